Context: an optimization exercise on an open-source flow, tuned for small area, a short achievable clock period and few clock cycles per item. The choices shown serve that exercise and are no tape-out recipe.
In this exercise RTL edits were held to simulation tests only and were not proved equivalent to the original.
Runs are listed by start time; runs that overlapped did not see each other's results, and the first one shown may already differ from the original design.
Some runs may be left out. An edit can pass the tests and still lose a function that they never use.
Power figures rest on the tool's default switching activity, not on a simulated workload.

[config.mk]
export PLATFORM = sky130hd
export DESIGN_NAME = divider_top
export DESIGN_NICKNAME = divider_top
export VERILOG_FILES = /design/flow/design.v
export SDC_FILE = /design/flow/constraint.sdc
export NUM_CORES = 4
export LEC_CHECK = 0
export CAP_MARGIN = 20
export CORE_MARGIN = 2
export CORE_UTILIZATION = 40
export SLEW_MARGIN = 20
[constraint.sdc]
create_clock -name core_clock -period 130.0 [get_ports {clk}]
set_input_delay 26.0000 -clock core_clock [delete_from_list [all_inputs] [get_ports {clk}]]
set_output_delay 26.0000 -clock core_clock [all_outputs]
set_load 0.01 [all_outputs]
[design.v]
module divider #(parameter S = 8, parameter W = 32 + S - 1, parameter STYLE = 0) (
  input  wire [31:0]  rem_in,
  input  wire [W-1:0] d,
  output wire [31:0]  rem_out,
  output wire [S-1:0] qbits
);
  wire [31:0] r [0:S];
  assign r[0] = rem_in;
  genvar t, i;
  generate
    for (t = 0; t < S; t = t + 1) begin : step
      wire [W-1:0] y = d >> t;
      wire         ovf;
      if (W - 1 >= 32 + t) begin : hi
        assign ovf = |y[W-1:32];
      end else begin : nohi
        assign ovf = 1'b0;
      end
      wire [31:0] diff;
      wire        nb;    
      if (STYLE == 0) begin : op
        wire [32:0] dd = {1'b0, r[t]} - {1'b0, y[31:0]};
        assign diff = dd[31:0];
        assign nb = ~dd[32];
      end else begin : rip
        wire [32:0] c;
        assign c[0] = 1'b1;
        for (i = 0; i < 32; i = i + 1) begin : b
          wire a = r[t][i];
          wire bb = ~y[i];
          assign diff[i] = a ^ bb ^ c[i];
          assign c[i+1] = (a & bb) | (a & c[i]) | (bb & c[i]);
        end
        assign nb = c[32];
      end
      wire        ge = nb & ~ovf;
      assign r[t+1] = ge ? diff : r[t];
      assign qbits[S-1-t] = ge;
    end
  endgenerate
  assign rem_out = r[S];
endmodule
module divider_top (
  input  wire        clk,
  input  wire        rst,
  input  wire        start,
  input  wire [31:0] dividend,
  input  wire [31:0] divisor,
  output wire        ready,
  output reg         done,
  output reg  [31:0] quotient
);
  localparam S  = 8;
  localparam W  = 32 + S - 1;
  localparam K  = (32 + S - 1) / S;           
  localparam CW = (K > 16) ? 5 : (K > 8) ? 4 : (K > 4) ? 3 : (K > 2) ? 2 : 1;
  reg  [31:0]   rem_r;     
  reg  [31:0]   q_r;       
  reg  [W-1:0]  d_r;       
  reg  [CW-1:0] cnt_r;     
  reg           busy_r;
  reg           ready_r;
  reg [CW-1:0] z;
  integer c;
  always @(*) begin
    z = K - 1;
    for (c = K - 2; c >= 0; c = c - 1)
      if ((divisor >> (32 - S * (c + 1))) != 32'd0) z = c;
  end
  wire [31:0] dnorm = divisor << (S * z);
  wire [31:0]  rem_n;
  wire [S-1:0] qb;
  divider #(.S(S)) u_div (.rem_in(rem_r), .d(d_r), .rem_out(rem_n), .qbits(qb));
  wire [31:0] q_n = (q_r << S) | qb;
  wire last   = (cnt_r == 0);
  wire accept = start & ready_r & ~rst;
  always @(posedge clk) begin
    if (ready_r) begin
      rem_r <= dividend;
      q_r   <= 32'd0;
      d_r   <= {dnorm, {(S-1){1'b0}}};
    end else begin
      rem_r <= rem_n;
      q_r   <= q_n;
      d_r   <= d_r >> S;
    end
    quotient <= q_n;
  end
  always @(posedge clk) begin
    if (rst) begin
      busy_r  <= 1'b0;
      done    <= 1'b0;
      ready_r <= 1'b1;
      cnt_r   <= 0;
    end else begin
      done <= busy_r & last;
      if (accept) begin
        busy_r  <= 1'b1;
        cnt_r   <= z;
        ready_r <= (z == 0);
      end else begin
        busy_r  <= busy_r & ~last;
        cnt_r   <= cnt_r - 1'b1;
        ready_r <= ~busy_r | last | (cnt_r == 1);
      end
    end
  end
  assign ready = ready_r;
endmodule
[run.sh]
#!/bin/bash
# synth_recipe.tcl (not shown) runs the flow's synth.tcl, then flattens the netlist and writes it again
# the make line also repeats each setting of config.mk as NAME=value (left out here)
make -C /OpenROAD-flow-scripts/flow DESIGN_CONFIG=/design/flow/config.mk WORK_HOME=/design/flow/orfs CLKGATE_MAP_FILE= SYNTH_SCRIPT=/design/flow/synth_recipe.tcl finish
==> results.cfg, run 1 <==
[outcome]
outcome = finished clean

[power_and_ir_drop]
power_leakage_nw = 10.1
power_uw = 302
power_density_nw_per_um2 = 12.8
ir_worst_vdd_uv = 11.8

[synth]
syn_avg_cell_area_um2 = 7.23
async_reset_ff_share_pct = 0
synth-edff-count = 0
ys_ff_latch = 132
synth-warning-count = 2
dominantRegCellSynth = dfxtp_1
synth-seq-area-share_pct = 12.4
netlist_instances = 2942
synth_cell_types = 102
synth_area_um2 = 21300

[worst_setup_path]
path_class = flop to flop
timing.rr.end = rem_r[0]$_DFF_P_
r2r-start = d_r[4]$_SDFF_PP0_
critical_path_peak_fanout = 50
end_kind = flop
reg2reg_slack_ps = 101420
slowest_delay_ps = 710
worstRegToRegCells = 98
cp.arrival_ps = 28910
start_kind = flop
crit_required_ps = 130320
cp_slowest_cell = o21ai_4
crit_top_cell = buf_4

[timing]
relSlewSlack_pct = 42.8
fmax_mhz = 35.0
min_period_over_period_pct = 22.0
tns_ps = 0
rsz0062_at_grt = no
slew_viol_final = 0
finalHoldViolations = 0
setup_viol = 0
worst_pin_slew_ps = 850
worst_slack_ps = 101420
clock-skew-final_ps = 21.6
fin_crit_ps = 28580

[cts]
cts.clk_slew.worst_paths_ps = 80
htree_levels = 4
tritoncts = yes
numCtsBuffers = 17
clock_sinks = 132
ctsRootBufferMaster = clkbuf_16
post_cts.repair.setup_buffers = 0
cts_max_path_buffers = 2
cts_hold_buf = 0
cts_resized = 0
clk_latency_ps = 480

[global_routing]
gr-total-overflow = 0
track_usage_pct = 29.9
grt_pass1_wl_um = 127000
antenna_found_initial = 2
grt_max_degree = 60
grt_pass1_vias = 22000

[min_path]
hold_path_class = flop to flop
hold_start = q_r[20]$_SDFF_PP0_
hold_path_depth = 0
whs_endpoint = quotient[28]$_DFF_P_

[floorplan]
die_area_um2 = 55000
initial_core_util_pct = 40.5
die_h_um = 235
io_pins = 101
die_w_um = 235
rows = 84
core_area_um2 = 52600

[placed_design]
dpl.hpwl_um = 67300
portBuffers = 100
gp_congestion = 0.986
pre_cts_slack_ps = 101290
place_area_um2 = 23000

[cells_and_area]
fin_nets = 3320
drive_gt1_share_pct = 5.90
areaGrowthSynthToFinish_pct = 11.0
fin_util_pct = 44.9
fin_area_um2 = 23600
antenna_cells = 0

[routing]
drt_iter0_drc = 2685
routed_wl_um = 83400
drcViolationCount = 0
antenna_left = 0
route.vias.total = 23200
routedWlPerCell_um = 22.6
dr.pass1.iters = 6
via_per_inst = 6.29

[run]
maxCapViolations = 0
[per-stage QoR]
step / std cells / hold WS, ps
after floorplan: 2942 / 310
after global placement: 3656 / 310
after detailed placement: 3656 / 312
after CTS: 3688 / 322
after global routing: 3688 / 327
final: 3688 / 319
[where the power goes]
part           internal (mW)  total [mW]  switching, mW
clock                 0.0278      0.0517         0.0239
sequential            0.0424      0.0445        0.00208
combinational         0.0810       0.206          0.125
[synth_stat cells (42+ instances only)]
cell,count,area share (%)
o21ai_0,166,3.9
inv_1,153,2.7
a31oi_1,42,1.2
xnor2_1,122,5.0
nand2_1,286,5.0
dfxtp_1,132,12
a21o_1,111,3.9
mux2i_1,47,2.2
o211ai_1,44,1.6
a21oi_1,296,7.0
nand3_1,64,1.5
xor2_1,71,2.9
o21a_1,71,2.5
nor3_1,54,1.3
clkbuf_1,79,1.4
nor2_1,250,4.4
ha_1,258,15
[per-layer routing]
metal  global-route usage [%]  up-vias  routed length [um]
met2                     49.6     1130               38000
li1                         -    11000                   -
met3                     5.26      156                7630
met4                     9.08        0                2270
met1                     39.4    10900               35500
met5                        0        -                   0
[worst max-delay path by stage]
stage,from,end,slack [ps],depth (start not counted)
after detailed placement,divisor[28],d_r[26]$_DFF_P_,101290,6
after floorplan,divisor[20],d_r[28]$_DFF_P_,101630,6
after CTS,divisor[28],d_r[26]$_DFF_P_,101800,6
after global routing,d_r[4]$_SDFF_PP0_,rem_r[0]$_DFF_P_,99880,100
after global placement,divisor[25],d_r[26]$_DFF_P_,100920,6
final,d_r[4]$_SDFF_PP0_,rem_r[0]$_DFF_P_,101420,98
[registers in the layout, indices dropped and copies added (netlist names)]
register and flops:
busy_r 1, cnt_r 2, d_r 39, done 1, q_r 24, quotient 32
ready_r 1, rem_r 32
[logic make-up (layout without fill, tap and decap cells)]
group | after synthesis | after routing | share of synthesized area, %
AO/OA/AOI/OAI | 1078 | 1078 | 34.2
XOR/XNOR | 193 | 193 | 7.95
adder cells (fa/ha/maj) | 266 | 266 | 15.9
buffers and inverters | 277 | 335 | 5.09
flip-flops | 132 | 132 | 12.4
multiplexers | 76 | 76 | 3.82
AND/OR/NAND/NOR | 920 | 920 | 20.6
[critical path: cells and delay by family, from the launching register on]
kind / cells / cell delay (ps)
adder cells (fa/ha/maj): 10 / 3440
AND/OR/NAND/NOR: 21 / 5340
AO/OA/AOI/OAI: 44 / 12770
flip-flops: 1 / 390
buffers and inverters: 22 / 5730
multiplexers: 1 / 460
[placed cells by master (no fill, tap or decap), types with 42 or more instances in the layout]
cell type,n
ha_1,258
nor2_1,249
o211ai_1,44
nor3_1,52
o21a_1,71
a31oi_1,42
inv_1,153
nand2_1,286
xnor2_1,122
clkdlybuf4s50_1,100
o21ai_0,166
xor2_1,71
mux2i_1,47
a21oi_1,296
nand3_1,64
buf_4,43
dfxtp_1,131
a21o_1,111
[cell type report]
type,count,area (um^2)
Timing Repair Buffer,143,1320
Sequential cell,132,2650
Multi-Input combinational cell,2533,17600
Clock inverter,14,153
Fill cell,5327,28900
Clock buffer,18,439
Inverter,160,603
Tap cell,688,861
Testbench counts, summed over its fixed seeds: cycles 7,980, items 3,200.
==> run 2: changes to the inputs <==
--- a/design.v
+++ b/design.v
@@ -1,4 +1,4 @@
-module divider #(parameter S = 8, parameter W = 32 + S - 1, parameter STYLE = 0) (
+module divider #(parameter S = 8, parameter G = 4, parameter LOCAL = 0) (
   input  wire [31:0]  rem_in,
-  input  wire [W-1:0] d,
+  input  wire [31:0]  d,
   output wire [31:0]  rem_out,
@@ -6,11 +6,13 @@
 );
+  localparam NG = 32 / G;
   wire [31:0] r [0:S];
   assign r[0] = rem_in;
-  genvar t, i;
+  genvar t, i, j;
   generate
     for (t = 0; t < S; t = t + 1) begin : step
-      wire [W-1:0] y = d >> t;
-      wire         ovf;
-      if (W - 1 >= 32 + t) begin : hi
-        assign ovf = |y[W-1:32];
+      localparam SH = S - 1 - t;
+      wire [31:0] y = d << SH;
+      wire        ovf;
+      if (SH > 0) begin : hi
+        assign ovf = |d[31:32-SH];
       end else begin : nohi
@@ -18,20 +20,27 @@
       end
-      wire [31:0] diff;
-      wire        nb;    
-      if (STYLE == 0) begin : op
-        wire [32:0] dd = {1'b0, r[t]} - {1'b0, y[31:0]};
-        assign diff = dd[31:0];
-        assign nb = ~dd[32];
-      end else begin : rip
-        wire [32:0] c;
-        assign c[0] = 1'b1;
-        for (i = 0; i < 32; i = i + 1) begin : b
-          wire a = r[t][i];
-          wire bb = ~y[i];
-          assign diff[i] = a ^ bb ^ c[i];
-          assign c[i+1] = (a & bb) | (a & c[i]) | (bb & c[i]);
+      wire [31:0] p = r[t] ~^ y;
+      wire [31:0] g = r[t] & ~y;
+      wire [NG:0] gc;
+      wire [31:0] c;
+      assign gc[0] = 1'b1;
+      for (i = 0; i < NG; i = i + 1) begin : grp
+        wire [G-1:0] pg, gg;
+        assign pg[0] = p[G*i];
+        assign gg[0] = g[G*i];
+        for (j = 1; j < G; j = j + 1) begin : pre
+          assign gg[j] = g[G*i+j] | p[G*i+j] & gg[j-1];
+          assign pg[j] = p[G*i+j] & pg[j-1];
         end
-        assign nb = c[32];
+        assign gc[i+1] = gg[G-1] | pg[G-1] & gc[i];
+        assign c[G*i] = gc[i];
+        for (j = 1; j < G; j = j + 1) begin : lc
+          if (LOCAL == 0) begin : la
+            assign c[G*i+j] = gg[j-1] | pg[j-1] & gc[i];
+          end else begin : rp
+            assign c[G*i+j] = g[G*i+j-1] | p[G*i+j-1] & c[G*i+j-1];
+          end
+        end
       end
-      wire        ge = nb & ~ovf;
+      wire [31:0] diff = p ^ c;
+      wire        ge = gc[NG] & ~ovf;
       assign r[t+1] = ge ? diff : r[t];
@@ -53,3 +62,2 @@
   localparam S  = 8;
-  localparam W  = 32 + S - 1;
   localparam K  = (32 + S - 1) / S;           
@@ -57,4 +65,4 @@
   reg  [31:0]   rem_r;     
-  reg  [31:0]   q_r;       
-  reg  [W-1:0]  d_r;       
+  reg           first_r;   
+  reg  [31:0]   d_r;       
   reg  [CW-1:0] cnt_r;     
@@ -72,4 +80,4 @@
   wire [S-1:0] qb;
-  divider #(.S(S)) u_div (.rem_in(rem_r), .d(d_r), .rem_out(rem_n), .qbits(qb));
-  wire [31:0] q_n = (q_r << S) | qb;
+  divider #(.S(S), .G(4), .LOCAL(0)) u_div (.rem_in(rem_r), .d(d_r), .rem_out(rem_n), .qbits(qb));
+  wire [31:0] q_n = (first_r ? 32'd0 : (quotient << S)) | qb;
   wire last   = (cnt_r == 0);
@@ -79,9 +87,8 @@
       rem_r <= dividend;
-      q_r   <= 32'd0;
-      d_r   <= {dnorm, {(S-1){1'b0}}};
+      d_r   <= dnorm;
     end else begin
       rem_r <= rem_n;
-      q_r   <= q_n;
       d_r   <= d_r >> S;
     end
+    first_r  <= ready_r;
     quotient <= q_n;
==> run 2 against run 1 <==
Effect of this change: utilization up 0.28 points; die area is 22% lower; routed wire length shrank 32%; synthesized area is 23% lower; clock-buffer cell count down 7; critical path depth decreased by 3; fmax up 0.16%; cell count is 28% lower; synthesized cell count decreased by 30%; worst hold slack better by 120 ps; cell area fell by 22%; highest routed layer unchanged.
==> results.cfg, run 2 <==
[outcome]
outcome = finished clean

[timing]
worst_slack_ps = 101460
finalHoldViolations = 0
clock-skew-final_ps = 20.2
min_period_over_period_pct = 22.0
tns_ps = 0
fin_crit_ps = 28540
worst_pin_slew_ps = 970
rsz0062_at_grt = no
slew_viol_final = 0
setup_viol = 0
relSlewSlack_pct = 35.3
fmax_mhz = 35.0

[floorplan]
initial_core_util_pct = 40.4
die_h_um = 207
die_w_um = 207
die_area_um2 = 42700
core_area_um2 = 40600
rows = 74
io_pins = 101

[run]
maxCapViolations = 0

[synth]
synth-warning-count = 2
syn_avg_cell_area_um2 = 7.97
synth_top_area_share_pct = 17.8
async_reset_ff_share_pct = 0
yosys.area.top_type = ha_1
synth-seq-area-share_pct = 12.5
synth-edff-count = 1
ys_ff_latch = 102
netlist_instances = 2061
synth_cell_types = 94
dominantRegCellSynth = dfxtp_1
post-synth-top-count-cell = ha_1
synth_area_um2 = 16400
ys_top_cells_by_count = 234 x ha_1, 169 x nand2_1, 156 x a21oi_1
synth_area_leaders = ha_1 18%, dfxtp_1 12%, fa_1 6.5%

[cts]
tritoncts = yes
numCtsBuffers = 9
ctsRootBufferMaster = clkbuf_16
cts_max_path_buffers = 2
cts_resized = 0
cts_hold_buf = 0
post_cts.repair.setup_buffers = 0
htree_levels = 3
clock_sinks = 102
clk_latency_ps = 400
cts.clk_slew.worst_paths_ps = 80

[worst_setup_path]
end_kind = flop
path_class = flop to flop
cp_slowest_cell = nor2_1
crit_required_ps = 130230
timing.rr.end = rem_r[14]$_DFF_P_
start_kind = flop
reg2reg_slack_ps = 101460
worstRegToRegCells = 95
crit_top_cell = buf_4
critical_path_peak_fanout = 46
slowest_delay_ps = 760
cp.arrival_ps = 28770
r2r-start = d_r[14]$_DFF_P_

[placed_design]
gp_congestion = 0.946
dpl.hpwl_um = 46500
dpl.cell_count = 2656
portBuffers = 100
pre_cts_slack_ps = 101560

[cells_and_area]
areaGrowthSynthToFinish_pct = 11.9
ff_latch_area_um2 = 2060
fin_cells = 2673
fill_cells = 3986
final_cell_mix = 234 x ha_1, 169 x nand2_1, 156 x a21oi_1
multi_input_area_um2 = 13600
final_common_cell = ha_1
drive_gt1_share_pct = 6.64
top_regs = d_r (32), quotient (32), rem_r (32)
fin_nets = 2489

[min_path]
hold_path_depth = 2
whs_endpoint = done$_SDFF_PP0_
hold_path_class = flop to flop
hold_start = busy_r$_SDFF_PP0_

[global_routing]
grt_max_degree = 60
grt_pass1_wl_um = 86700
antenna_found_initial = 2
grt_pass1_vias = 15200
track_usage_pct = 26.7
gr-total-overflow = 0

[routing]
drt_iter0_drc = 1385
routedWlPerCell_um = 21.3
antenna_left = 0
route.vias.total = 15900
drcViolationCount = 0
via_per_inst = 5.96
routed_wl_um = 57000
dr.pass1.iters = 5
-- run 2: layout make-up --
class                      count  share of cell area [%]
antenna                        1                  0.0136
tap                          532                    3.62
timing repair buffer         128                    6.59
clock inverter                 5                   0.429
inverter                     137                    2.80
sequential                   102                    11.2
multi-input combinational   1757                    74.0
clock buffer                  11                    1.38
-- run 2: stage by stage --
step,instance area (um^2),utilization (%),hold WS (ps)
finish,18400,45.2,438
global route,18400,45.2,460
CTS,18400,45.2,444
global placement,18000,44.4,428
floorplan,16400,-,417
detailed placement,18000,44.4,434
-- run 2: routing by layer --
metal  wire length, um  global-route usage (%)  vias to the layer above  part of all wire (%)
met1             26900                    38.1                     7556                    47
met3              3880                    4.19                       69                   6.8
met2             24500                    40.8                      541                    43
met4              1700                    9.11                        0                   3.0
li1                  -                       -                     7757                     -
met5                 0                       0                        -                     0
-- run 2: critical path: cells and delay by family (launching register included) --
| family | cells | cell delay (ps) |
|---|---|---|
| compound gates | 47 | 13160 |
| simple gates | 17 | 5260 |
| buf+inv | 22 | 5950 |
| mux | 1 | 360 |
| fa+ha+maj | 8 | 2740 |
| flops | 1 | 650 |
-- run 2: worst max-delay path by stage --
stage                          from           endpoint  slack (ps)  cells after the start
floorplan               divisor[20]    d_r[21]$_DFF_P_      101630                      6
global placement        divisor[28]    d_r[18]$_DFF_P_      101290                      6
detailed placement      divisor[21]    d_r[21]$_DFF_P_      101560                      6
CTS                 d_r[14]$_DFF_P_  rem_r[20]$_DFF_P_      101800                     95
global route        d_r[14]$_DFF_P_  rem_r[20]$_DFF_P_       99870                     95
finish              d_r[14]$_DFF_P_  rem_r[14]$_DFF_P_      101460                     95
-- run 2: cells by family (layout without fill, tap and decap cells) --
logic type / Yosys count / count (layout) / share of synthesized area, %
AOI/OAI and AO/OA: 670 / 670 / 27.9
xor gates and xnor gates: 145 / 145 / 7.73
adders and majority gates: 287 / 287 / 24.3
buffers and inverters: 205 / 281 / 4.96
DFF: 102 / 102 / 12.5
muxes: 101 / 101 / 6.83
other: 1 / 5 / 0.0228
and+or+nand+nor: 550 / 550 / 15.8
Testbench counts for the RTL of run 2, summed over its fixed seeds: cycles 7,980, items 3,200.
Power of run 2 is not shown: the default activity estimate is doubtful for this run.
==> run 3: changes to the inputs <==
--- a/config.mk
+++ b/config.mk
@@ -9,3 +9,3 @@
 export CORE_MARGIN = 2
-export CORE_UTILIZATION = 40
+export CORE_UTILIZATION = 65
 export SLEW_MARGIN = 20
==> run 3 against run 2 <==
Effect of this change: critical path depth fell by 7; setup slack got worse by 400 ps; die area down 38%; critical path type unchanged; synthesized area stayed put; first-iteration DRC count increased by 7.6%; cell count shrank 7.8%; global-route usage grew 14 points; critical endpoint is now rem_r[11]$_DFF_P_; sequential share of layout area is 0.20 points higher; clock skew shrank 2.5 ps; flip-flop and latch count unchanged; via count grew 3.7%; cell area decreased by 1.8%.
==> results.cfg, run 3 <==
[routing]
routed_wl_um = 54700
via_per_inst = 6.70
drt_iter0_drc = 1490
dr.pass1.iters = 7
routedWlPerCell_um = 22.2
drcViolationCount = 0
route.vias.total = 16500
antenna_left = 0

[cts]
clock_sinks = 102
tritoncts = yes
cts_hold_buf = 0
htree_levels = 3
cts.clk_slew.worst_paths_ps = 80
post_cts.repair.setup_buffers = 0
cts_resized = 0
numCtsBuffers = 9
cts_max_path_buffers = 2
ctsRootBufferMaster = clkbuf_16
clk_latency_ps = 370

[worst_setup_path]
start_kind = flop
crit_required_ps = 130210
worstRegToRegCells = 88
slowest_delay_ps = 830
path_class = flop to flop
crit_top_cell = inv_1
cp.arrival_ps = 29150
reg2reg_slack_ps = 101060
cp_slowest_cell = o311ai_0
crit_family = compound AO/OA/AOI/OAI gates
critical_path_peak_fanout = 47
worst-path-buf-inv = 18
end_kind = flop
r2r-start = d_r[14]$_DFF_P_
timing.rr.end = rem_r[11]$_DFF_P_

[min_path]
hold_start = busy_r$_SDFF_PP0_
hold_path_class = flop to flop
hold_path_depth = 2
whs_endpoint = done$_SDFF_PP0_

[timing]
worst_pin_slew_ps = 1090
fin_crit_ps = 28940
fmax_mhz = 34.6
slew_viol_final = 0
clock-skew-final_ps = 17.7
tns_ps = 0
setup_viol = 0
min_period_over_period_pct = 22.3
rsz0062_at_grt = no
relSlewSlack_pct = 26.8
finalHoldViolations = 0

[global_routing]
gr-total-overflow = 0
grt_pass1_vias = 15800
track_usage_pct = 40.9
grt_pass1_wl_um = 84300
antenna_found_initial = 1
grt_max_degree = 73

[placed_design]
dpl.cell_count = 2447
dpl.hpwl_um = 44800
gp_congestion = 1.02
portBuffers = 100

[synth]
synth-edff-count = 1
synth_area_leaders = ha_1 18%, dfxtp_1 12%, fa_1 6.5%
post-synth-top-count-cell = ha_1
netlist_instances = 2061
ys_top_cells_by_count = 234 x ha_1, 169 x nand2_1, 156 x a21oi_1
synth_cell_types = 94
yosys.area.top_type = ha_1
synth-seq-area-share_pct = 12.5
dominantRegCellSynth = dfxtp_1
syn_avg_cell_area_um2 = 7.97
async_reset_ff_share_pct = 0
synth_top_area_share_pct = 17.8
synth-warning-count = 2
ys_ff_latch = 102
synth_area_um2 = 16400

[run]
maxCapViolations = 0

[floorplan]
core_area_um2 = 25000
die_h_um = 163
initial_core_util_pct = 65.8
rows = 58
die_area_um2 = 26600
io_pins = 101
die_w_um = 163

[outcome]
outcome = finished clean

[cells_and_area]
fin_cells = 2464
areaGrowthSynthToFinish_pct = 9.86
ff_latch_area_um2 = 2060
final_common_cell = ha_1
top_regs = d_r (32), quotient (32), rem_r (32)
final_cell_mix = 234 x ha_1, 169 x nand2_1, 156 x a21oi_1
multi_input_area_um2 = 13600
fin_nets = 2482
fill_cells = 2015
drive_gt1_share_pct = 6.33
run 3: cell counts after synthesis:
No cell type changed its count.
run 3: cells by family after synthesis:
group | synth area share [%]
AND/OR/NAND/NOR | 15.8
multiplexers | 6.83
other | 0.0228
XOR/XNOR | 7.73
buffers and inverters | 4.96
AO/OA/AOI/OAI | 27.9
flip-flops | 12.5
adder cells (fa/ha/maj) | 24.3
run 3: routing by layer:
metal	wire, um	vias to the layer above	GRT usage [%]
met1	21400	7757	49.3
met2	24300	812	65.6
met3	4450	205	6.82
li1	-	7732	-
met5	0	-	0
met4	4500	0	30.4
run 3: worst max-delay path by stage:
stage                          startpoint  slack (ps)                end  cells past startpoint
after floorplan               divisor[20]      101630    d_r[21]$_DFF_P_                      6
after global placement        divisor[28]      101350    d_r[22]$_DFF_P_                      6
after detailed placement      divisor[16]      101550    d_r[17]$_DFF_P_                      6
after CTS                     divisor[16]      101940    d_r[17]$_DFF_P_                      6
after global routing      d_r[14]$_DFF_P_       99790  rem_r[12]$_DFF_P_                     89
final                     d_r[14]$_DFF_P_      101060  rem_r[11]$_DFF_P_                     88
run 3: final cells by class:
type / count / share of cell area, %
inverters: 137 / 2.85
well taps: 330 / 2.29
diodes: 1 / 0.0139
clock inverters: 7 / 0.472
repair buffers: 121 / 6.42
flip-flops and latches: 102 / 11.4
multi-input cells: 1757 / 75.3
clock buffers: 9 / 1.25
run 3: metrics by stage:
step	setup slack, ps	instance area [um^2]	utilization (%)	hold WS [ps]
CTS	101940	18000	72.3	444
global route	99790	18000	72.3	466
finish	101060	18000	72.3	446
global placement	101350	17700	71.0	429
floorplan	101630	16400	-	417
detailed placement	101550	17700	71.0	430
run 3: worst min-delay path, delay by kind of cell, from the launching register on:
kind | cells | cell delay [ps]
simple gates | 2 | 90
flops | 1 | 320
Power of run 3 is not shown: the default activity estimate is doubtful for this run.
==> run 4: changes to the inputs <==
--- a/design.v
+++ b/design.v
@@ -7,5 +7,6 @@
   localparam NG = 32 / G;
+  localparam LV = (NG > 16) ? 5 : (NG > 8) ? 4 : (NG > 4) ? 3 : (NG > 2) ? 2 : 1;
   wire [31:0] r [0:S];
   assign r[0] = rem_in;
-  genvar t, i, j;
+  genvar t, i, j, lv;
   generate
@@ -25,2 +26,19 @@
       assign gc[0] = 1'b1;
+      wire [NG-1:0] GGa, GPa;
+      wire [NG-1:0] GL [0:LV];
+      wire [NG-1:0] PL [0:LV];
+      assign GL[0] = {GGa[NG-1:1], GGa[0] | GPa[0]};
+      assign PL[0] = GPa;
+      for (lv = 0; lv < LV; lv = lv + 1) begin : lvl
+        for (i = 0; i < NG; i = i + 1) begin : nd
+          if ((i >> lv) & 1) begin : cmb
+            localparam integer SRC = ((i >> lv) << lv) - 1;
+            assign GL[lv+1][i] = GL[lv][i] | PL[lv][i] & GL[lv][SRC];
+            assign PL[lv+1][i] = PL[lv][i] & PL[lv][SRC];
+          end else begin : pass
+            assign GL[lv+1][i] = GL[lv][i];
+            assign PL[lv+1][i] = PL[lv][i];
+          end
+        end
+      end
       for (i = 0; i < NG; i = i + 1) begin : grp
@@ -33,3 +51,9 @@
         end
-        assign gc[i+1] = gg[G-1] | pg[G-1] & gc[i];
+        assign GGa[i] = gg[G-1];
+        assign GPa[i] = pg[G-1];
+        if (LOCAL == 2) begin : pfx
+          assign gc[i+1] = GL[LV][i];
+        end else begin : rip
+          assign gc[i+1] = gg[G-1] | pg[G-1] & gc[i];
+        end
         assign c[G*i] = gc[i];
@@ -61,3 +85,3 @@
 );
-  localparam S  = 8;
+  localparam S  = 7;
   localparam K  = (32 + S - 1) / S;           
@@ -77,3 +101,8 @@
   end
-  wire [31:0] dnorm = divisor << (S * z);
+  reg [31:0] dnorm;
+  always @(*) begin
+    dnorm = 32'd0;
+    for (c = 0; c < K; c = c + 1)
+      if (z == c) dnorm = divisor << (S * c);
+  end
   wire [31:0]  rem_n;
--- a/config.mk
+++ b/config.mk
@@ -9,3 +9,3 @@
 export CORE_MARGIN = 2
-export CORE_UTILIZATION = 65
+export CORE_UTILIZATION = 40
 export SLEW_MARGIN = 20
==> run 4 against run 3 <==
Effect of this change: still clean; first-iteration DRC count down 29%; cell count is 1.4% lower; fmax is 2.1% higher; critical path type is now input port to flop; highest routed layer is now met5.
==> results.cfg, run 4 <==
[global_routing]
grt_pass1_wl_um = 78800
grt_max_degree = 68
track_usage_pct = 26.2
antenna_found_initial = 5
gr-total-overflow = 0
grt_pass1_vias = 14100

[worst_setup_path]
critPathCapture = cnt_r[0]$_SDFF_PP0_
reg2reg_slack_ps = 104360
worstRegToRegCells = 78
end_kind = flop
timing.rr.end = rem_r[11]$_DFF_P_
cp.arrival_ps = 28650
cp-startpoint = divisor[22]
r2r-start = d_r[0]$_DFF_P_
start_kind = input port
critical_path_peak_fanout = 12
crit_required_ps = 130310
path_class = input port to flop

[timing]
tns_ps = 0
finalHoldViolations = 0
slew_viol_final = 0
rsz0062_at_grt = no
clock-skew-final_ps = 11.9
relSlewSlack_pct = 35.2
min_period_over_period_pct = 21.8
setup_viol = 0
worst_pin_slew_ps = 959
fin_crit_ps = 28340
fmax_mhz = 35.3

[cts]
post_cts.repair.setup_buffers = 0
numCtsBuffers = 9
htree_levels = 3
cts_resized = 0
cts_hold_buf = 0
ctsRootBufferMaster = clkbuf_16
cts.clk_slew.worst_paths_ps = 80
cts_max_path_buffers = 2
tritoncts = yes
clk_latency_ps = 380
clock_sinks = 103

[synth]
ys_top_cells_by_count = 210 x ha_1, 171 x nor2_1, 169 x a21oi_1
ys_ff_latch = 103
yosys.area.top_type = ha_1
synth_area_leaders = ha_1 18%, dfxtp_1 14%, fa_1 6.3%
synth_top_area_share_pct = 17.5
synth-seq-area-share_pct = 13.8
synth-edff-count = 1
synth_cell_types = 104
post-synth-top-count-cell = ha_1
synth_area_um2 = 15000
synth-warning-count = 2
syn_avg_cell_area_um2 = 7.95
async_reset_ff_share_pct = 0
netlist_instances = 1886
dominantRegCellSynth = dfxtp_1

[placed_design]
gp_congestion = 0.901
place_area_um2 = 16400
portBuffers = 100
dpl.hpwl_um = 41800

[min_path]
hold_path_class = flop to flop
hold_start = busy_r$_SDFF_PP0_

[cells_and_area]
drive_gt1_share_pct = 6.88
fin_nets = 2281
final_common_cell = ha_1
areaGrowthSynthToFinish_pct = 11.7
fill_cells = 3711
fin_area_um2 = 16700
final_cell_mix = 210 x ha_1, 171 x nor2_1, 169 x a21oi_1
top_regs = d_r (32), quotient (32), rem_r (32)

[routing]
route.vias.total = 14500
via_per_inst = 5.95
routed_wl_um = 50500
routedWlPerCell_um = 20.8
drt_iter0_drc = 1058
dr.pass1.iters = 6
antenna_left = 0
drcViolationCount = 0

[outcome]
outcome = finished clean

[floorplan]
initial_core_util_pct = 40.8
die_area_um2 = 39100
rows = 70
core_area_um2 = 36800
io_pins = 101
die_w_um = 198
die_h_um = 198

[run]
maxCapViolations = 0
-- run 4: worst min path at each step --
stage,endpoint,slack (ps),cells after the start
4_1_cts,done$_SDFF_PP0_,440,2
3_5_place_dp,done$_SDFF_PP0_,430,2
2_1_floorplan,done$_SDFF_PP0_,420,2
6_report,done$_SDFF_PP0_,440,2
3_3_place_gp,done$_SDFF_PP0_,430,2
5_1_grt,quotient[24]$_SDFF_PP0_,470,1
-- run 4: cells by family (layout without fill, tap and decap cells) --
group                    count (synthesis)  in the layout  share of synthesized area [%]
AO/OA/AOI/OAI                          601            601                           27.4
XOR/XNOR                               122            122                           7.13
adder cells (fa/ha/maj)                257            257                           23.8
buffers and inverters                  192            265                           5.25
flip-flops                             103            103                           13.8
multiplexers                            76             76                           5.60
other                                    1              4                         0.0250
AND/OR/NAND/NOR                        534            534                           17.0
-- run 4: area by class of cell --
type	count	area, um^2	area share [%]
inverters	135	509	3.04
well taps	468	586	3.50
flip-flops and latches	103	2070	12.4
diodes	1	2.50	0.0149
repair buffers	115	1110	6.65
multi-input cells	1593	12200	72.6
clock inverters	4	55.1	0.329
clock buffers	11	243	1.45
-- run 4: per-layer routing --
metal	track usage [%]	share of wire (%)
met2	40.4	43
met3	3.67	6.1
met4	11.2	4.0
met1	36.5	47
met5	0	0.069
-- run 4: metrics by stage --
stage | util (%) | hold WS [ps] | setup WS [ps] | instances
after detailed placement | 44.7 | 428 | 101230 | 2414
after global routing | 45.5 | 472 | 101290 | 2429
final | 45.5 | 442 | 101660 | 2430
after floorplan | - | 417 | 102380 | 1888
after global placement | 44.7 | 432 | 100860 | 2414
after CTS | 45.5 | 441 | 101600 | 2429
-- run 4: worst max-delay path, stage by stage --
cell	delay, ps
clkdlybuf4s50_1	480
nor4_1	340
and2_1	460
nand3_1	360
nor3b_1	280
buf_4	230
nor2_1	60
or3_1	300
a21oi_1	150
Testbench counts for the RTL of run 4, summed over its fixed seeds: cycles 8,917, items 3,200.
Power of run 4 is left out: the tool's default activity adds up to more than one toggle a clock period on the data nets, which glitch-free logic cannot reach.
==> run 5: changes to the inputs <==
--- a/design.v
+++ b/design.v
@@ -7,6 +7,5 @@
   localparam NG = 32 / G;
-  localparam LV = (NG > 16) ? 5 : (NG > 8) ? 4 : (NG > 4) ? 3 : (NG > 2) ? 2 : 1;
   wire [31:0] r [0:S];
   assign r[0] = rem_in;
-  genvar t, i, j, lv;
+  genvar t, i, j;
   generate
@@ -26,19 +25,2 @@
       assign gc[0] = 1'b1;
-      wire [NG-1:0] GGa, GPa;
-      wire [NG-1:0] GL [0:LV];
-      wire [NG-1:0] PL [0:LV];
-      assign GL[0] = {GGa[NG-1:1], GGa[0] | GPa[0]};
-      assign PL[0] = GPa;
-      for (lv = 0; lv < LV; lv = lv + 1) begin : lvl
-        for (i = 0; i < NG; i = i + 1) begin : nd
-          if ((i >> lv) & 1) begin : cmb
-            localparam integer SRC = ((i >> lv) << lv) - 1;
-            assign GL[lv+1][i] = GL[lv][i] | PL[lv][i] & GL[lv][SRC];
-            assign PL[lv+1][i] = PL[lv][i] & PL[lv][SRC];
-          end else begin : pass
-            assign GL[lv+1][i] = GL[lv][i];
-            assign PL[lv+1][i] = PL[lv][i];
-          end
-        end
-      end
       for (i = 0; i < NG; i = i + 1) begin : grp
@@ -51,9 +33,3 @@
         end
-        assign GGa[i] = gg[G-1];
-        assign GPa[i] = pg[G-1];
-        if (LOCAL == 2) begin : pfx
-          assign gc[i+1] = GL[LV][i];
-        end else begin : rip
-          assign gc[i+1] = gg[G-1] | pg[G-1] & gc[i];
-        end
+        assign gc[i+1] = gg[G-1] | pg[G-1] & gc[i];
         assign c[G*i] = gc[i];
@@ -85,3 +61,3 @@
 );
-  localparam S  = 7;
+  localparam S  = 8;
   localparam K  = (32 + S - 1) / S;           
@@ -101,8 +77,3 @@
   end
-  reg [31:0] dnorm;
-  always @(*) begin
-    dnorm = 32'd0;
-    for (c = 0; c < K; c = c + 1)
-      if (z == c) dnorm = divisor << (S * c);
-  end
+  wire [31:0] dnorm = divisor << (S * z);
   wire [31:0]  rem_n;
--- a/config.mk
+++ b/config.mk
@@ -7,2 +7,3 @@
 export LEC_CHECK = 0
+export ABC_AREA = 1
 export CAP_MARGIN = 20
==> run 5 against run 4 <==
Effect of this change: setup slack got worse by 240 ps; cell count grew 29%; clock-buffer cell count down 1; critical endpoint is now d_r[25]$_SDFF_PN0_.
==> results.cfg, run 5 <==
[outcome]
outcome = finished clean

[cells_and_area]
antenna_cells = 0
fill_cells = 4324
top_regs = d_r (32), quotient (32), rem_r (32)
fin_nets = 2961
fin_cells = 3144
final_common_cell = nand2_1
fin_area_um2 = 18300
drive_gt1_share_pct = 8.77
final_cell_mix = 667 x nand2_1, 349 x inv_1, 290 x nand3_1
areaGrowthSynthToFinish_pct = 10.0

[cts]
cts_hold_buf = 0
post_cts.repair.setup_buffers = 0
clock_sinks = 102
cts_max_path_buffers = 2
tritoncts = yes
numCtsBuffers = 9
cts.clk_slew.worst_paths_ps = 90
clk_latency_ps = 390
cts_resized = 0
htree_levels = 3
ctsRootBufferMaster = clkbuf_16

[worst_setup_path]
timing.rr.end = rem_r[16]$_DFF_P_
worstRegToRegCells = 190
path_class = input port to flop
crit_required_ps = 130260
cp.arrival_ps = 28850
r2r-start = d_r[2]$_DFF_P_
reg2reg_slack_ps = 105260
start_kind = input port
cp-startpoint = divisor[25]
critPathCapture = d_r[25]$_SDFF_PN0_
end_kind = flop
critical_path_peak_fanout = 18

[timing]
fin_crit_ps = 28580
setup_viol = 0
worst_pin_slew_ps = 885
min_period_over_period_pct = 22.0
relSlewSlack_pct = 41.0
tns_ps = 0
clock-skew-final_ps = 23.6
slew_viol_final = 0
fmax_mhz = 35.0
rsz0062_at_grt = no
worst_slack_ps = 101420
finalHoldViolations = 0

[placed_design]
portBuffers = 100
gp_congestion = 0.896
dpl.hpwl_um = 39700
pre_cts_slack_ps = 101090
place_area_um2 = 18000
dpl.cell_count = 3128

[floorplan]
core_area_um2 = 40900
die_h_um = 208
rows = 74
die_area_um2 = 43200
initial_core_util_pct = 40.6
die_w_um = 208
io_pins = 101

[routing]
routed_wl_um = 49900
antenna_left = 0
route.vias.total = 16400
routedWlPerCell_um = 15.9
dr.pass1.iters = 6
drcViolationCount = 0
drt_iter0_drc = 1021
via_per_inst = 5.23

[synth]
synth-warning-count = 2
yosys.area.top_type = ha_1
synth_top_area_share_pct = 17.6
ys_top_cells_by_count = 667 x nand2_1, 349 x inv_1, 290 x nand3_1
synth-seq-area-share_pct = 12.3
synth_area_um2 = 16600
dominantRegCellSynth = dfxtp_1
synth_area_leaders = ha_1 18%, nand2_1 15%, dfxtp_1 12%
synth_cell_types = 52
ys_ff_latch = 102
async_reset_ff_share_pct = 0
synth-edff-count = 1
netlist_instances = 2539
syn_avg_cell_area_um2 = 6.55
post-synth-top-count-cell = nand2_1

[min_path]
hold_start = quotient[7]$_DFF_P_
hold_path_class = flop to flop

[global_routing]
grt_pass1_wl_um = 79000
grt_max_degree = 48
grt_pass1_vias = 15600
gr-total-overflow = 0
track_usage_pct = 22.7
antenna_found_initial = 1

[run]
maxCapViolations = 0
[run 5: cell types whose count changed after synthesis, sizes merged, moves of 42 or more]
cell	before	now
a21oi	177	128
nand3	35	343
nor2b	42	0
nand2	135	744
inv	135	365
o21ai	123	77
a21o	50	1
[run 5: through the flow]
| step | util (%) | hold WS, ps |
|---|---|---|
| 2_1_floorplan | - | 417 |
| 3_3_place_gp | 44.0 | 406 |
| 3_5_place_dp | 44.0 | 410 |
| 4_1_cts | 44.7 | 424 |
| 5_1_grt | 44.7 | 438 |
| 6_report | 44.7 | 419 |
[run 5: worst max-delay path, cell delays in order]
cell and delay [ps]:
clkdlybuf4s50_1 450, or4_1 510, nor2_1 610, inv_1 160, nor2_1 250, inv_1 100
nand2_1 470, o21bai_1 210, o21ai_0 100
[run 5: worst min path at each step]
stage	slack [ps]	cells after the start	to
2_1_floorplan	420	2	done$_SDFF_PP0_
3_3_place_gp	410	2	quotient[25]$_SDFF_PP0_
3_5_place_dp	410	2	quotient[31]$_SDFF_PP0_
4_1_cts	420	2	quotient[31]$_SDFF_PP0_
5_1_grt	440	2	quotient[26]$_SDFF_PP0_
6_report	420	2	quotient[15]$_SDFF_PP0_
[run 5: logic make-up (layout without fill, tap and decap cells)]
| kind of cell | count (synthesis) | in the layout | synth area share, % |
|---|---|---|---|
| other cells | 1 | 4 | 0.0225 |
| xor+xnor | 93 | 93 | 4.90 |
| buf+inv | 427 | 497 | 10.8 |
| simple gates | 1363 | 1363 | 38.6 |
| compound gates | 266 | 266 | 9.37 |
| fa+ha+maj | 287 | 287 | 24.0 |
| flops | 102 | 102 | 12.3 |
[run 5: metal layers]
layer / up-vias / part of all wire, % / GRT usage [%]
met2: 328 / 50 / 41.4
met3: 87 / 3.2 / 2.63
met4: 0 / 4.1 / 9.56
met1: 7667 / 43 / 26.7
met5: - / 0 / 0
li1: 8358 / - / -
[run 5: area by class of cell]
class | instances | area (um^2) | area share [%]
Clock buffer | 10 | 229 | 1.25
Inverter | 365 | 1370 | 7.50
Timing Repair Buffer | 116 | 1120 | 6.13
Multi-Input combinational cell | 2013 | 12800 | 69.9
Sequential cell | 102 | 2060 | 11.2
Tap cell | 532 | 666 | 3.64
Clock inverter | 6 | 65.1 | 0.356
Testbench counts for the RTL of run 5, summed over its fixed seeds: cycles 7,980, items 3,200.
Power of run 5 is not shown: the default activity estimate is doubtful for this run.
==> run 6: changes to the inputs <==
--- a/design.v
+++ b/design.v
@@ -7,5 +7,6 @@
   localparam NG = 32 / G;
+  localparam LV = (NG > 16) ? 5 : (NG > 8) ? 4 : (NG > 4) ? 3 : (NG > 2) ? 2 : 1;
   wire [31:0] r [0:S];
   assign r[0] = rem_in;
-  genvar t, i, j;
+  genvar t, i, j, lv;
   generate
@@ -25,2 +26,19 @@
       assign gc[0] = 1'b1;
+      wire [NG-1:0] GGa, GPa;
+      wire [NG-1:0] GL [0:LV];
+      wire [NG-1:0] PL [0:LV];
+      assign GL[0] = {GGa[NG-1:1], GGa[0] | GPa[0]};
+      assign PL[0] = GPa;
+      for (lv = 0; lv < LV; lv = lv + 1) begin : lvl
+        for (i = 0; i < NG; i = i + 1) begin : nd
+          if ((i >> lv) & 1) begin : cmb
+            localparam integer SRC = ((i >> lv) << lv) - 1;
+            assign GL[lv+1][i] = GL[lv][i] | PL[lv][i] & GL[lv][SRC];
+            assign PL[lv+1][i] = PL[lv][i] & PL[lv][SRC];
+          end else begin : pass
+            assign GL[lv+1][i] = GL[lv][i];
+            assign PL[lv+1][i] = PL[lv][i];
+          end
+        end
+      end
       for (i = 0; i < NG; i = i + 1) begin : grp
@@ -33,3 +51,9 @@
         end
-        assign gc[i+1] = gg[G-1] | pg[G-1] & gc[i];
+        assign GGa[i] = gg[G-1];
+        assign GPa[i] = pg[G-1];
+        if (LOCAL == 2) begin : pfx
+          assign gc[i+1] = GL[LV][i];
+        end else begin : rip
+          assign gc[i+1] = gg[G-1] | pg[G-1] & gc[i];
+        end
         assign c[G*i] = gc[i];
@@ -65,31 +89,38 @@
   reg  [31:0]   rem_r;     
-  reg           first_r;   
   reg  [31:0]   d_r;       
   reg  [CW-1:0] cnt_r;     
+  reg           first_r;   
   reg           busy_r;
   reg           ready_r;
-  reg [CW-1:0] z;
+  reg [CW-1:0] zf;
   integer c;
   always @(*) begin
-    z = K - 1;
+    zf = K - 1;
     for (c = K - 2; c >= 0; c = c - 1)
-      if ((divisor >> (32 - S * (c + 1))) != 32'd0) z = c;
+      if ((d_r >> (32 - S * (c + 1))) != 32'd0) zf = c;
   end
-  wire [31:0] dnorm = divisor << (S * z);
+  wire [CW-1:0] z = first_r ? zf : {CW{1'b0}};
+  reg [31:0] dn;
+  always @(*) begin
+    dn = 32'd0;
+    for (c = 0; c < K; c = c + 1)
+      if (z == c) dn = d_r << (S * c);
+  end
   wire [31:0]  rem_n;
   wire [S-1:0] qb;
-  divider #(.S(S), .G(4), .LOCAL(0)) u_div (.rem_in(rem_r), .d(d_r), .rem_out(rem_n), .qbits(qb));
-  wire [31:0] q_n = (first_r ? 32'd0 : (quotient << S)) | qb;
-  wire last   = (cnt_r == 0);
-  wire accept = start & ready_r & ~rst;
+  divider #(.S(S), .G(4), .LOCAL(0)) u_div (.rem_in(rem_r), .d(dn), .rem_out(rem_n), .qbits(qb));
+  wire [CW-1:0] cur  = first_r ? zf : cnt_r;
+  wire          last = (cur == 0);
+  wire          ld   = ~busy_r | last;       
+  wire          accept = start & ready_r & ~rst;
   always @(posedge clk) begin
-    if (ready_r) begin
+    if (ld) begin
       rem_r <= dividend;
-      d_r   <= dnorm;
+      d_r   <= divisor;
     end else begin
       rem_r <= rem_n;
-      d_r   <= d_r >> S;
+      d_r   <= dn >> S;
     end
-    first_r  <= ready_r;
-    quotient <= q_n;
+    first_r <= ld;
+    quotient <= (first_r ? 32'd0 : (quotient << S)) | qb;
   end
@@ -100,3 +131,2 @@
       ready_r <= 1'b1;
-      cnt_r   <= 0;
     end else begin
@@ -105,10 +135,9 @@
         busy_r  <= 1'b1;
-        cnt_r   <= z;
-        ready_r <= (z == 0);
+        ready_r <= ((divisor >> (32 - S)) != 32'd0);   
       end else begin
         busy_r  <= busy_r & ~last;
-        cnt_r   <= cnt_r - 1'b1;
-        ready_r <= ~busy_r | last | (cnt_r == 1);
+        ready_r <= ~busy_r | last | (cur == 1);
       end
     end
+    cnt_r <= cur - 1'b1;
   end
==> run 6 against run 5 <==
Effect of this change: critical endpoint is now quotient[4]; cell count rose by 3.1%; largest cell class unchanged; setup slack gained 1200 ps; synthesized cell count rose by 3.0%.
==> results.cfg, run 6 <==
[placed_design]
gp_congestion = 0.980
dpl.hpwl_um = 44800
portBuffers = 100

[global_routing]
grt_pass1_vias = 16200
gr-total-overflow = 0
antenna_found_initial = 0
grt_max_degree = 91
track_usage_pct = 24.4
grt_pass1_wl_um = 85900

[min_path]
hold_path_class = flop to flop

[synth]
netlist_instances = 2614
post-synth-top-count-cell = nand2_1
synth_area_um2 = 17200
synth_area_leaders = ha_1 17%, nand2_1 16%, dfxtp_1 12%
synth-warning-count = 2
ys_ff_latch = 102
dominantRegCellSynth = dfxtp_1
synth_top_area_share_pct = 17.1
synth_cell_types = 60
ys_top_cells_by_count = 715 x nand2_1, 367 x inv_1, 270 x nand3_1
yosys.area.top_type = ha_1
synth-seq-area-share_pct = 12.0
async_reset_ff_share_pct = 0
syn_avg_cell_area_um2 = 6.56
synth-edff-count = 1

[worst_setup_path]
path_class = flop to primary output
crit_family = buffers and inverters
cp.arrival_ps = 1380
end_kind = primary output
cp_slowest_cell = clkdlybuf4s50_1
crit_required_ps = 104000
worst-path-buf-inv = 1
start_kind = flop
crit_chain = clkdlybuf4s50_1
slowest_delay_ps = 560
critical_path_peak_fanout = 2

[timing]
fin_crit_ps = 27380
rsz0062_at_grt = no
fmax_mhz = 36.5
holdWs_ps = 412
slew_viol_final = 0
relSlewSlack_pct = 42.7
finalHoldViolations = 0
setup_viol = 0
tns_ps = 0
clock-skew-final_ps = 18.9
worst_pin_slew_ps = 851
min_period_over_period_pct = 21.1

[cells_and_area]
top_regs = d_r (32), quotient (32), rem_r (32)
antenna_cells = 0
drive_gt1_share_pct = 10.3
final_common_cell = nand2_1
fill_cells = 4276
fin_nets = 3052
areaGrowthSynthToFinish_pct = 9.80
final_cell_mix = 715 x nand2_1, 367 x inv_1, 270 x nand3_1

[cts]
htree_levels = 3
clk_latency_ps = 400
cts_max_path_buffers = 2
numCtsBuffers = 9
cts.clk_slew.worst_paths_ps = 80
cts_resized = 0
tritoncts = yes
clock_sinks = 102
post_cts.repair.setup_buffers = 0
cts_hold_buf = 0
ctsRootBufferMaster = clkbuf_16

[floorplan]
die_h_um = 211
die_w_um = 211
core_area_um2 = 42100
io_pins = 101
initial_core_util_pct = 40.7
die_area_um2 = 44600
rows = 75

[routing]
routed_wl_um = 53500
drcViolationCount = 0
dr.pass1.iters = 5
route.vias.total = 17000
routedWlPerCell_um = 16.5
antenna_left = 0
via_per_inst = 5.24
drt_iter0_drc = 1199

[run]
maxCapViolations = 0

[power_and_ir_drop]
ir_worst_vdd_uv = 7.54
power_leakage_nw = 10.2
power_density_nw_per_um2 = 8.40

[outcome]
outcome = finished clean
-- run 6: cell count changes in the layout (fill, tap and decap cells not counted), moves of 16 or more --
cell	delta
nand2_2	-38
nand3_2	+52
nand3_1	-20
inv_1	+18
or2_2	+16
buf_4	+17
nand2_1	+48
o21ai_0	+25
-- run 6: kinds of logic (layout without fill, tap and decap cells) --
logic type | after synthesis | count (layout) | share of synthesized area (%)
DFF | 102 | 102 | 12.0
other | 1 | 4 | 0.0219
AOI/OAI and AO/OA | 271 | 271 | 9.00
and+or+nand+nor | 1421 | 1421 | 39.7
adders and majority gates | 287 | 287 | 23.3
xor gates and xnor gates | 86 | 86 | 4.39
buffers and inverters | 446 | 532 | 11.7
-- run 6: path summary, 6_finish.rpt --
path | slack [ps] | from | cells past startpoint | to
hold reg to reg | 410 | quotient[11]$_SDFF_PP0_ | 2 | quotient[19]$_SDFF_PP0_
setup / recovery | 102620 | quotient[4]$_DFF_P_ | 1 | quotient[4]
setup reg to reg | 103620 | d_r[24]$_SDFF_PP0_ | 192 | rem_r[17]$_DFF_P_
hold / removal | 410 | quotient[11]$_SDFF_PP0_ | 2 | quotient[19]$_SDFF_PP0_
-- run 6: through the flow --
step           utilization, %  instances  power, mW  setup slack, ps  area, um^2
5_1_grt                  44.7       3242      0.173           100740       18800
3_5_place_dp             44.0       3226      0.128           102960       18500
6_report                 44.7       3242      0.158           102620       18800
3_3_place_gp             44.0       3226      0.127           102960       18500
2_1_floorplan               -       2617      0.106           103510       17200
4_1_cts                  44.7       3242      0.158           102600       18800
-- run 6: layout make-up --
type / instances / area, um^2 / share of cell area (%)
sequential: 102 / 2050 / 10.9
tap: 539 / 674 / 3.58
clock buffer: 12 / 278 / 1.47
clock inverter: 4 / 35.0 / 0.186
multi-input combinational: 2069 / 13100 / 69.6
timing repair buffer: 133 / 1250 / 6.63
inverter: 383 / 1440 / 7.64
-- run 6: where the power goes --
| group | internal, mW | switching (mW) | leakage [nW] |
|---|---|---|---|
| combinational | 0.0359 | 0.0587 | 9.16 |
| sequential | 0.0327 | 0.00132 | 0.850 |
| clock | 0.0154 | 0.0143 | 0.154 |
-- run 6: routing by layer --
metal,global-route usage [%],wire length (um),vias up
li1,-,-,8594
met1,35.2,26100,7832
met2,38.0,22800,510
met3,3.61,3420,64
met4,6.05,1130,0
met5,0,0,-
Testbench counts for the RTL of run 6, summed over its fixed seeds: cycles 7,980, items 3,200.
==> run 7: changes to the inputs <==
==> flow/run.sh (new file) <==
#!/bin/bash
# The standard layout, with the port buffers made from the plain buffer cell
# (buf_1) rather than the delay buffer the resizer picks by default.
set -euo pipefail
export BUFFER_PORTS_ARGS="-buffer_cell sky130_fd_sc_hd__buf_1"
bash standard.sh > standard.log 2>&1
==> standard.sh (new file) <==
#!/bin/bash
# synth_recipe.tcl (not shown) runs the flow's synth.tcl, then flattens the netlist and writes it again
# the make line also repeats each setting of config.mk as NAME=value (left out here)
make -C /OpenROAD-flow-scripts/flow DESIGN_CONFIG=/design/flow/config.mk WORK_HOME=/design/flow/orfs CLKGATE_MAP_FILE= SYNTH_SCRIPT=/design/flow/synth_recipe.tcl "${@:-finish}"
removed: run.sh
==> run 7 against run 6 <==
Effect of this change: flip-flop and latch count unchanged; total power decreased by 2.8%; global-route usage decreased by 0.77 points; clock-buffer cell count decreased by 3; combinational power decreased by 3.3%; sequential share of layout area increased by 0.39 points; non-clock buffer count unchanged; still clean on timing, DRC and antenna; routed wire length decreased by 2.5%; largest cell class unchanged; cell count unchanged.
==> results.cfg, run 7 <==
[floorplan]
die_h_um = 211
io_pins = 101
initial_core_util_pct = 40.7
die_area_um2 = 44600
die_w_um = 211
core_area_um2 = 42100
rows = 75

[routing]
routed_wl_um = 52100
via_per_inst = 5.18
antenna_left = 0
drcViolationCount = 0
route.vias.total = 16800
routedWlPerCell_um = 16.1
dr.pass1.iters = 8
drt_iter0_drc = 1248

[cells_and_area]
antenna_cells = 0
areaGrowthSynthToFinish_pct = 6.03
drive_gt1_share_pct = 10.3
final_common_cell = nand2_1
top_regs = d_r (32), quotient (32), rem_r (32)
fin_nets = 3052
fill_cells = 4377
fin_cells = 3242
final_cell_mix = 715 x nand2_1, 367 x inv_1, 270 x nand3_1
ff_latch_area_um2 = 2050
multi_input_area_um2 = 13100

[power_and_ir_drop]
power_leakage_nw = 9.89
ir_worst_vdd_uv = 6.45
power_density_nw_per_um2 = 8.46

[timing]
setup_viol = 0
min_period_over_period_pct = 22.3
slew_viol_final = 0
fmax_mhz = 34.5
worst_pin_slew_ps = 956
fin_crit_ps = 28960
finalHoldViolations = 0
clock-skew-final_ps = 21.7
relSlewSlack_pct = 36.2
tns_ps = 0
rsz0062_at_grt = no

[global_routing]
grt_pass1_vias = 15800
gr-total-overflow = 0
antenna_found_initial = 0
track_usage_pct = 23.6
grt_max_degree = 56
grt_pass1_wl_um = 83600

[synth]
dominantRegCellSynth = dfxtp_1
synth-edff-count = 1
synth_area_um2 = 17200
syn_avg_cell_area_um2 = 6.56
netlist_instances = 2614
ys_top_cells_by_count = 715 x nand2_1, 367 x inv_1, 270 x nand3_1
synth_cell_types = 60
async_reset_ff_share_pct = 0
yosys.area.top_type = ha_1
post-synth-top-count-cell = nand2_1
synth_area_leaders = ha_1 17%, nand2_1 16%, dfxtp_1 12%
synth-seq-area-share_pct = 12.0
synth_top_area_share_pct = 17.1
ys_ff_latch = 102
synth-warning-count = 2

[cts]
post_cts.repair.setup_buffers = 0
ctsRootBufferMaster = clkbuf_16
cts_resized = 0
htree_levels = 3
cts_max_path_buffers = 2
cts.clk_slew.worst_paths_ps = 80
tritoncts = yes
numCtsBuffers = 9
clock_sinks = 102
clk_latency_ps = 410
cts_hold_buf = 0

[worst_setup_path]
reg2reg_slack_ps = 101040
start_kind = flop
slowest_delay_ps = 950
crit_required_ps = 130340
worstRegToRegCells = 189
cp.arrival_ps = 29310
critPathCapture = rem_r[24]$_DFF_P_
crit_top_cell = nand2_1
critical_path_peak_fanout = 39
cp-startpoint = first_r$_DFF_P_
end_kind = flop
r2r-start = first_r$_DFF_P_
path_class = flop to flop
cp_slowest_cell = dfxtp_1
timing.rr.end = rem_r[24]$_DFF_P_

[placed_design]
gp_congestion = 0.986
dpl.hpwl_um = 43700
dpl.cell_count = 3226
portBuffers = 100

[outcome]
outcome = finished clean

[min_path]
hold_path_class = flop to flop

[run]
maxCapViolations = 0
## run 7: report_power, final
part | internal (mW) | switching (mW)
combinational | 0.0341 | 0.0575
sequential | 0.0327 | 0.00143
clock | 0.0134 | 0.0149
## run 7: area by class of cell
class,count,area share (%)
multi-input cells,2069,72.1
flip-flops and latches,102,11.3
inverters,383,7.91
well taps,539,3.71
repair buffers,133,3.43
clock buffers,9,1.24
clock inverters,7,0.365
## run 7: critical path: cells and delay by family, from the launching register on
| kind | cells | cell delay [ps] |
|---|---|---|
| AO/OA/AOI/OAI | 12 | 2550 |
| adder cells (fa/ha/maj) | 8 | 2340 |
| buffers and inverters | 19 | 4870 |
| flip-flops | 1 | 950 |
| AND/OR/NAND/NOR | 150 | 17950 |
## run 7: worst min-delay path by stage
stage | slack [ps] | startpoint | depth (start not counted) | end
5_1_grt | 440 | quotient[23]$_SDFF_PP0_ | 2 | quotient[31]$_SDFF_PP0_
6_report | 420 | quotient[10]$_SDFF_PP0_ | 2 | quotient[18]$_SDFF_PP0_
4_1_cts | 420 | quotient[10]$_SDFF_PP0_ | 2 | quotient[18]$_SDFF_PP0_
2_1_floorplan | 410 | busy_r$_SDFF_PP0_ | 2 | done$_SDFF_PP0_
3_5_place_dp | 410 | quotient[10]$_SDFF_PP0_ | 2 | quotient[18]$_SDFF_PP0_
3_3_place_gp | 410 | quotient[21]$_SDFF_PP0_ | 2 | quotient[29]$_SDFF_PP0_
## run 7: logic make-up (layout without fill, tap and decap cells)
logic type      count (synthesis)  after routing  synth area share, %
other cells                     1              4               0.0219
simple gates                 1421           1421                 39.7
fa+ha+maj                     287            287                 23.3
flops                         102            102                 12.0
buf+inv                       446            532                 11.7
compound gates                271            271                 9.00
xor+xnor                       86             86                 4.39
## run 7: stage by stage
stage                     power [mW]  hold WS [ps]  utilization, %  cell area [um^2]  setup slack [ps]
after floorplan                0.106           410               -             17200            103510
after global placement         0.123           405            42.5             17900            101170
after detailed placement       0.125           407            42.5             17900            101000
after CTS                      0.154           418            43.2             18200            100910
after global routing           0.168           439            43.2             18200             97990
final                          0.154           417            43.2             18200            101040
## run 7: layer usage
metal | track usage [%] | up-vias | wire [um]
met2 | 36.1 | 463 | 21600
li1 | - | 8608 | -
met1 | 35.2 | 7656 | 26400
met5 | 0 | - | 0
met4 | 5.95 | 0 | 892
met3 | 2.48 | 52 | 3230
==> run 8: changes to the inputs <==
--- a/design.v
+++ b/design.v
@@ -110,3 +110,3 @@
   wire [S-1:0] qb;
-  divider #(.S(S), .G(4), .LOCAL(0)) u_div (.rem_in(rem_r), .d(dn), .rem_out(rem_n), .qbits(qb));
+  divider #(.S(S), .G(8), .LOCAL(0)) u_div (.rem_in(rem_r), .d(dn), .rem_out(rem_n), .qbits(qb));
   wire [CW-1:0] cur  = first_r ? zf : cnt_r;
==> run.sh (new file) <==
#!/bin/bash
# synth_recipe.tcl (not shown) runs the flow's synth.tcl, then flattens the netlist and writes it again
# the make line also repeats each setting of config.mk as NAME=value (left out here)
make -C /OpenROAD-flow-scripts/flow DESIGN_CONFIG=/design/flow/config.mk WORK_HOME=/design/flow/orfs CLKGATE_MAP_FILE= SYNTH_SCRIPT=/design/flow/synth_recipe.tcl finish
removed: flow/run.sh
removed: standard.sh
==> run 8 against run 7 <==
Effect of this change: global-route usage down 0.94 points; largest power group unchanged; clock skew down 8.1 ps; flip-flop and latch count is the same; first-iteration DRC count decreased by 26%; routed wire length shrank 5.1%; register-to-register slack improved by 2300 ps; critical path type is now flop to primary output; cell count shrank 0.28%; die area down 2.5%; largest cell class unchanged; setup slack better by 1700 ps; clock-buffer cell count unchanged.
==> results.cfg, run 8 <==
[outcome]
outcome = finished clean

[floorplan]
io_pins = 101
core_area_um2 = 41000
die_w_um = 208
die_area_um2 = 43400
initial_core_util_pct = 40.8
die_h_um = 208
rows = 74

[timing]
rsz0062_at_grt = no
slew_viol_final = 0
min_period_over_period_pct = 21.0
fin_crit_ps = 27250
clock-skew-final_ps = 13.7
finalHoldViolations = 0
tns_ps = 0
worst_slack_ps = 102750
relSlewSlack_pct = 41.8
worst_pin_slew_ps = 872
setup_viol = 0
fmax_mhz = 36.7

[cts]
clk_latency_ps = 380
cts_hold_buf = 0
clock_sinks = 102
post_cts.repair.setup_buffers = 0
cts_resized = 0
htree_levels = 3
tritoncts = yes
cts.clk_slew.worst_paths_ps = 80
numCtsBuffers = 9
cts_max_path_buffers = 2
ctsRootBufferMaster = clkbuf_16

[cells_and_area]
fin_util_pct = 45.0
fin_nets = 3018
drive_gt1_share_pct = 10.0
antenna_cells = 0
areaGrowthSynthToFinish_pct = 10.5
final_cell_mix = 709 x nand2_1, 373 x inv_1, 272 x nand3_1
top_regs = d_r (32), quotient (32), rem_r (32)
final_common_cell = nand2_1

[global_routing]
grt_pass1_wl_um = 78900
antenna_found_initial = 0
gr-total-overflow = 0
grt_max_degree = 86
grt_pass1_vias = 15700
track_usage_pct = 22.7

[routing]
routedWlPerCell_um = 15.3
drt_iter0_drc = 926
via_per_inst = 5.17
antenna_left = 0
routed_wl_um = 49500
dr.pass1.iters = 6
drcViolationCount = 0
route.vias.total = 16700

[placed_design]
gp_congestion = 0.903
pre_cts_slack_ps = 102980
portBuffers = 100
dpl.hpwl_um = 41200

[synth]
ys_ff_latch = 102
synth_area_leaders = ha_1 17%, nand2_1 16%, dfxtp_1 12%
yosys.area.top_type = ha_1
synth-edff-count = 1
netlist_instances = 2622
post-synth-top-count-cell = nand2_1
synth_area_um2 = 16700
synth-warning-count = 2
synth-seq-area-share_pct = 12.3
async_reset_ff_share_pct = 0
synth_cell_types = 59
syn_avg_cell_area_um2 = 6.37
ys_top_cells_by_count = 709 x nand2_1, 374 x inv_1, 272 x nand3_1
dominantRegCellSynth = dfxtp_1
synth_top_area_share_pct = 17.3

[worst_setup_path]
end_kind = primary output
path_class = flop to primary output
cp.arrival_ps = 1250
critical_path_peak_fanout = 2
start_kind = flop
crit_family = buffers and inverters
worst-path-buf-inv = 1
crit_chain = clkdlybuf4s50_1
crit_required_ps = 104000
cp_slowest_cell = clkdlybuf4s50_1
reg2reg_slack_ps = 103320
slowest_delay_ps = 530

[power_and_ir_drop]
ir_worst_vdd_uv = 5.78
power_density_nw_per_um2 = 8.30
power_leakage_nw = 9.91

[run]
maxCapViolations = 0

[min_path]
hold_path_class = flop to flop
[run 8: logic make-up (layout without fill, tap and decap cells)]
family	after synthesis	after routing	share of synthesized area [%]
AO/OA/AOI/OAI	268	268	9.85
buffers and inverters	454	533	11.2
adder cells (fa/ha/maj)	255	255	20.2
AND/OR/NAND/NOR	1434	1434	40.8
flip-flops	102	102	12.3
XOR/XNOR	109	109	5.71
[run 8: worst paths after layout]
kind | from | end | cells after the start
min | quotient[23]$_SDFF_PP0_ | quotient[31]$_SDFF_PP0_ | 2
max | quotient[16]$_SDFF_PP0_ | quotient[16] | 1
min reg2reg | quotient[23]$_SDFF_PP0_ | quotient[31]$_SDFF_PP0_ | 2
max reg2reg | first_r$_DFF_P_ | rem_r[11]$_DFF_P_ | 179
[run 8: final cells by class]
cell class	instances	area (um^2)
clock buffer	9	225
tap	532	666
fill	4354	22500
timing repair buffer	122	1170
multi-input combinational	2066	12800
clock inverter	7	91.3
sequential	102	2050
inverter	395	1490
[run 8: metal layers]
metal  GRT usage (%)  share of wire [%]
met5               0                  0
met4            7.84                3.5
met3            3.73                4.3
met2            41.4                 49
met1            26.8                 43
[run 8: where the power goes]
group          leakage (nW)  internal [mW]  switching [mW]  total, mW
clock network         0.157         0.0155          0.0148     0.0302
logic                  8.91         0.0354          0.0537     0.0891
registers             0.850         0.0327         0.00147     0.0341
total                  9.91         0.0835          0.0699      0.153
[run 8: worst register-to-register path, delay by kind of cell (launching register included)]
| kind | cells | cell delay, ps |
|---|---|---|
| flops | 1 | 310 |
| simple gates | 124 | 13360 |
| fa+ha+maj | 8 | 2520 |
| buf+inv | 19 | 5450 |
| compound gates | 28 | 4940 |
[run 8: stage by stage]
stage | hold slack (ps) | instance area [um^2] | total power [mW] | cells
floorplan | 410 | 16700 | 0.104 | 2622
global placement | 409 | 18200 | 0.121 | 3217
detailed placement | 413 | 18200 | 0.124 | 3217
CTS | 424 | 18500 | 0.154 | 3233
global route | 433 | 18500 | 0.168 | 3233
finish | 419 | 18500 | 0.153 | 3233
Testbench counts for the RTL of run 8, summed over its fixed seeds: cycles 7,980, items 3,200.
==> run 9: changes to the inputs <==
--- a/design.v
+++ b/design.v
@@ -85,3 +85,3 @@
 );
-  localparam S  = 8;
+  localparam S  = 7;
   localparam K  = (32 + S - 1) / S;           
@@ -94,10 +94,10 @@
   reg           ready_r;
-  reg [CW-1:0] zf;
+  reg [CW-1:0] zin;
   integer c;
   always @(*) begin
-    zf = K - 1;
+    zin = K - 1;
     for (c = K - 2; c >= 0; c = c - 1)
-      if ((d_r >> (32 - S * (c + 1))) != 32'd0) zf = c;
+      if ((divisor >> (32 - S * (c + 1))) != 32'd0) zin = c;
   end
-  wire [CW-1:0] z = first_r ? zf : {CW{1'b0}};
+  wire [CW-1:0] z = first_r ? cnt_r : {CW{1'b0}};
   reg [31:0] dn;
@@ -111,6 +111,5 @@
   divider #(.S(S), .G(8), .LOCAL(0)) u_div (.rem_in(rem_r), .d(dn), .rem_out(rem_n), .qbits(qb));
-  wire [CW-1:0] cur  = first_r ? zf : cnt_r;
-  wire          last = (cur == 0);
-  wire          ld   = ~busy_r | last;       
-  wire          accept = start & ready_r & ~rst;
+  wire last   = (cnt_r == 0);
+  wire ld     = ~busy_r | last;              
+  wire accept = start & ready_r & ~rst;
   always @(posedge clk) begin
@@ -119,2 +118,3 @@
       d_r   <= divisor;
+      cnt_r <= zin;
     end else begin
@@ -122,2 +122,3 @@
       d_r   <= dn >> S;
+      cnt_r <= cnt_r - 1'b1;
     end
@@ -135,9 +136,8 @@
         busy_r  <= 1'b1;
-        ready_r <= ((divisor >> (32 - S)) != 32'd0);   
+        ready_r <= (zin == 0);
       end else begin
         busy_r  <= busy_r & ~last;
-        ready_r <= ~busy_r | last | (cur == 1);
+        ready_r <= ~busy_r | last | (cnt_r == 1);
       end
     end
-    cnt_r <= cur - 1'b1;
   end
==> flow/run.sh (new file) <==
#!/bin/bash
# The standard layout, with the port buffers made from the plain buffer cell
# (buf_1) rather than the delay buffer the resizer picks by default.
set -euo pipefail
export BUFFER_PORTS_ARGS="-buffer_cell sky130_fd_sc_hd__buf_1"
bash standard.sh > standard.log 2>&1
==> standard.sh (new file) <==
#!/bin/bash
# synth_recipe.tcl (not shown) runs the flow's synth.tcl, then flattens the netlist and writes it again
# the make line also repeats each setting of config.mk as NAME=value (left out here)
make -C /OpenROAD-flow-scripts/flow DESIGN_CONFIG=/design/flow/config.mk WORK_HOME=/design/flow/orfs CLKGATE_MAP_FILE= SYNTH_SCRIPT=/design/flow/synth_recipe.tcl "${@:-finish}"
removed: run.sh
==> run 9 against run 8 <==
Effect of this change: still clean on timing, DRC and antenna; sequential share of layout area rose by 1.6 points; clock skew fell by 3.4 ps; worst hold slack barely moved; die area fell by 8.6%; clock-buffer cell count rose by 2; first-iteration DRC count fell by 17%; total power rose by 13%; via count fell by 7.1%.
==> results.cfg, run 9 <==
[timing]
setup_viol = 0
worst_slack_ps = 102830
fmax_mhz = 36.8
relSlewSlack_pct = 28.7
tns_ps = 0
slew_viol_final = 0
fin_crit_ps = 27170
rsz0062_at_grt = no
worst_pin_slew_ps = 1060
finalHoldViolations = 0
clock-skew-final_ps = 10.2
min_period_over_period_pct = 20.9
holdWs_ps = 419

[synth]
ys_ff_latch = 103
yosys.area.top_type = nand2_1
post-synth-top-count-cell = nand2_1
async_reset_ff_share_pct = 0
syn_avg_cell_area_um2 = 6.18
synth_top_area_share_pct = 17.2
dominantRegCellSynth = dfxtp_1
synth_area_um2 = 15200
synth_cell_types = 52
synth_area_leaders = nand2_1 17%, ha_1 17%, dfxtp_1 13%
netlist_instances = 2467
synth-seq-area-share_pct = 13.6
ys_top_cells_by_count = 698 x nand2_1, 355 x inv_1, 299 x nand3_1
synth-warning-count = 2
synth-edff-count = 1

[routing]
antenna_left = 0
drcViolationCount = 0
dr.pass1.iters = 6
routedWlPerCell_um = 14.8
route.vias.total = 15500
drt_iter0_drc = 768
routed_wl_um = 45300
via_per_inst = 5.09

[cells_and_area]
drive_gt1_share_pct = 6.57
fin_area_um2 = 16400
final_common_cell = nand2_1
fill_cells = 4065
fin_nets = 2833
final_cell_mix = 698 x nand2_1, 354 x inv_1, 299 x nand3_1
areaGrowthSynthToFinish_pct = 7.35
top_regs = d_r (32), quotient (32), rem_r (32)

[cts]
ctsRootBufferMaster = clkbuf_16
cts_hold_buf = 0
clk_latency_ps = 380
cts_max_path_buffers = 2
htree_levels = 3
post_cts.repair.setup_buffers = 0
cts.clk_slew.worst_paths_ps = 80
numCtsBuffers = 9
cts_resized = 0
clock_sinks = 103
tritoncts = yes

[placed_design]
pre_cts_slack_ps = 102470
dpl.hpwl_um = 36400
gp_congestion = 0.906
portBuffers = 100
place_area_um2 = 16100

[worst_setup_path]
crit_required_ps = 130240
cp-startpoint = divisor[30]
r2r-start = first_r$_DFF_P_
end_kind = flop
cp.arrival_ps = 27420
reg2reg_slack_ps = 104910
critPathCapture = cnt_r[0]$_DFF_P_
worstRegToRegCells = 159
start_kind = input port
path_class = input port to flop
timing.rr.end = rem_r[30]$_DFF_P_
critical_path_peak_fanout = 3

[power_and_ir_drop]
ir_worst_vdd_uv = 6.71
power_density_nw_per_um2 = 10.6
power_leakage_nw = 8.90

[outcome]
outcome = finished clean

[global_routing]
grt_pass1_wl_um = 73200
track_usage_pct = 23.3
grt_max_degree = 79
antenna_found_initial = 0
grt_pass1_vias = 14800
gr-total-overflow = 0

[run]
maxCapViolations = 0

[floorplan]
initial_core_util_pct = 40.6
die_area_um2 = 39700
die_w_um = 199
die_h_um = 199
core_area_um2 = 37600
rows = 71
io_pins = 101

[min_path]
hold_path_class = flop to flop
## run 9: changes by cell type after synthesis, sizes merged, moves of 10 or more
| cell | previous run | this run |
|---|---|---|
| nand3 | 333 | 315 |
| o21bai | 31 | 20 |
| nor2 | 162 | 175 |
| inv | 391 | 370 |
| or2 | 54 | 40 |
| o21ai | 99 | 89 |
| xor2 | 73 | 57 |
| nand2 | 775 | 725 |
| ha | 231 | 207 |
## run 9: worst max-delay path, cell delays in order
cell and delay [ps]:
buf_1 80, nor2_1 220, nand4_1 190, nor3_1 370, nand4_1 170, nor4_1 280, o22ai_1 100
## run 9: worst min path at each step
stage,start,end,slack (ps),depth (start not counted)
floorplan,busy_r$_SDFF_PP0_,done$_SDFF_PP0_,410,2
global placement,quotient[0]$_DFF_P_,quotient[7]$_SDFF_PP0_,410,2
detailed placement,quotient[24]$_SDFF_PP0_,quotient[31]$_SDFF_PP0_,410,2
CTS,quotient[17]$_SDFF_PP0_,quotient[24]$_SDFF_PP0_,420,2
global route,quotient[24]$_SDFF_PP0_,quotient[31]$_SDFF_PP0_,440,2
finish,quotient[17]$_SDFF_PP0_,quotient[24]$_SDFF_PP0_,420,2
## run 9: logic make-up after synthesis
kind of cell	count (synthesis)	share of synthesized area, %
AND/OR/NAND/NOR	1347	39.3
buffers and inverters	434	11.6
AO/OA/AOI/OAI	260	10.3
adder cells (fa/ha/maj)	228	19.8
flip-flops	103	13.6
XOR/XNOR	95	5.46
## run 9: routing by layer
layer | up-vias | routed length [um] | global-route usage, % | part of all wire [%]
li1 | 8073 | - | - | -
met1 | 7118 | 20000 | 27.8 | 44
met2 | 289 | 22500 | 43.5 | 50
met3 | 64 | 1430 | 2.04 | 3.2
met4 | 0 | 1280 | 7.90 | 2.8
met5 | - | 0 | 0 | 0
## run 9: final cells by class
class / instances / area (um^2) / area share (%)
clock buffers: 11 / 253 / 1.54
clock inverters: 5 / 46.3 / 0.283
flip-flops and latches: 103 / 2070 / 12.7
inverters: 371 / 1390 / 8.52
multi-input cells: 1930 / 11400 / 69.7
well taps: 511 / 639 / 3.91
repair buffers: 123 / 548 / 3.35
diodes: 1 / 2.50 / 0.0153
## run 9: power by group
part / switching [mW] / total [mW] / leakage, nW / internal [mW]
clock network: 0.0152 / 0.0297 / 0.149 / 0.0145
registers: 0.00121 / 0.0344 / 0.857 / 0.0332
logic: 0.0687 / 0.110 / 7.89 / 0.0411
total: 0.0851 / 0.174 / 8.90 / 0.0887
## run 9: metrics by stage
step                std cells  util [%]  power (mW)
finish                   3055      43.5       0.174
global route             3054      43.5       0.192
CTS                      3054      43.5       0.175
detailed placement       3038      42.7       0.145
global placement         3038      42.7       0.141
floorplan                2467         -       0.122
Testbench counts for the RTL of run 9, summed over its fixed seeds: cycles 8,917, items 3,200.
==> run 10: changes to the inputs <==
--- a/design.v
+++ b/design.v
@@ -85,3 +85,3 @@
 );
-  localparam S  = 7;
+  localparam S  = 8;
   localparam K  = (32 + S - 1) / S;           
@@ -110,3 +110,3 @@
   wire [S-1:0] qb;
-  divider #(.S(S), .G(8), .LOCAL(0)) u_div (.rem_in(rem_r), .d(dn), .rem_out(rem_n), .qbits(qb));
+  divider #(.S(S), .G(4), .LOCAL(0)) u_div (.rem_in(rem_r), .d(dn), .rem_out(rem_n), .qbits(qb));
   wire last   = (cnt_r == 0);
==> run 10 against run 9 <==
Effect of this change: still clean on timing, DRC and antenna; cell count is 5.2% higher; non-clock buffer count is 11 higher; fmax is 0.96% higher; global-route usage is 0.80 points higher.
==> results.cfg, run 10 <==
[power_and_ir_drop]
p_switching_uw = 78.1
power_leakage_nw = 9.80
power_density_nw_per_um2 = 9.19
ir_worst_vdd_uv = 8.05
pwr-share-clk_pct = 19.2
combPwrFrac_pct = 60.3
pwr-share-seq_pct = 20.4
switching_share_pct = 47.0
p_int_uw = 87.9

[timing]
relSlewSlack_pct = 34.4
fin_crit_ps = 26910
worst_pin_slew_ps = 973
setup_viol = 0
rsz0062_at_grt = no
slew_viol_final = 0
clock-skew-final_ps = 17.1
fmax_mhz = 37.2
min_period_over_period_pct = 20.7
tns_ps = 0
finalHoldViolations = 0
holdWs_ps = 420

[cts]
clk_latency_ps = 390
cts_max_path_buffers = 2
cts.clk_slew.worst_paths_ps = 70
cts_resized = 0
htree_levels = 3
clock_sinks = 102
tritoncts = yes
numCtsBuffers = 9
cts_hold_buf = 0
post_cts.repair.setup_buffers = 0
ctsRootBufferMaster = clkbuf_16

[global_routing]
grt_pass1_wl_um = 83800
grt_pass1_vias = 15900
antenna_found_initial = 0
globalRouteMet2Util_pct = 38.3
top_usage_layer = met2
gr-total-overflow = 0
grt_max_degree = 60
met3_usage_pct = 2.71
met1_usage_pct = 34.8
track_usage_pct = 24.1

[placed_design]
gp_congestion = 0.959
dpl.hpwl_um = 43900
portBuffers = 100

[synth]
synth_cell_types = 51
async_reset_ff_share_pct = 0
synth_area_um2 = 16800
synth_area_leaders = ha_1 17%, nand2_1 16%, dfxtp_1 12%
syn_avg_cell_area_um2 = 6.51
post-synth-top-count-cell = nand2_1
yosys.area.top_type = ha_1
ys_top_cells_by_count = 714 x nand2_1, 352 x inv_1, 265 x nand3_1
synth-warning-count = 2
dominantRegCellSynth = dfxtp_1
netlist_instances = 2588
synth_top_area_share_pct = 17.4
ys_ff_latch = 102
synth-edff-count = 1
synth-seq-area-share_pct = 12.2

[worst_setup_path]
crit_family = flip-flops
reg2reg_slack_ps = 103510
critical_path_peak_fanout = 2
worst-path-buf-inv = 1
start_kind = flop
crit_required_ps = 104000
cp_slowest_cell = dfxtp_1
path_class = flop to primary output
end_kind = primary output
cp.arrival_ps = 910
crit_chain = buf_1
slowest_delay_ps = 360

[cells_and_area]
fin_nets = 3025
top_regs = d_r (32), quotient (32), rem_r (32)
areaGrowthSynthToFinish_pct = 7.22
drive_gt1_share_pct = 9.27
final_common_cell = nand2_1
final_cell_mix = 713 x nand2_1, 351 x inv_1, 265 x nand3_1
antenna_cells = 0

[routing]
routedWlPerCell_um = 16.3
routed_wl_um = 52500
via_per_inst = 5.25
dr.pass1.iters = 6
antenna_left = 0
route.vias.total = 16900
drcViolationCount = 0
drt_iter0_drc = 1375

[floorplan]
rows = 75
die_h_um = 209
core_area_um2 = 41800
die_w_um = 209
die_area_um2 = 43800
io_pins = 101
initial_core_util_pct = 40.3

[min_path]
hold_path_class = flop to flop

[run]
maxCapViolations = 0

[outcome]
outcome = finished clean
[run 10: worst paths after layout]
path | start | to | cells past startpoint
max | quotient[6]$_DFF_P_ | quotient[6] | 1
min | quotient[12]$_SDFF_PP0_ | quotient[20]$_SDFF_PP0_ | 2
max reg2reg | first_r$_DFF_P_ | rem_r[8]$_DFF_P_ | 190
min reg2reg | quotient[12]$_SDFF_PP0_ | quotient[20]$_SDFF_PP0_ | 2
[run 10: final cells by class]
class,instances,area (um^2)
Timing Repair Buffer,134,631
Sequential cell,102,2050
Clock inverter,4,77.6
Multi-Input combinational cell,2056,13000
Clock buffer,11,254
Inverter,368,1390
Fill cell,4363,23700
Tap cell,539,674
[run 10: per-layer routing]
| metal | wire length (um) | vias up |
|---|---|---|
| met5 | 0 | - |
| met4 | 849 | 0 |
| met3 | 3250 | 46 |
| met2 | 22900 | 489 |
| met1 | 25600 | 7805 |
| li1 | - | 8530 |
[run 10: logic make-up (layout without fill, tap and decap cells)]
group	after synthesis	count (layout)	synth area share (%)
buffers and inverters	433	517	10.8
flip-flops	102	102	12.2
AO/OA/AOI/OAI	298	298	9.97
other	1	4	0.0223
AND/OR/NAND/NOR	1375	1375	38.6
adder cells (fa/ha/maj)	287	287	23.7
XOR/XNOR	92	92	4.78
[run 10: metrics by stage]
stage / std cells / utilization (%) / instance area, um^2 / setup WS (ps) / power [mW]
finish: 3214 / 43.3 / 18100 / 103090 / 0.166
detailed placement: 3199 / 42.5 / 17700 / 103000 / 0.133
CTS: 3214 / 43.3 / 18100 / 103050 / 0.166
global placement: 3199 / 42.5 / 17700 / 103010 / 0.132
global route: 3214 / 43.3 / 18100 / 100770 / 0.182
floorplan: 2591 / - / 16900 / 103320 / 0.111
[run 10: power groups by stage]
stage | Clock, mW | Combinational, mW | Sequential, mW
floorplan | 0 | 0.0772 | 0.0342
global placement | 0 | 0.0969 | 0.0346
detailed placement | 0 | 0.0983 | 0.0346
CTS | 0.0326 | 0.0993 | 0.0339
global route | 0.0336 | 0.114 | 0.0341
finish | 0.0319 | 0.100 | 0.0339
Testbench counts for the RTL of run 10, summed over its fixed seeds: cycles 7,980, items 3,200.
==> run 11: changes to the inputs <==
--- a/design.v
+++ b/design.v
@@ -85,3 +85,3 @@
 );
-  localparam S  = 8;
+  localparam S  = 7;
   localparam K  = (32 + S - 1) / S;           
@@ -90,2 +90,3 @@
   reg  [31:0]   d_r;       
+  reg  [K-2:0]  nz_r;      
   reg  [CW-1:0] cnt_r;     
@@ -94,10 +95,18 @@
   reg           ready_r;
-  reg [CW-1:0] zin;
+  wire [K-2:0] nz_in;
+  genvar gi;
+  generate
+    for (gi = 0; gi < K - 1; gi = gi + 1) begin : chunk
+      assign nz_in[gi] = |divisor[31 - S * gi : 32 - S * (gi + 1)];
+    end
+  endgenerate
+  reg [CW-1:0] zf;
   integer c;
   always @(*) begin
-    zin = K - 1;
+    zf = K - 1;
     for (c = K - 2; c >= 0; c = c - 1)
-      if ((divisor >> (32 - S * (c + 1))) != 32'd0) zin = c;
+      if (nz_r[c]) zf = c;
   end
-  wire [CW-1:0] z = first_r ? cnt_r : {CW{1'b0}};
+  wire [CW-1:0] z   = first_r ? zf : {CW{1'b0}};
+  wire [CW-1:0] cur = first_r ? zf : cnt_r;
   reg [31:0] dn;
@@ -110,4 +119,4 @@
   wire [S-1:0] qb;
-  divider #(.S(S), .G(4), .LOCAL(0)) u_div (.rem_in(rem_r), .d(dn), .rem_out(rem_n), .qbits(qb));
-  wire last   = (cnt_r == 0);
+  divider #(.S(S), .G(8), .LOCAL(0)) u_div (.rem_in(rem_r), .d(dn), .rem_out(rem_n), .qbits(qb));
+  wire last   = (cur == 0);
   wire ld     = ~busy_r | last;              
@@ -118,3 +127,2 @@
       d_r   <= divisor;
-      cnt_r <= zin;
     end else begin
@@ -122,4 +130,5 @@
       d_r   <= dn >> S;
-      cnt_r <= cnt_r - 1'b1;
     end
+    nz_r    <= nz_in;
+    cnt_r   <= cur - 1'b1;
     first_r <= ld;
@@ -136,6 +145,6 @@
         busy_r  <= 1'b1;
-        ready_r <= (zin == 0);
+        ready_r <= nz_in[0];
       end else begin
         busy_r  <= busy_r & ~last;
-        ready_r <= ~busy_r | last | (cnt_r == 1);
+        ready_r <= ~busy_r | last | (cur == 1);
       end
==> run 11 against run 10 <==
Effect of this change: routed wire length shrank 15%; clock skew fell by 9.5 ps; synthesized cell count down 4.9%; critical path type unchanged.
==> results.cfg, run 11 <==
[cells_and_area]
fill_cells = 4078
multi_input_area_um2 = 11300
ff_latch_area_um2 = 2150
drive_gt1_share_pct = 6.36
final_common_cell = nand2_1
fin_nets = 2823
final_cell_mix = 719 x nand2_1, 377 x inv_1, 261 x nand3_1
areaGrowthSynthToFinish_pct = 6.45
fin_cells = 3043
top_regs = d_r (32), quotient (32), rem_r (32)
antenna_cells = 0

[global_routing]
grt_max_degree = 79
grt_pass1_vias = 14700
track_usage_pct = 23.1
grt_pass1_wl_um = 72400
antenna_found_initial = 0
gr-total-overflow = 0

[synth]
synth_top_area_share_pct = 17.6
synth_area_um2 = 15400
synth_xor_area_share_pct = 5.13
post-synth-top-count-cell = nand2_1
synth_cell_types = 56
yosys.area.top_type = nand2_1
synth_compound_area_share_pct = 10.7
ys_top_cells_by_count = 719 x nand2_1, 377 x inv_1, 261 x nand3_1
async_reset_ff_share_pct = 0
netlist_instances = 2461
synth_mux_area_share_pct = 0
yosys.area_share.adder_pct = 19.6
ys_ff_latch = 107
synth-seq-area-share_pct = 14.0
syn_avg_cell_area_um2 = 6.24
dominantRegCellSynth = dfxtp_1
synth_area_leaders = nand2_1 18%, ha_1 17%, dfxtp_1 14%
synth-warning-count = 2
synth_top_family_by_area = simple AND/OR/NAND/NOR gates
synth-edff-count = 1
yosys.area_share.simple_pct = 38.2

[placed_design]
gp_congestion = 0.907
dpl.hpwl_um = 36700
pre_cts_slack_ps = 103100
portBuffers = 100
dpl.cell_count = 3028

[floorplan]
die_h_um = 200
initial_core_util_pct = 40.7
core_area_um2 = 37800
die_area_um2 = 40000
io_pins = 101
die_w_um = 200
rows = 71

[power_and_ir_drop]
p_switching_uw = 66.3
p_int_uw = 79.3
pwr-share-clk_pct = 19.1
combPwrFrac_pct = 56.5
power_leakage_nw = 8.95
power_density_nw_per_um2 = 8.90
switching_share_pct = 45.5
pwr-share-seq_pct = 24.3
ir_worst_vdd_uv = 6.62

[worst_setup_path]
timing.rr.end = rem_r[11]$_DFF_P_
worstRegToRegCells = 156
slowest_delay_ps = 330
crit_required_ps = 104000
cp.arrival_ps = 870
crit_family = flip-flops
reg2reg_slack_ps = 104690
worst-path-buf-inv = 1
r2r-start = first_r$_DFF_P_
cp_slowest_cell = dfxtp_1
critical_path_peak_fanout = 2
crit_chain = buf_1
end_kind = primary output
start_kind = flop
path_class = flop to primary output

[cts]
cts_resized = 0
post_cts.repair.setup_buffers = 0
tritoncts = yes
ctsRootBufferMaster = clkbuf_16
cts_max_path_buffers = 2
htree_levels = 3
clk_latency_ps = 370
cts.clk_slew.worst_paths_ps = 70
numCtsBuffers = 9
cts_hold_buf = 0
clock_sinks = 107

[routing]
routedWlPerCell_um = 14.7
routed_wl_um = 44700
dr.pass1.iters = 5
drt_iter0_drc = 811
antenna_left = 0
via_per_inst = 5.04
route.vias.total = 15300
drcViolationCount = 0

[timing]
tns_ps = 0
clock-skew-final_ps = 7.64
min_period_over_period_pct = 20.7
fin_crit_ps = 26870
worst_pin_slew_ps = 944
finalHoldViolations = 0
holdWs_ps = 421
worst_slack_ps = 103130
relSlewSlack_pct = 37.0
fmax_mhz = 37.2
slew_viol_final = 0
rsz0062_at_grt = no
setup_viol = 0

[min_path]
hold_start = quotient[8]$_SDFF_PP0_
hold_path_depth = 2
hold_path_class = flop to flop
whs_endpoint = quotient[15]$_SDFF_PP0_

[outcome]
outcome = finished clean

[run]
maxCapViolations = 0
run 11: changes by cell type after synthesis, sizes merged, moves of 12 or more:
cell	delta
buf	-17
a21oi	-65
inv	+24
xnor2	+14
nand3	-69
xor2	-16
ha	-27
fa	-32
a21o	+12
run 11: metal layers:
metal  track usage, %  vias to the layer above  part of all wire, %
li1                 -                     8022                    -
met1             27.2                     6964                   44
met2             43.1                      292                   50
met3             2.62                       59                  3.5
met4             7.71                        0                  3.1
met5                0                        -                    0
run 11: power groups by stage:
stage,Combinational [mW],Clock [mW],Sequential (mW)
detailed placement,0.0818,0,0.0362
floorplan,0.0654,0,0.0357
global route,0.0950,0.0298,0.0356
CTS,0.0824,0.0284,0.0354
global placement,0.0799,0,0.0362
finish,0.0823,0.0278,0.0354
run 11: layout make-up:
type / count / share of cell area (%)
Clock buffer: 10 / 1.46
Clock inverter: 5 / 0.275
Inverter: 392 / 9.03
Multi-Input combinational cell: 1903 / 69.2
Timing Repair Buffer: 115 / 2.98
Tap cell: 511 / 3.91
Sequential cell: 107 / 13.2
run 11: worst max path at each step:
stage / to / cells past startpoint / startpoint / slack [ps]
2_1_floorplan: ready_r$_SDFF_PP1_ / 4 / divisor[26] / 103390
3_3_place_gp: ready_r$_SDFF_PP1_ / 5 / divisor[26] / 103140
3_5_place_dp: ready_r$_SDFF_PP1_ / 5 / divisor[26] / 103100
4_1_cts: quotient[0] / 1 / quotient[0]$_DFF_P_ / 103110
5_1_grt: rem_r[11]$_DFF_P_ / 154 / first_r$_DFF_P_ / 101870
6_report: quotient[0] / 1 / quotient[0]$_DFF_P_ / 103130
run 11: metrics by stage:
step           util [%]  cell area (um^2)  power (mW)
3_5_place_dp       42.6             16100       0.118
4_1_cts            43.3             16400       0.146
6_report           43.3             16400       0.146
2_1_floorplan         -             15400       0.101
3_3_place_gp       42.6             16100       0.116
5_1_grt            43.3             16400       0.160
run 11: cell families after synthesis:
kind of cell | after synthesis
DFF | 107
and+or+nand+nor | 1307
AOI/OAI and AO/OA | 278
xor gates and xnor gates | 90
adders and majority gates | 228
buffers and inverters | 451
Testbench counts for the RTL of run 11, summed over its fixed seeds: cycles 8,917, items 3,200.
==> run 12: changes to the inputs <==
--- a/config.mk
+++ b/config.mk
@@ -11,2 +11,3 @@
 export CORE_UTILIZATION = 40
+export CTS_BUF_LIST = sky130_fd_sc_hd__clkbuf_4 sky130_fd_sc_hd__clkbuf_8
 export SLEW_MARGIN = 20
==> run 12 against run 11 <==
Effect of this change: die area is the same; synthesized cell count is the same; synthesized area is the same; critical path depth is the same; routed wire length grew 0.21%; combinational power is essentially flat; largest cell class unchanged.
==> results.cfg, run 12 <==
[synth]
dominantRegCellSynth = dfxtp_1
syn_avg_cell_area_um2 = 6.24
synth_cell_types = 56
async_reset_ff_share_pct = 0
synth_area_leaders = nand2_1 18%, ha_1 17%, dfxtp_1 14%
synth_top_area_share_pct = 17.6
synth-seq-area-share_pct = 14.0
synth-warning-count = 2
synth-edff-count = 1
post-synth-top-count-cell = nand2_1
synth_area_um2 = 15400
netlist_instances = 2461
ys_top_cells_by_count = 719 x nand2_1, 377 x inv_1, 261 x nand3_1
ys_ff_latch = 107
yosys.area.top_type = nand2_1

[routing]
via_per_inst = 5.05
drt_iter0_drc = 797
routedWlPerCell_um = 14.7
drcViolationCount = 0
route.vias.total = 15400
antenna_left = 0
dr.pass1.iters = 5
routed_wl_um = 44800

[worst_setup_path]
start_kind = flop
crit_required_ps = 104000
cp_slowest_cell = dfxtp_1
crit_chain = buf_1
cp.depth = 1
worstRegToRegCells = 156
end_kind = primary output
path_class = flop to primary output
crit_family = flip-flops
critical_path_peak_fanout = 2
worst-path-buf-inv = 1
slowest_delay_ps = 360
cp.arrival_ps = 930

[power_and_ir_drop]
p_int_uw = 73.3
ir_worst_vdd_uv = 4.87
switching_share_pct = 47.2
combPwrFrac_pct = 59.4
pwr-share-clk_pct = 15.1
p_switching_uw = 65.6
power_density_nw_per_um2 = 8.55
pwr-share-seq_pct = 25.5
power_leakage_nw = 8.91

[cells_and_area]
areaGrowthSynthToFinish_pct = 5.81
drive_gt1_share_pct = 6.36
fin_nets = 2823
fin_util_pct = 43.0
top_regs = d_r (32), quotient (32), rem_r (32)
final_common_cell = nand2_1
final_cell_mix = 719 x nand2_1, 377 x inv_1, 261 x nand3_1

[timing]
clock-skew-final_ps = 12.3
tns_ps = 0
finalHoldViolations = 0
rsz0062_at_grt = no
fmax_mhz = 37.1
worst_pin_slew_ps = 939
worst_slack_ps = 103070
holdWs_ps = 422
min_period_over_period_pct = 20.7
relSlewSlack_pct = 37.3
setup_viol = 0
slew_viol_final = 0
fin_crit_ps = 26930

[global_routing]
grt_pass1_vias = 14700
track_usage_pct = 23.1
grt_pass1_wl_um = 72400
gr-total-overflow = 0
grt_max_degree = 79
antenna_found_initial = 1

[cts]
cts_resized = 0
cts_hold_buf = 0
numCtsBuffers = 9
post_cts.repair.setup_buffers = 0
clock_sinks = 107
cts.clk_slew.worst_paths_ps = 110
clk_latency_ps = 410
cts_max_path_buffers = 2
htree_levels = 3
ctsRootBufferMaster = clkbuf_8
tritoncts = yes

[placed_design]
pre_cts_slack_ps = 103100
dpl.hpwl_um = 36700
portBuffers = 100
gp_congestion = 0.907

[run]
maxCapViolations = 0

[floorplan]
die_area_um2 = 40000
rows = 71
io_pins = 101
core_area_um2 = 37800
initial_core_util_pct = 40.7
die_w_um = 200
die_h_um = 200

[min_path]
hold_path_class = flop to flop
hold_path_depth = 2

[outcome]
outcome = finished clean
run 12: per-stage QoR:
step / power, mW / instances / cell area (um^2)
3_5_place_dp: 0.118 / 3028 / 16100
2_1_floorplan: 0.101 / 2461 / 15400
5_1_grt: 0.154 / 3044 / 16300
6_report: 0.139 / 3044 / 16300
4_1_cts: 0.139 / 3043 / 16200
3_3_place_gp: 0.116 / 3028 / 16100
run 12: final cells by class:
cell class | count | area [um^2]
multi-input cells | 1903 | 11300
flip-flops and latches | 107 | 2150
repair buffers | 115 | 488
clock inverters | 5 | 45.0
clock buffers | 10 | 138
well taps | 511 | 639
diodes | 1 | 2.50
fillers | 4090 | 21500
inverters | 392 | 1480
run 12: power groups by stage:
stage	clock, mW	combinational [mW]	sequential (mW)
floorplan	0	0.0654	0.0357
global placement	0	0.0799	0.0362
detailed placement	0	0.0818	0.0362
CTS	0.0215	0.0824	0.0355
global route	0.0231	0.0950	0.0356
finish	0.0210	0.0825	0.0355
run 12: kinds of logic (layout without fill, tap and decap cells):
kind of cell    count (synthesis)  after routing  share of synthesized area, %
compound gates                278            278                          10.7
buf+inv                       451            522                          12.4
simple gates                 1307           1307                          38.2
flops                         107            107                          14.0
other cells                     0              1                             0
fa+ha+maj                     228            228                          19.6
xor+xnor                       90             90                          5.13
run 12: per-layer routing:
metal / track usage, % / routed length, um / vias up
li1: - / - / 8015
met5: 0 / 0 / -
met2: 43.2 / 22400 / 289
met1: 27.2 / 19500 / 7003
met3: 2.62 / 1600 / 62
met4: 7.57 / 1310 / 0
run 12: path summary, 6_finish.rpt:
path                          start                      end  slack [ps]
max             quotient[4]$_DFF_P_              quotient[4]      103070
min          quotient[8]$_SDFF_PP0_  quotient[15]$_SDFF_PP0_         420
max reg2reg         first_r$_DFF_P_        rem_r[11]$_DFF_P_      104690
min reg2reg  quotient[8]$_SDFF_PP0_  quotient[15]$_SDFF_PP0_         420
==> run 13: changes to the inputs <==
--- a/design.v
+++ b/design.v
@@ -119,3 +119,3 @@
   wire [S-1:0] qb;
-  divider #(.S(S), .G(8), .LOCAL(0)) u_div (.rem_in(rem_r), .d(dn), .rem_out(rem_n), .qbits(qb));
+  divider #(.S(S), .G(4), .LOCAL(0)) u_div (.rem_in(rem_r), .d(dn), .rem_out(rem_n), .qbits(qb));
   wire last   = (cur == 0);
--- a/config.mk
+++ b/config.mk
@@ -11,3 +11,2 @@
 export CORE_UTILIZATION = 40
-export CTS_BUF_LIST = sky130_fd_sc_hd__clkbuf_4 sky130_fd_sc_hd__clkbuf_8
 export SLEW_MARGIN = 20
==> run 13 against run 12 <==
Effect of this change: still clean on timing, DRC and antenna; clock power rose by 53%; worst hold slack worse by 16 ps; die area is 0.79% lower; cell area is 1.0% higher; via count grew 1.0%; fmax about the same; sequential power is essentially flat; critical path type unchanged; largest cell class unchanged.
==> results.cfg, run 13 <==
[outcome]
outcome = finished clean

[cells_and_area]
fin_util_pct = 43.7
final_common_cell = nand2_1
top_regs = d_r (32), quotient (32), rem_r (32)
areaGrowthSynthToFinish_pct = 7.77
fill_cells = 4040
drive_gt1_share_pct = 5.85
final_cell_mix = 673 x nand2_1, 347 x inv_1, 294 x nand3_1
multi_input_area_um2 = 11400
fin_cells = 2974
ff_latch_area_um2 = 2150
fin_nets = 2780

[routing]
routedWlPerCell_um = 16.5
route.vias.total = 15500
drt_iter0_drc = 1002
via_per_inst = 5.22
drcViolationCount = 0
antenna_left = 0
routed_wl_um = 49100
dr.pass1.iters = 6

[cts]
ctsRootBufferMaster = clkbuf_16
numCtsBuffers = 9
cts_resized = 0
tritoncts = yes
clock_sinks = 107
cts.clk_slew.worst_paths_ps = 100
post_cts.repair.setup_buffers = 0
clk_latency_ps = 390
htree_levels = 3
cts_hold_buf = 0
cts_max_path_buffers = 2

[timing]
setup_viol = 0
slew_viol_final = 0
fin_crit_ps = 26950
min_period_over_period_pct = 20.7
clock-skew-final_ps = 21.8
rsz0062_at_grt = no
worst_pin_slew_ps = 861
holdWs_ps = 406
finalHoldViolations = 0
fmax_mhz = 37.1
tns_ps = 0
relSlewSlack_pct = 42.5

[power_and_ir_drop]
power_density_nw_per_um2 = 9.55
power_leakage_nw = 8.92
power_uw = 157
ir_worst_vdd_uv = 6.92

[floorplan]
rows = 71
die_h_um = 199
core_area_um2 = 37600
die_w_um = 199
io_pins = 101
initial_core_util_pct = 40.5
die_area_um2 = 39700

[synth]
yosys.area.top_type = ha_1
netlist_instances = 2386
ys_ff_latch = 107
synth_cell_types = 50
synth-seq-area-share_pct = 14.1
synth-warning-count = 2
synth_top_area_share_pct = 17.2
synth_area_leaders = ha_1 17%, nand2_1 17%, dfxtp_1 14%
syn_avg_cell_area_um2 = 6.39
async_reset_ff_share_pct = 0
dominantRegCellSynth = dfxtp_1
ys_top_cells_by_count = 673 x nand2_1, 348 x inv_1, 294 x nand3_1
synth_area_um2 = 15200
synth-edff-count = 1
post-synth-top-count-cell = nand2_1

[placed_design]
gp_congestion = 0.907
dpl.cell_count = 2957
portBuffers = 100
dpl.hpwl_um = 37600

[worst_setup_path]
r2r-start = first_r$_DFF_P_
start_kind = flop
slowest_delay_ps = 380
worst-path-buf-inv = 1
worstRegToRegCells = 161
crit_chain = buf_1
cp.arrival_ps = 950
cp.depth = 1
reg2reg_slack_ps = 104520
cp-startpoint = quotient[24]$_SDFF_PP0_
crit_required_ps = 104000
crit_family = flip-flops
timing.rr.end = rem_r[0]$_DFFE_PP_
critical_path_peak_fanout = 2
end_kind = primary output
cp_slowest_cell = dfxtp_1
path_class = flop to primary output
critPathCapture = quotient[24]

[global_routing]
grt_max_degree = 59
grt_pass1_vias = 14800
track_usage_pct = 25.2
grt_pass1_wl_um = 77800
gr-total-overflow = 0
antenna_found_initial = 0

[min_path]
hold_path_class = flop to flop

[run]
maxCapViolations = 0
run 13: cell types whose count changed in the layout (fill, tap and decap cells not counted), sizes merged, moves of 10 or more:
cell | before | now
a21oi | 87 | 122
fa | 21 | 47
inv | 395 | 364
nand2 | 748 | 685
nand3 | 288 | 322
nand4 | 16 | 6
o21ai | 110 | 80
xnor2 | 35 | 24
run 13: worst min-delay path by stage:
| stage | startpoint | to | cells past startpoint | slack, ps |
|---|---|---|---|---|
| 3_3_place_gp | quotient[16]$_SDFF_PP0_ | quotient[23]$_SDFF_PP0_ | 2 | 410 |
| 2_1_floorplan | busy_r$_SDFF_PP0_ | done$_SDFF_PP0_ | 2 | 410 |
| 5_1_grt | quotient[2]$_DFF_P_ | quotient[9]$_SDFF_PP0_ | 2 | 420 |
| 6_report | quotient[2]$_DFF_P_ | quotient[9]$_SDFF_PP0_ | 2 | 410 |
| 3_5_place_dp | quotient[19]$_SDFF_PP0_ | quotient[26]$_SDFF_PP0_ | 2 | 410 |
| 4_1_cts | quotient[2]$_DFF_P_ | quotient[9]$_SDFF_PP0_ | 2 | 410 |
run 13: cell type report:
| cell class | instances | share of cell area [%] |
|---|---|---|
| tap | 511 | 3.89 |
| timing repair buffer | 120 | 3.20 |
| clock inverter | 7 | 0.625 |
| sequential | 107 | 13.1 |
| inverter | 362 | 8.30 |
| antenna | 1 | 0.0152 |
| clock buffer | 9 | 1.37 |
| multi-input combinational | 1857 | 69.5 |
run 13: tightest hold or removal path: stages (launching register included):
cell and delay (ps):
dfxtp_1 320, inv_1 40, nor2_1 30
run 13: cell families (layout without fill, tap and decap cells):
group / after synthesis / after routing / synth area share (%)
and+or+nand+nor: 1246 / 1246 / 36.5
buffers and inverters: 424 / 498 / 11.1
AOI/OAI and AO/OA: 269 / 269 / 10.2
adders and majority gates: 256 / 256 / 23.3
DFF: 107 / 107 / 14.1
xor gates and xnor gates: 83 / 83 / 4.77
other: 1 / 4 / 0.0246
run 13: through the flow:
step | cell area [um^2] | setup WS (ps)
final | 16400 | 103050
after global routing | 16400 | 102300
after CTS | 16400 | 103040
after detailed placement | 16100 | 102950
after global placement | 16100 | 102980
after floorplan | 15200 | 103400
run 13: metal layers:
layer / share of wire (%) / vias up / global-route usage [%]
met3: 5.6 / 69 / 2.92
li1: - / 7813 / -
met1: 45 / 7224 / 32.9
met5: 0 / - / 0
met2: 47 / 422 / 43.5
met4: 2.5 / 0 / 7.21
run 13: report_power, final:
group / switching (mW) / internal, mW / total (mW) / leakage, nW
Combinational: 0.0568 / 0.0323 / 0.0891 / 7.87
Sequential: 0.00117 / 0.0343 / 0.0354 / 0.890
Clock: 0.0165 / 0.0157 / 0.0322 / 0.160
Total: 0.0745 / 0.0823 / 0.157 / 8.92
Testbench counts for the RTL of run 13, summed over its fixed seeds: cycles 8,917, items 3,200.
==> run 14: changes to the inputs <==
--- a/design.v
+++ b/design.v
@@ -119,3 +119,3 @@
   wire [S-1:0] qb;
-  divider #(.S(S), .G(4), .LOCAL(0)) u_div (.rem_in(rem_r), .d(dn), .rem_out(rem_n), .qbits(qb));
+  divider #(.S(S), .G(8), .LOCAL(0)) u_div (.rem_in(rem_r), .d(dn), .rem_out(rem_n), .qbits(qb));
   wire last   = (cur == 0);
--- a/config.mk
+++ b/config.mk
@@ -11,2 +11,3 @@
 export CORE_UTILIZATION = 40
+export CTS_BUF_LIST = sky130_fd_sc_hd__clkbuf_8
 export SLEW_MARGIN = 20
==> run 14 against run 13 <==
Effect of this change: sequential share of layout area rose by 0.14 points; die area grew 0.79%; still clean; highest routed layer unchanged; global-route usage down 2.1 points; synthesized cell count up 3.1%.
==> results.cfg, run 14 <==
[cts]
htree_levels = 3
numCtsBuffers = 9
tritoncts = yes
cts_resized = 0
post_cts.repair.setup_buffers = 0
cts.clk_slew.worst_paths_ps = 110
ctsRootBufferMaster = clkbuf_8
clock_sinks = 107
cts_max_path_buffers = 2
cts_hold_buf = 0
clk_latency_ps = 410

[power_and_ir_drop]
power_leakage_nw = 8.91
power_density_nw_per_um2 = 8.55
ir_worst_vdd_uv = 4.87

[timing]
slew_viol_final = 0
clock-skew-final_ps = 12.3
rsz0062_at_grt = no
fin_crit_ps = 26930
setup_viol = 0
min_period_over_period_pct = 20.7
relSlewSlack_pct = 37.3
holdWs_ps = 422
finalHoldViolations = 0
worst_pin_slew_ps = 939
fmax_mhz = 37.1
tns_ps = 0
worst_slack_ps = 103070

[synth]
synth-seq-area-share_pct = 14.0
yosys.area.top_type = nand2_1
post-synth-top-count-cell = nand2_1
synth_area_leaders = nand2_1 18%, ha_1 17%, dfxtp_1 14%
syn_avg_cell_area_um2 = 6.24
synth_top_area_share_pct = 17.6
synth_area_um2 = 15400
ys_top_cells_by_count = 719 x nand2_1, 377 x inv_1, 261 x nand3_1
netlist_instances = 2461
ys_ff_latch = 107
synth-edff-count = 1
synth-warning-count = 2
synth_cell_types = 56
async_reset_ff_share_pct = 0
dominantRegCellSynth = dfxtp_1

[worst_setup_path]
crit_required_ps = 104000
worst-path-buf-inv = 1
crit_family = flip-flops
crit_chain = buf_1
slowest_delay_ps = 360
critical_path_peak_fanout = 2
cp_slowest_cell = dfxtp_1
end_kind = primary output
cp.arrival_ps = 930
start_kind = flop
path_class = flop to primary output

[cells_and_area]
final_common_cell = nand2_1
drive_gt1_share_pct = 6.36
final_cell_mix = 719 x nand2_1, 377 x inv_1, 261 x nand3_1
areaGrowthSynthToFinish_pct = 5.81
fin_area_um2 = 16300
fin_util_pct = 43.0
fin_nets = 2823
top_regs = d_r (32), quotient (32), rem_r (32)

[floorplan]
rows = 71
die_h_um = 200
initial_core_util_pct = 40.7
die_area_um2 = 40000
die_w_um = 200
io_pins = 101
core_area_um2 = 37800

[min_path]
hold_path_class = flop to flop

[global_routing]
grt_max_degree = 79
grt_pass1_wl_um = 72400
grt_pass1_vias = 14700
antenna_found_initial = 1
gr-total-overflow = 0
track_usage_pct = 23.1

[routing]
routed_wl_um = 44800
routedWlPerCell_um = 14.7
antenna_left = 0
dr.pass1.iters = 5
drt_iter0_drc = 797
drcViolationCount = 0
route.vias.total = 15400
via_per_inst = 5.05

[placed_design]
dpl.hpwl_um = 36700
pre_cts_slack_ps = 103100
place_area_um2 = 16100
gp_congestion = 0.907
portBuffers = 100

[outcome]
outcome = finished clean

[run]
maxCapViolations = 0
run 14: cell types whose count changed in the layout (fill, tap and decap cells not counted), sizes merged, moves of 8 or more:
| cell | before | now |
|---|---|---|
| a21o | 3 | 12 |
| nand4 | 6 | 16 |
| xnor2 | 24 | 35 |
| nand3 | 322 | 288 |
| or2 | 31 | 40 |
| inv | 364 | 395 |
| a22oi | 17 | 9 |
| o21ai | 80 | 110 |
| nand2 | 685 | 748 |
| fa | 47 | 21 |
| a21oi | 122 | 87 |
run 14: power by group:
group / leakage [nW] / internal [mW] / switching (mW)
Combinational: 7.93 / 0.0313 / 0.0511
Clock: 0.0927 / 0.00772 / 0.0133
Sequential: 0.890 / 0.0343 / 0.00120
Total: 8.91 / 0.0733 / 0.0656
run 14: layout make-up:
class,count,area [um^2]
flip-flops and latches,107,2150
repair buffers,115,488
clock buffers,10,138
inverters,392,1480
well taps,511,639
clock inverters,5,45.0
multi-input cells,1903,11300
fillers,4090,21500
diodes,1,2.50
run 14: cells by family (layout without fill, tap and decap cells):
logic type      Yosys count  count (layout)  synth area share (%)
flops                   107             107                  14.0
compound gates          278             278                  10.7
buf+inv                 451             522                  12.4
other cells               0               1                     0
fa+ha+maj               228             228                  19.6
simple gates           1307            1307                  38.2
xor+xnor                 90              90                  5.13
run 14: worst paths after layout:
kind / from / to / slack (ps) / depth (start not counted)
min reg2reg: quotient[8]$_SDFF_PP0_ / quotient[15]$_SDFF_PP0_ / 420 / 2
max reg2reg: first_r$_DFF_P_ / rem_r[11]$_DFF_P_ / 104690 / 156
max: quotient[4]$_DFF_P_ / quotient[4] / 103070 / 1
min: quotient[8]$_SDFF_PP0_ / quotient[15]$_SDFF_PP0_ / 420 / 2
run 14: metrics by stage:
step / power [mW] / instances
2_1_floorplan: 0.101 / 2461
3_3_place_gp: 0.116 / 3028
3_5_place_dp: 0.118 / 3028
4_1_cts: 0.139 / 3043
5_1_grt: 0.154 / 3044
6_report: 0.139 / 3044
run 14: per-layer routing:
layer | global-route usage (%) | vias to the layer above | part of all wire [%]
met4 | 7.57 | 0 | 2.9
met1 | 27.2 | 7003 | 44
met2 | 43.2 | 289 | 50
li1 | - | 8015 | -
met3 | 2.62 | 62 | 3.6
met5 | 0 | - | 0
Testbench counts for the RTL of run 14, summed over its fixed seeds: cycles 8,917, items 3,200.
==> run 15: changes to the inputs <==
--- a/design.v
+++ b/design.v
@@ -1,2 +1,2 @@
-module divider #(parameter S = 8, parameter G = 4, parameter LOCAL = 0) (
+module divider #(parameter S = 8, parameter G = 4, parameter LOCAL = 0, parameter MUXF = 0, parameter PROP = 0) (
   input  wire [31:0]  rem_in,
@@ -21,3 +21,3 @@
       end
-      wire [31:0] p = r[t] ~^ y;
+      wire [31:0] p = (PROP == 0) ? (r[t] ~^ y) : (r[t] | ~y);
       wire [31:0] g = r[t] & ~y;
@@ -67,5 +67,9 @@
       end
-      wire [31:0] diff = p ^ c;
+      wire [31:0] diff = (PROP == 0) ? (p ^ c) : (r[t] ^ (~y ^ c));
       wire        ge = gc[NG] & ~ovf;
-      assign r[t+1] = ge ? diff : r[t];
+      if (MUXF == 0) begin : mx
+        assign r[t+1] = ge ? diff : r[t];
+      end else begin : xm
+        assign r[t+1] = r[t] ^ ({32{ge}} & (~y ^ c));
+      end
       assign qbits[S-1-t] = ge;
@@ -85,3 +89,3 @@
 );
-  localparam S  = 7;
+  localparam S  = 8;
   localparam K  = (32 + S - 1) / S;           
@@ -119,3 +123,3 @@
   wire [S-1:0] qb;
-  divider #(.S(S), .G(8), .LOCAL(0)) u_div (.rem_in(rem_r), .d(dn), .rem_out(rem_n), .qbits(qb));
+  divider #(.S(S), .G(4), .LOCAL(0), .MUXF(0), .PROP(1)) u_div (.rem_in(rem_r), .d(dn), .rem_out(rem_n), .qbits(qb));
   wire last   = (cur == 0);
--- a/config.mk
+++ b/config.mk
@@ -11,3 +11,2 @@
 export CORE_UTILIZATION = 40
-export CTS_BUF_LIST = sky130_fd_sc_hd__clkbuf_8
 export SLEW_MARGIN = 20
==> run 15 against run 14 <==
Effect of this change: clock power up 47%; global-route usage up 3.7 points; worst hold slack better by 1.3 ps; cell area up 6.1%; critical path depth unchanged; routed wire length up 25%; synthesized area up 6.1%; die area up 5.9%; synthesized cell count up 18%; fmax about the same; clock-buffer cell count down 1; critical endpoint is now quotient[23].
==> results.cfg, run 15 <==
[outcome]
outcome = finished clean

[cells_and_area]
final_cell_mix = 1016 x nand2_1, 414 x inv_1, 280 x nor2_1
fin_util_pct = 43.1
antenna_cells = 0
fin_nets = 3096
fin_cells = 3491
final_common_cell = nand2_1
areaGrowthSynthToFinish_pct = 5.79
fin_area_um2 = 17200
top_regs = d_r (32), quotient (32), rem_r (32)
drive_gt1_share_pct = 7.96
fill_cells = 4416

[timing]
tns_ps = 0
relSlewSlack_pct = 44.1
worst_slack_ps = 103080
holdWs_ps = 423
setup_viol = 0
min_period_over_period_pct = 20.7
fmax_mhz = 37.1
fin_crit_ps = 26920
finalHoldViolations = 0
clock-skew-final_ps = 23.0
rsz0062_at_grt = no
slew_viol_final = 0
worst_pin_slew_ps = 832

[power_and_ir_drop]
ir_worst_vdd_uv = 5.98
power_uw = 174
power_density_nw_per_um2 = 10.1
power_leakage_nw = 9.50

[cts]
htree_levels = 3
cts_resized = 0
ctsRootBufferMaster = clkbuf_16
post_cts.repair.setup_buffers = 0
clock_sinks = 105
cts_max_path_buffers = 2
clk_latency_ps = 420
numCtsBuffers = 9
cts_hold_buf = 0
tritoncts = yes
cts.clk_slew.worst_paths_ps = 80

[placed_design]
portBuffers = 100
gp_congestion = 0.929
place_area_um2 = 16900
dpl.hpwl_um = 42400
pre_cts_slack_ps = 102970
dpl.cell_count = 3475

[routing]
antenna_left = 0
routed_wl_um = 56100
via_per_inst = 5.12
routedWlPerCell_um = 16.1
drcViolationCount = 0
dr.pass1.iters = 6
route.vias.total = 17900
drt_iter0_drc = 1377

[worst_setup_path]
path_class = flop to primary output
worst-path-buf-inv = 1
crit_family = flip-flops
cp_slowest_cell = dfxtp_1
cp.arrival_ps = 920
slowest_delay_ps = 350
end_kind = primary output
crit_chain = buf_1
start_kind = flop
critical_path_peak_fanout = 2
crit_required_ps = 104000

[global_routing]
track_usage_pct = 26.8
gr-total-overflow = 0
grt_max_degree = 51
antenna_found_initial = 1
grt_pass1_vias = 16600
grt_pass1_wl_um = 88000

[synth]
ys_ff_latch = 105
synth-warning-count = 2
synth_cell_types = 59
async_reset_ff_share_pct = 0
syn_avg_cell_area_um2 = 5.59
synth_area_leaders = nand2_1 23%, dfxtp_1 13%, inv_1 9.6%
ys_top_cells_by_count = 1016 x nand2_1, 415 x inv_1, 281 x nor2_1
synth_area_um2 = 16300
synth-edff-count = 1
netlist_instances = 2915
post-synth-top-count-cell = nand2_1
yosys.area.top_type = nand2_1
synth-seq-area-share_pct = 13.0
synth_top_area_share_pct = 23.4
dominantRegCellSynth = dfxtp_1

[floorplan]
initial_core_util_pct = 40.7
rows = 73
core_area_um2 = 40000
die_area_um2 = 42400
io_pins = 101
die_w_um = 206
die_h_um = 206

[min_path]
hold_path_class = flop to flop

[run]
maxCapViolations = 0
run 15: worst paths after layout:
path / start / end / cells after the start / slack [ps]
worst min-delay path: quotient[1]$_DFF_P_ / quotient[9]$_SDFF_PP0_ / 2 / 420
worst max-delay path: quotient[23]$_SDFF_PP0_ / quotient[23] / 1 / 103080
worst max register to register: first_r$_DFF_P_ / rem_r[22]$_DFF_P_ / 156 / 106510
worst min register to register: quotient[1]$_DFF_P_ / quotient[9]$_SDFF_PP0_ / 2 / 420
run 15: area by class of cell:
type | instances | area [um^2] | share of cell area, %
flip-flops and latches | 105 | 2110 | 12.3
clock inverters | 7 | 91.3 | 0.530
multi-input cells | 2236 | 11800 | 68.3
well taps | 525 | 657 | 3.81
repair buffers | 120 | 526 | 3.05
clock buffers | 9 | 225 | 1.31
inverters | 489 | 1850 | 10.7
run 15: metal layers:
metal  vias to the layer above  global-route usage [%]  routed length, um
met4                         0                    12.4               2420
li1                       9053                       -                  -
met5                         -                       0                  0
met1                      8178                    33.8              24800
met3                       113                    2.93               3030
met2                       547                    45.8              25800
run 15: power by group:
group / total (mW) / switching, mW / internal (mW)
combinational: 0.109 / 0.0720 / 0.0367
clock: 0.0308 / 0.0168 / 0.0140
sequential: 0.0349 / 0.00132 / 0.0336
run 15: cell families (layout without fill, tap and decap cells):
logic type	count (synthesis)	in the layout	share of synthesized area, %
AOI/OAI and AO/OA	369	369	12.9
adders and majority gates	70	70	7.75
and+or+nand+nor	1627	1627	42.3
xor gates and xnor gates	170	170	9.28
buffers and inverters	574	625	14.8
DFF	105	105	13.0
Testbench counts for the RTL of run 15, summed over its fixed seeds: cycles 7,980, items 3,200.
==> run 16: changes to the inputs <==
--- a/design.v
+++ b/design.v
@@ -1,2 +1,2 @@
-module divider #(parameter S = 8, parameter G = 4, parameter LOCAL = 0, parameter MUXF = 0, parameter PROP = 0) (
+module divider #(parameter S = 8, parameter G = 4, parameter LOCAL = 0, parameter MUXF = 0, parameter PROP = 0, parameter P2MASK = 0) (
   input  wire [31:0]  rem_in,
@@ -14,2 +14,3 @@
       localparam SH = S - 1 - t;
+      localparam PR = ((P2MASK >> t) & 1) ? 2 : PROP;
       wire [31:0] y = d << SH;
@@ -21,7 +22,7 @@
       end
-      wire [31:0] p = (PROP == 0) ? (r[t] ~^ y) : (r[t] | ~y);
-      wire [31:0] g = r[t] & ~y;
+      wire [31:0] p = (PR == 0) ? (r[t] ~^ y) : (PR == 1) ? (r[t] | ~y) : (~r[t] | y);
+      wire [31:0] g = (PR == 2) ? (~r[t] & y) : (r[t] & ~y);
       wire [NG:0] gc;
       wire [31:0] c;
-      assign gc[0] = 1'b1;
+      assign gc[0] = (PR == 2) ? 1'b0 : 1'b1;
       wire [NG-1:0] GGa, GPa;
@@ -29,3 +30,3 @@
       wire [NG-1:0] PL [0:LV];
-      assign GL[0] = {GGa[NG-1:1], GGa[0] | GPa[0]};
+      assign GL[0] = (PR == 2) ? GGa : {GGa[NG-1:1], GGa[0] | GPa[0]};
       assign PL[0] = GPa;
@@ -67,4 +68,4 @@
       end
-      wire [31:0] diff = (PROP == 0) ? (p ^ c) : (r[t] ^ (~y ^ c));
-      wire        ge = gc[NG] & ~ovf;
+      wire [31:0] diff = (PR == 0) ? (p ^ c) : (PR == 1) ? (r[t] ^ (~y ^ c)) : (r[t] ^ (y ^ c));
+      wire        ge = ((PR == 2) ? ~gc[NG] : gc[NG]) & ~ovf;
       if (MUXF == 0) begin : mx
@@ -123,3 +124,3 @@
   wire [S-1:0] qb;
-  divider #(.S(S), .G(4), .LOCAL(0), .MUXF(0), .PROP(1)) u_div (.rem_in(rem_r), .d(dn), .rem_out(rem_n), .qbits(qb));
+  divider #(.S(S), .G(4), .LOCAL(0), .MUXF(1), .PROP(1), .P2MASK(0)) u_div (.rem_in(rem_r), .d(dn), .rem_out(rem_n), .qbits(qb));
   wire last   = (cur == 0);
==> run 16 against run 15 <==
Effect of this change: clock-buffer cell count unchanged; flip-flop and latch count did not move; global-route usage fell by 2.5 points; fmax hardly changed; critical path type unchanged; largest power group unchanged.
==> results.cfg, run 16 <==
[synth]
synth_area_um2 = 16000
syn_avg_cell_area_um2 = 5.83
async_reset_ff_share_pct = 0
yosys.area.top_type = nand2_1
synth-edff-count = 0
synth-seq-area-share_pct = 13.1
ys_top_cells_by_count = 779 x nand2_1, 315 x nand3_1, 259 x inv_1
netlist_instances = 2753
dominantRegCellSynth = dfxtp_1
post-synth-top-count-cell = nand2_1
synth_cell_types = 70
synth-warning-count = 2
synth_top_area_share_pct = 18.2
ys_ff_latch = 105
synth_area_leaders = nand2_1 18%, dfxtp_1 13%, nand3_1 9.8%

[timing]
relSlewSlack_pct = 33.5
worst_slack_ps = 103090
tns_ps = 0
clock-skew-final_ps = 29.4
worst_pin_slew_ps = 997
fin_crit_ps = 26920
slew_viol_final = 0
fmax_mhz = 37.2
min_period_over_period_pct = 20.7
setup_viol = 0
finalHoldViolations = 0
rsz0062_at_grt = no

[global_routing]
grt_pass1_wl_um = 81300
gr-total-overflow = 0
grt_pass1_vias = 15900
grt_max_degree = 80
track_usage_pct = 24.4
antenna_found_initial = 0

[floorplan]
core_area_um2 = 39600
die_w_um = 204
die_h_um = 204
die_area_um2 = 41700
io_pins = 101
rows = 73
initial_core_util_pct = 40.5

[cts]
htree_levels = 3
cts_max_path_buffers = 2
numCtsBuffers = 9
cts_hold_buf = 0
tritoncts = yes
cts.clk_slew.worst_paths_ps = 110
post_cts.repair.setup_buffers = 0
cts_resized = 0
ctsRootBufferMaster = clkbuf_16
clk_latency_ps = 410
clock_sinks = 105

[routing]
routedWlPerCell_um = 15.2
antenna_left = 0
dr.pass1.iters = 5
via_per_inst = 5.21
routed_wl_um = 50500
drcViolationCount = 0
route.vias.total = 17300
drt_iter0_drc = 1269

[worst_setup_path]
end_kind = primary output
crit_required_ps = 104000
cp.arrival_ps = 920
critical_path_peak_fanout = 2
start_kind = flop
crit_chain = buf_1
crit_family = flip-flops
cp_slowest_cell = dfxtp_1
slowest_delay_ps = 350
path_class = flop to primary output
worst-path-buf-inv = 1

[cells_and_area]
fin_nets = 2855
fin_area_um2 = 16900
final_common_cell = nand2_1
antenna_cells = 0
drive_gt1_share_pct = 12.3
areaGrowthSynthToFinish_pct = 5.51
final_cell_mix = 779 x nand2_1, 315 x nand3_1, 258 x inv_1
fin_cells = 3316
fin_util_pct = 42.7
top_regs = d_r (32), quotient (32), rem_r (32)
fill_cells = 4333

[power_and_ir_drop]
power_leakage_nw = 8.13
ir_worst_vdd_uv = 6.22
power_density_nw_per_um2 = 9.76

[placed_design]
dpl.cell_count = 3300
dpl.hpwl_um = 39300
pre_cts_slack_ps = 102850
place_area_um2 = 16600
gp_congestion = 0.936
portBuffers = 100

[outcome]
outcome = finished clean

[run]
maxCapViolations = 0

[min_path]
hold_path_class = flop to flop
==> run 16: path summary, 6_finish.rpt <==
| check | from | to | slack, ps | depth (start not counted) |
|---|---|---|---|---|
| setup / recovery | quotient[3]$_DFF_P_ | quotient[3] | 103090 | 1 |
| hold / removal | quotient[23]$_SDFF_PP0_ | quotient[31]$_SDFF_PP0_ | 420 | 2 |
| setup reg to reg | first_r$_DFF_P_ | rem_r[16]$_DFF_P_ | 108720 | 145 |
| hold reg to reg | quotient[23]$_SDFF_PP0_ | quotient[31]$_SDFF_PP0_ | 420 | 2 |
==> run 16: logic make-up (layout without fill, tap and decap cells) <==
kind of cell,after synthesis,count (layout),share of synthesized area [%]
compound gates,369,369,13.6
xor+xnor,252,252,14.3
fa+ha+maj,12,12,0.819
buf+inv,431,469,12.0
flops,105,105,13.1
simple gates,1584,1584,46.1
==> run 16: area by class of cell <==
class	count	area (um^2)	area share (%)
flip-flops and latches	105	2100	12.4
well taps	525	657	3.88
repair buffers	125	563	3.33
inverters	328	1260	7.42
multi-input cells	2217	12000	71.0
clock inverters	7	103	0.606
clock buffers	9	225	1.33
==> run 16: through the flow <==
| step | hold slack [ps] | power (mW) |
|---|---|---|
| 6_report | 419 | 0.165 |
| 5_1_grt | 437 | 0.179 |
| 4_1_cts | 420 | 0.165 |
| 3_5_place_dp | 408 | 0.132 |
| 3_3_place_gp | 406 | 0.131 |
| 2_1_floorplan | 410 | 0.115 |
==> run 16: where the power goes <==
part           switching [mW]  internal, mW  leakage, nW  total, mW
Clock                  0.0166        0.0158        0.160     0.0324
Sequential            0.00156        0.0335        0.872     0.0351
Combinational          0.0647        0.0329         7.10     0.0976
==> run 16: layer usage <==
metal | GRT usage (%) | share of wire, % | vias to the layer above | routed length [um]
li1 | - | - | 8873 | -
met1 | 31.5 | 46 | 7886 | 23300
met2 | 41.7 | 46 | 448 | 23100
met3 | 2.90 | 5.0 | 79 | 2530
met4 | 8.39 | 3.2 | 0 | 1600
met5 | 0 | 0 | - | 0
Testbench counts for the RTL of run 16, summed over its fixed seeds: cycles 7,980, items 3,200.

## what the ideal ports hide
How much do the figures lean on ideal ports? The routed layouts below were timed once more, with nothing changed but the port constraints. Step 1: set_driving_cell puts a clkbuf_16 on clk and a buf_2 on each other input, an assumption about the parent block. Step 2 adds t to the input delays and takes it off the output delays; t is the mean of the earliest and latest rising clock arrival at the registers after step 1. Input paths then give back, and output paths get back, about the clock's delay inside the block. a / b / c = ideal ports / drivers / drivers and shift; a / b = the first two.
| run | shift t [ns] | setup WS [ns] | worst register clock-pin slew, ns |
|---|---|---|---|
| run 1 | 0.526 | 101.418 / 101.418 / 101.260 | 0.08 / 0.08 |
| run 2 | 0.442 | 101.463 / 101.463 / 101.463 | 0.08 / 0.08 |
| run 3 | 0.412 | 101.063 / 101.063 / 101.063 | 0.09 / 0.09 |
| run 4 | 0.433 | 101.661 / 101.698 / 101.264 | 0.08 / 0.08 |
| run 5 | 0.431 | 101.418 / 101.448 / 101.017 | 0.10 / 0.10 |
| run 6 | 0.444 | 102.622 / 102.570 / 102.945 | 0.08 / 0.08 |
| run 7 | 0.447 | 101.036 / 101.036 / 101.036 | 0.09 / 0.09 |
| run 8 | 0.427 | 102.750 / 102.700 / 102.968 | 0.09 / 0.09 |
| run 9 | 0.422 | 102.828 / 102.861 / 102.438 | 0.08 / 0.08 |
| run 10 | 0.434 | 103.087 / 103.034 / 103.008 | 0.09 / 0.09 |
| run 11 | 0.419 | 103.130 / 103.074 / 103.075 | 0.08 / 0.08 |
| run 12 | 0.462 | 103.070 / 103.015 / 103.096 | 0.11 / 0.11 |
| run 13 | 0.429 | 103.050 / 103.002 / 102.936 | 0.10 / 0.10 |
| run 14 | 0.462 | 103.070 / 103.015 / 103.096 | 0.11 / 0.11 |
| run 15 | 0.453 | 103.077 / 103.029 / 102.932 | 0.11 / 0.11 |
| run 16 | 0.451 | 103.085 / 103.031 / 102.931 | 0.11 / 0.11 |
After both steps every run listed still meets setup and hold. The setup slack of run 5, which loses most, moves by +0.030 ns with the drivers and by -0.401 ns with both steps.
